Background: an optimization exercise with open tools, aiming at a short achievable clock period and few clock cycles. Do not read the settings as production practice.
At most, simulation tests tie the RTL to the original design; equivalence was not proved.
The runs stand in the order in which they began. Some may have run side by side, so a run need not build on the results above it, and the first need not be the original design.
The series may have gaps, and a smaller design here may also do less where the tests do not look.
For runs 2 and 4 to 6, only the layout was checked, not whether the RTL still works.
The clock port is modelled as an ideal driver; clocking choices that lean on that would not hold on a real chip.
Power is estimated from default activity; no workload was simulated.

==> design.v <==
 module ALU(
	input [1:0] ALUOp,
	input [31:0] SrcA,
	input [31:0] SrcB,	
	output signed [31:0] ALUout,
	output flag
 );
   reg signed [32:0] tout;
	always @(*)begin  
		case(ALUOp)
			2'b00: tout <= SrcA + SrcB;
			2'b01: tout <= SrcA - SrcB;
			2'b10: tout <= SrcA & SrcB;
			2'b11: tout <= SrcA | SrcB;
		endcase
	end
    assign flag = tout[32];  
    assign ALUout = tout[31:0];  
endmodule
 module DECODER(
	input [31:0] INST,
	output [4:0] rs,
	output [4:0] rt,
	output [4:0] rd,
	output [1:0] ALUOp,
	output InstType,
	output RegWrite,
	output MemWrite,
	output MemRegWriteSelect,
	output BranchEnable
 );
	wire [31:0] opcode;
	wire [5:0]  funct;
	assign opcode = INST[31:26];
	assign rs = INST[25:21];
	assign funct = INST[5:0];
	assign rt = INST[20:16];
	assign rd = INST[15:11];
	reg [1:0]ALUOp_temp;
	assign ALUOp = ALUOp_temp;
	reg InstType_temp;
	assign InstType = InstType_temp;
	reg RegWrite_temp;
	assign RegWrite = RegWrite_temp;
	reg MemWrite_temp;
	assign MemWrite = MemWrite_temp;
	reg MemRegWriteSelect_temp;
	assign MemRegWriteSelect = MemRegWriteSelect_temp;
	reg BranchEnable_temp;
	assign BranchEnable = BranchEnable_temp;
	always @(*)begin
		if(opcode == 6'b0)begin  
			InstType_temp = 0;
			BranchEnable_temp = 0;
			case(funct)
				6'b100000 : begin ALUOp_temp = 2'b00; 
									RegWrite_temp = 1;
									MemWrite_temp = 0;
									MemRegWriteSelect_temp = 0;
								end
				6'b101011 : begin ALUOp_temp = 2'b01; 
									RegWrite_temp = 1;
									MemWrite_temp = 0;
									MemRegWriteSelect_temp = 0;
								end
				6'b100100 : begin ALUOp_temp = 2'b01; 
									RegWrite_temp = 1;
									MemWrite_temp = 0;
									MemRegWriteSelect_temp = 0;
								end
				6'b100101 : begin ALUOp_temp = 2'b11; 
									RegWrite_temp = 1;
									MemWrite_temp = 0;
									MemRegWriteSelect_temp = 0;
								end
				default   : begin ALUOp_temp = 2'b00; 
									RegWrite_temp = 1;
									MemWrite_temp = 0;
									MemRegWriteSelect_temp = 0;
							   end
			endcase
		end
		else begin  
			InstType_temp = 1;
			case(opcode)
				6'b001000 : begin ALUOp_temp = 2'b00; 
									RegWrite_temp = 1;
									MemWrite_temp = 0;
									MemRegWriteSelect_temp = 0;
									BranchEnable_temp = 0;
								end
				6'b101011 : begin ALUOp_temp = 2'b00; 
									RegWrite_temp = 0;
									MemWrite_temp = 1;
									MemRegWriteSelect_temp = 0;
									BranchEnable_temp = 0;
								end
				6'b100011 : begin ALUOp_temp = 2'b00; 
									RegWrite_temp = 1;
									MemWrite_temp = 0;
									MemRegWriteSelect_temp = 1;
									BranchEnable_temp = 0;
								end
				6'b000111 : begin ALUOp_temp = 2'b00; 
									RegWrite_temp = 0;
									MemWrite_temp = 0;
									MemRegWriteSelect_temp = 1;
									BranchEnable_temp = 1;
								end
				default :   begin ALUOp_temp = 2'b00; 
									RegWrite_temp = 1;
									MemWrite_temp = 0;
									MemRegWriteSelect_temp = 0;
									BranchEnable_temp = 0;
								end
			endcase
		end
	end
 endmodule
	 module REGISTER(
	input CLK,
	input RST,
	input [4:0] REGNUM0,REGNUM1,REGNUM2,  
	input [31:0] data_in,
	input WE0,  
	output [31:0] DOUT0,DOUT1
	);
	reg[31:0] r[15:0];  
	assign DOUT0 = (REGNUM0==0 || REGNUM0[4]) ? 0 : r[REGNUM0[3:0]];
	assign DOUT1 = (REGNUM1==0 || REGNUM1[4]) ? 0 : r[REGNUM1[3:0]];
	integer i;
	always @(posedge CLK) begin
		if(WE0 && !REGNUM2[4]) r[REGNUM2[3:0]] <= data_in;
		if(RST)begin
			for(i=0;i<16;i=i+1)
				r[i] <= 0;
		end
	end
endmodule
	 module RAM(
	input CLK,
	input RST,
	input [5:0] ADDR,
	input [31:0] data_in,
	input WE0,
	output [31:0] ReadData,
	output [9:0]M0
	);
	reg[31:0] m[31:0];  
	assign ReadData = m[ADDR[4:0]];
	assign M0 = m[5'b0][9:0];
	integer i;
	always @(posedge CLK) begin
		if(WE0) m[ADDR[4:0]] <= data_in;
		if(RST)begin
			for(i=0;i<32;i=i+1)
				m[i] <= 0;
		end
	end
endmodule
 module PC(
	input CLK,
	input RST,
	output [4:0] IADDR,  
	input [31:0] IDATA,  
	output[31:0] INST,  
	input BranchTrue,
	input [31:0] SrcB
);
	wire [4:0] addr;
	assign IADDR = addr;
	assign INST = IDATA;  
	COUNTER5b COUNTER(.CLK(CLK),
							.RST(RST),
							.addr(addr),
							.BranchTrue(BranchTrue),
							.SrcB(SrcB)
							);
endmodule
module COUNTER5b(
	input CLK,
	input RST,
	output [4:0] addr,
	input BranchTrue,
	input [31:0] SrcB
);
	reg[4:0] count;
	always @(posedge CLK) begin
		if(RST == 1 ) begin
			count <= 5'b0;
		end
		else if(BranchTrue == 1) begin
			count <= count + SrcB[4:0];
		end
		else begin
			count <= count + 5'b1;
		end
	end
	assign addr = count;
endmodule
module MY32CPU_top(
	input CLK,
	input RST,
	output [4:0] imem_addr,    
	input [31:0] imem_data,    
	output reg_we,             
	output [4:0] reg_waddr,
	output [31:0] reg_wdata,
	output mem_we,             
	output [4:0] mem_addr,
	output [31:0] mem_wdata,
	output [9:0] LEDR
);
	wire [31:0] INST;
	wire [4:0] rs;
	wire [4:0] rt;
	wire [4:0] rd;
	reg [4:0] A0;  
	reg [4:0] A1;
	reg [4:0] A2;
	wire InstType;
	wire [1:0] ALUOp;
	wire signed [31:0] ALUout;
	wire [31:0] SrcA;  
	reg [31:0] SrcB;
	wire[31:0] RD0;  
	wire[31:0] RD1;
	wire WriteEnable;
	wire MemWriteEnable;
	wire[31:0] ReadData;
	wire flag;
	assign SrcA = RD0;
	wire MemRegWriteSelect;  
	reg [31:0]REG_DIN;
	wire BranchEnable;
	reg BranchTrue;
	always @(*)begin
		A0 = rs;
		if(InstType == 0)begin 
			A1 <= rt;
			A2 <= rd;
			SrcB <= RD1;
		end
		else begin  
			A1 <= rt;
			A2 <= rt;
			SrcB <= INST[5:0];  
		end
		if(MemRegWriteSelect == 0)begin
			REG_DIN <= ALUout;
		end
		else begin
			REG_DIN <= ReadData;
		end
		if(BranchEnable)begin  
			if(SrcA >0)begin
				BranchTrue <= 1;
			end
			else begin
				BranchTrue <= 0;
			end
		end
		else begin
			BranchTrue <= 0;
		end
	end
	assign reg_we = WriteEnable;
	assign reg_waddr = A2;
	assign reg_wdata = REG_DIN;
	assign mem_we = MemWriteEnable;
	assign mem_addr = ALUout[4:0];
	assign mem_wdata = RD1;
	DECODER DEC(.INST(INST),
					.rs(rs),
					.rt(rt),
					.rd(rd),
					.ALUOp(ALUOp),
					.InstType(InstType),
					.RegWrite(WriteEnable),
					.MemWrite(MemWriteEnable),
					.MemRegWriteSelect(MemRegWriteSelect),
					.BranchEnable(BranchEnable)
					);
	REGISTER REG(.REGNUM0(A0),
					 .REGNUM1(A1),
					 .REGNUM2(A2),
					 .data_in(REG_DIN),
					 .DOUT0(RD0),  
					 .DOUT1(RD1),  
					 .CLK(CLK),
					 .RST(RST),
					 .WE0(WriteEnable)
					 );
	PC PC(.CLK(CLK),  
			.RST(RST),
			.IADDR(imem_addr),
			.IDATA(imem_data),
			.INST(INST),
			.BranchTrue(BranchTrue),
			.SrcB(SrcB)
			);
	ALU ALU(.ALUOp(ALUOp),
			  .SrcA(SrcA),
			  .SrcB(SrcB),
			  .ALUout(ALUout),
			  .flag(flag));
	RAM RAM(.CLK(CLK),
			  .RST(RST),
			  .ADDR(ALUout[5:0]),
			  .data_in(RD1),
			  .WE0(MemWriteEnable),
			  .ReadData(ReadData),
			  .M0(LEDR)
			  );
endmodule
==> run.sh <==
#!/bin/bash
# synth_recipe.tcl (not shown) runs the flow's synth.tcl, then flattens the netlist and writes it again
# the make line also repeats each setting of config.mk as NAME=value (left out here)
make -C /OpenROAD-flow-scripts/flow DESIGN_CONFIG=/design/flow/config.mk WORK_HOME=/design/flow/orfs CLKGATE_MAP_FILE= SYNTH_SCRIPT=/design/flow/synth_recipe.tcl finish
==> config.mk <==
export PLATFORM = sky130hd
export DESIGN_NAME = MY32CPU_top
export DESIGN_NICKNAME = MY32CPU_top
export VERILOG_FILES = /design/flow/design.v
export SDC_FILE = /design/flow/constraint.sdc
export NUM_CORES = 4
export LEC_CHECK = 0
export CAP_MARGIN = 20
export CORE_MARGIN = 2
export CORE_UTILIZATION = 40
export PLACE_DENSITY = 0.6
export SLEW_MARGIN = 20
==> constraint.sdc <==
create_clock -name core_clock -period 11.0 [get_ports {CLK}]
set_input_delay 2.2000 -clock core_clock [delete_from_list [all_inputs] [get_ports {CLK}]]
set_output_delay 2.2000 -clock core_clock [all_outputs]
set_load 0.01 [all_outputs]
==> results of run 1 <==
-- final cells by class --
class                   instances  share of cell area
diodes                          6            0.000177
clock buffers                 251              0.0572
clock inverters                46             0.00635
inverters                      53             0.00248
multi-input cells            5859               0.472
flip-flops and latches       1541               0.364
well taps                    2464              0.0364
repair buffers                571              0.0618
repair inverters                1           0.0000590
-- placed cells by master, fill, tap and decap left out, types with 20 or more instances in the layout --
| master | instances |
|---|---|
| mux2i_1 | 49 |
| dfxtp_1 | 1541 |
| mux4_2 | 518 |
| o32ai_1 | 24 |
| a31oi_1 | 20 |
| inv_1 | 46 |
| a311oi_1 | 20 |
| o31ai_1 | 29 |
| clkbuf_1 | 51 |
| mux2_2 | 37 |
| nand2_1 | 2150 |
| a21o_1 | 26 |
| nand4_1 | 27 |
| o211ai_1 | 34 |
| and2_1 | 49 |
| nor2_4 | 37 |
| xor2_1 | 23 |
| nand3b_1 | 214 |
| o21ai_1 | 24 |
| nor2_1 | 258 |
| nor4_1 | 26 |
| a211oi_1 | 120 |
| buf_4 | 405 |
| buf_12 | 43 |
| nor3_1 | 41 |
| o22ai_1 | 184 |
| and3_1 | 24 |
| clkinv_2 | 24 |
| nand2b_1 | 207 |
| a22oi_1 | 128 |
| clkdlybuf4s50_1 | 108 |
| o21ai_0 | 216 |
| clkbuf_16 | 169 |
| clkbuf_8 | 31 |
| ha_1 | 37 |
| a21oi_1 | 1048 |
| nand3_1 | 28 |
-- state kept, by name, summed over array words and instances (netlist names) --
name / cells
REG.r: 512
PC.COUNTER.count: 5
RAM.m: 1024
-- repair_timing --
action                                  in CTS  in global routing
resized for setup                            2                 22
buffers inserted                             0                  4
endpoints found under the setup margin       2                 17
pin swaps                                    0                  2
gates cloned                                 0                  1
-- final timing paths --
kind / start / endpoint / slack, ns
worst min-delay path: RAM.m[24][23] / RAM.m[24][23] / 0.45
worst max register to register: REG.r[15][0] / REG.r[8][28] / 4.35
worst max-delay path: imem_data[18] / reg_wdata[17] / 0.16
worst min register to register: RAM.m[24][23] / RAM.m[24][23] / 0.45
-- per-layer routing --
layer,vias to the layer above,GRT usage,routed length [microns],share of wire
met5,-,0,70,0.00023
met4,12,0.180,19700,0.065
met3,842,0.0772,35300,0.12
met2,4048,0.461,130000,0.43
met1,32900,0.414,116000,0.38
li1,29100,-,-,-
-- stage by stage --
step / util / TNS [ns] / total power [mW] / instances / worst slack [ns]
final: 0.463 / 0 / 12.5 / 10800 / 0.161
after floorplan: - / 0 / 6.43 / 8297 / 0.243
after global placement: 0.431 / -0.0615 / 6.96 / 10500 / -0.0494
after detailed placement: 0.432 / 0 / 6.97 / 10500 / 0.0197
after global routing: 0.463 / -0.0664 / 12.8 / 10800 / -0.0344
after CTS: 0.461 / 0 / 12.5 / 10800 / 0.0333
-- where the power goes --
group,internal (mW),switching [mW]
logic,0.424,0.865
clock network,3.15,2.48
registers,5.60,0.0127
-- cell families (layout without fill, tap and decap cells) --
logic type / after synthesis / in the layout / synth area share
XOR/XNOR: 42 / 42 / 0.00498
other: 0 / 6 / 0
flip-flops: 1541 / 1541 / 0.418
adder cells (fa/ha/maj): 39 / 39 / 0.00681
buffers and inverters: 897 / 922 / 0.0508
multiplexers: 607 / 607 / 0.171
AO/OA/AOI/OAI: 1995 / 1995 / 0.159
AND/OR/NAND/NOR: 3176 / 3176 / 0.190
-- worst max-delay path: cells and delay by family --
family	cells	cell delay, ns
XOR/XNOR	2	0.36
multiplexers	2	1.14
AND/OR/NAND/NOR	5	0.84
buffers and inverters	10	2.49
AO/OA/AOI/OAI	5	1.12
adder cells (fa/ha/maj)	1	0.38
==> impl_metrics.tcl, run 1 <==
set metrics [dict create \
    initial_core_util 0.403 \
    hp-class "flip-flop to flip-flop" \
    p_per_area_nw_per_um2 148 \
    antenna_found_initial 14 \
    netlist.area_leader.share 0.418 \
    synth-async-reset-ratio 0 \
    crit_required_ns 8.80 \
    cap_viol_max_count 0 \
    tightest_slew_ns 1.21 \
    path_common_cell "buf_4" \
    min_period_over_period 0.985 \
    syn_avg_cell_area_sq_um 8.91 \
    path_max_fanout 28 \
    ys_ff_latch 1541 \
    ys_warn_count 6 \
    synth_area_sq_um 73900 \
    drt_iter0_drc 9033 \
    netlist_instances 8297 \
    cts_max_level 4 \
    slew_headroom 0.187 \
    layout-drive-gt1-share 0.170 \
    grt-ovfl-total 0 \
    insertion_delay_ns 0.86 \
    rows 157 \
    fin_skew_ns 0.0606 \
    synth_seq_area_share 0.418 \
    hold_path_depth 2 \
    period_needed_ns 10.84 \
    regArea_sq_um 30800 \
    clock_path_buffers 3 \
    grt_first_pass_wirelength_microns 435000 \
    ctsHoldBuffers 0 \
    synth_fp_nets 8370 \
    area_growth_pct 14.7 \
    drt_wl_total_microns 301000 \
    wl_per_cell_microns 27.9 \
    drc 0 \
    track_usage 0.312 \
    numCtsBuffers 167 \
    cts_root_buf "clkbuf_16" \
    die_w_microns 434 \
    synth_flop_cell "dfxtp_1" \
    port_buffers 119 \
    critPathKind "primary input to primary output" \
    rr_worst_depth 28 \
    via_per_inst 6.20 \
    die_h_microns 434 \
    synth_top_area_cell "dfxtp_1" \
    report.final.hold_viol_count 0 \
    num_vias 66900 \
    setup_viol 0 \
    pin_count 125 \
    place.gp.congestion 0.987 \
    path_clk_slew_ns 0.06 \
    dpl.hpwl_microns 189000 \
    die-area_sq_um 188000 \
    critPathArrivalTime_ns 8.64 \
    synth_edf_count 0 \
    dpl-instance-area_sq_um 79100 \
    cts.sink_count 1541 \
    status "no timing/DRC/antenna violations" \
    fmax_mhz 92.3 \
    grt_pass1_vias 62800 \
    multi_input_area_sq_um 40000 \
    yosysMostFrequentCell "nand2_1" \
    core-area_sq_um 183000 \
    yosysUniqueCellTypes 94 \
    synthTopCellsByArea "dfxtp_1 (42%), mux4_2 (16%), nand2_1 (11%)" \
    worst_hold_slack_ns 0.448 \
    cts_tree "built" \
    end_kind "primary output" \
    fill_cells 17400 \
    power_leakage_nw 27.8 \
    crit_slowest_cell "clkdlybuf4s50_1" \
    final_nets 8267 \
    critical-path-max-stage-delay_ns 0.61 \
    vdd_drop_max_mv 0.134 \
    grt_start_max_net_pins 288 \
    start_kind "primary input" \
    drv_slew 0 \
    synth_commonest_cells "nand2_1 (2,152), dfxtp_1 (1,541), a21oi_1 (1,052)" \
    ant_nets 0 \
    fin_area_sq_um 84800 \
    firstDrtPassIters 6 \
]
Testbench counts, summed over its fixed seeds: cycles 19,041.
==> inputs of run 2 (changes only) <==
==> design.v (replaced) <==
module MY32CPU_top(
	input CLK,
	input RST,
	output [4:0] imem_addr,
	input [31:0] imem_data,
	output reg_we,
	output [4:0] reg_waddr,
	output [31:0] reg_wdata,
	output mem_we,
	output [4:0] mem_addr,
	output [31:0] mem_wdata,
	output [9:0] LEDR
);
	integer i;
	reg [31:0] R [1:15];    
	reg [31:0] M [0:31];    
	reg [15:0] nz;          
	reg [31:0] Mnz;         
	reg [31:0] C  [0:31];   
	reg [4:0]  T  [0:31];   
	reg [31:0] V;           
	reg [31:0] BR;          
	reg [31:0] PT;          
	reg        fp_v;
	reg [4:0]  fp_pc;
	reg [31:0] fp_inst;
	reg [4:0] pc;
	assign imem_addr = pc;
	wire [4:0] pc1 = pc + 5'd1;
	wire [4:0] pc2 = pc + 5'd2;
	wire [4:0] pc3 = pc + 5'd3;
	wire        h0  = V[pc];
	wire        br0 = BR[pc];
	wire        h1  = V[pc1];
	wire        br1 = BR[pc1];
	wire        h2  = V[pc2];
	wire        br2 = BR[pc2];
	wire [31:0] c0  = C[pc];
	wire [4:0]  rs0 = c0[25:21];
	wire [4:0]  rs1 = C[pc1][25:21];
	wire [4:0]  rs2 = C[pc2][25:21];
	wire [4:0]  t0  = T[pc];
	wire [4:0]  t1  = T[pc1];
	wire [4:0]  t2  = T[pc2];
	wire        fp0 = PT[pc]  & nz[rs0[3:0]];
	wire        fp1 = PT[pc1] & nz[rs1[3:0]];
	wire        fp2 = PT[pc2] & nz[rs2[3:0]];
	wire [31:0] i0 = h0 ? c0 : imem_data;
	wire fbub  = h0 & br0;                        
	wire fold1 = h0 & ~br0 & h1 & br1;            
	wire fold2 = fold1 & ~fp1 & h2 & br2;         
	wire [4:0] f_next = fbub  ? (fp0 ? t0 : pc1) :
	                    fold2 ? (fp2 ? t2 : pc3) :
	                    fold1 ? (fp1 ? t1 : pc2) : pc1;
	wire       f_hasbr = fbub | fold1;
	wire [4:0] f_brs1  = fbub ? rs0 : rs1;
	wire       f_pred1 = fbub ? fp0 : fp1;
	wire [4:0] f_alt1  = fbub ? (fp0 ? pc1 : t0) : (fp1 ? pc2 : t1);
	wire [4:0] f_alt2  = fp2 ? pc3 : t2;
	reg        d_valid;
	reg [31:0] d_inst;
	reg [4:0]  d_pc;
	reg        d_fbr, d_pred1, d_br2, d_pred2;
	reg [4:0]  d_brs1, d_alt1, d_brs2, d_alt2;
	wire [5:0] d_op = d_inst[31:26];
	wire [4:0] d_rs = d_inst[25:21];
	wire [4:0] d_rt = d_inst[20:16];
	wire [4:0] d_rd = d_inst[15:11];
	wire [5:0] d_fn = d_inst[5:0];
	wire d_isbr = (d_op == 6'b000111);
	wire d_isr  = (d_op == 6'b000000);
	wire d_issw = (d_op == 6'b101011);
	wire d_islw = (d_op == 6'b100011);
	wire d_rsok = (d_rs != 5'd0) & ~d_rs[4];
	wire d_rtok = (d_rt != 5'd0) & ~d_rt[4];
	wire [4:0] d_tgt = d_pc + d_inst[4:0];
	wire d_mbr   = d_isbr & ~d_fbr;
	wire d_bpred = d_rsok & nz[d_rs[3:0]];
	wire [4:0] d_dest = d_isr ? d_rd : d_rt;
	wire d_wr   = ~d_isbr & ~d_issw;
	wire d_wreg = d_wr & (d_dest != 5'd0) & ~d_dest[4];
	wire d_hasbr = d_isbr | d_fbr;
	wire [4:0] d_b1s  = d_mbr ? d_rs : d_brs1;
	wire d_b1p = d_mbr ? d_bpred : d_pred1;
	wire [4:0] d_b1a = d_mbr ? (d_bpred ? d_pc + 5'd1 : d_tgt) : d_alt1;
	wire d_sub = d_isr & ((d_fn == 6'b101011) | (d_fn == 6'b100100));
	wire d_or  = d_isr & (d_fn == 6'b100101);
	reg        e_valid;
	reg [31:0] e_a, e_b, e_sd;
	reg        e_sub, e_or, e_lw, e_sw, e_wr, e_wreg;
	reg [4:0]  e_dest;
	reg [15:0] e_wsel;
	reg [4:0]  e_maddr;
	reg        e_br1, e_pred1, e_dep1, e_br2, e_pred2, e_dep2;
	reg [4:0]  e_brs1, e_alt1, e_brs2, e_alt2;
	wire [31:0] e_bx  = e_b ^ {32{e_sub}};
	wire [31:0] e_sum = e_a + e_bx + {31'd0, e_sub};
	wire [31:0] e_ld  = M[e_maddr];
	wire [31:0] e_res = e_lw ? e_ld : e_or ? (e_a | e_b) : e_sum;
	wire [31:0] e_k     = {e_a[30:0] | e_bx[30:0], e_sub};
	wire        e_zadd  = ~|(e_a ^ e_bx ^ e_k);
	wire        e_resnz = e_lw ? Mnz[e_maddr] : e_or ? |(e_a | e_b) : ~e_zadd;
	wire e_c1 = e_dep1 ? e_resnz : ((e_brs1[4] | (e_brs1 == 5'd0)) ? 1'b0 : nz[e_brs1[3:0]]);
	wire e_c2 = e_dep2 ? e_resnz : ((e_brs2[4] | (e_brs2 == 5'd0)) ? 1'b0 : nz[e_brs2[3:0]]);
	wire e_mis1 = e_br1 & (e_c1 != e_pred1);
	wire e_mis2 = e_br2 & (e_c2 != e_pred2);
	wire squash = e_valid & (e_mis1 | e_mis2);
	wire [4:0] e_alt = e_mis1 ? e_alt1 : e_alt2;
	wire d_redir = d_valid & d_mbr & d_bpred & ~squash;
	wire [31:0] rf_a = (~d_rsok) ? 32'd0 : R[d_rs[3:0]];
	wire [31:0] rf_b = (~d_rtok) ? 32'd0 : R[d_rt[3:0]];
	wire byp_a = e_valid & e_wreg & (e_dest == d_rs);
	wire byp_b = e_valid & e_wreg & (e_dest == d_rt);
	wire [31:0] d_a  = byp_a ? e_res : rf_a;
	wire [31:0] d_bv = byp_b ? e_res : rf_b;
	wire [31:0] d_imm = {26'd0, d_inst[5:0]};
	reg        o_reg_we, o_mem_we;
	reg [4:0]  o_waddr, o_maddr;
	reg [31:0] o_wdata, o_mwdata;
	assign reg_we    = o_reg_we;
	assign reg_waddr = o_waddr;
	assign reg_wdata = o_wdata;
	assign mem_we    = o_mem_we;
	assign mem_addr  = o_maddr;
	assign mem_wdata = o_mwdata;
	assign LEDR      = M[0][9:0];
	always @(posedge CLK) begin
		if (RST) begin
			pc <= 5'd0;
			V <= 32'd0;
			fp_v <= 1'b0;
			d_valid <= 1'b0;
			e_valid <= 1'b0;
			o_reg_we <= 1'b0;
			o_mem_we <= 1'b0;
			nz <= 16'd0;
			Mnz <= 32'd0;
			for (i = 1; i < 16; i = i + 1) R[i] <= 32'd0;
			for (i = 0; i < 32; i = i + 1) M[i] <= 32'd0;
		end else begin
			fp_v <= ~h0;
			fp_pc <= pc;
			fp_inst <= imem_data;
			if (fp_v) begin
				V[fp_pc] <= 1'b1;
				C[fp_pc] <= fp_inst;
				BR[fp_pc] <= (fp_inst[31:26] == 6'b000111);
				PT[fp_pc] <= (fp_inst[25:21] != 5'd0) & ~fp_inst[25];
				T[fp_pc] <= fp_pc + fp_inst[4:0];
			end
			pc <= squash ? e_alt : d_redir ? d_tgt : f_next;
			d_valid <= ~squash & ~d_redir;
			d_inst <= i0;
			d_pc <= pc;
			d_fbr <= f_hasbr;
			d_brs1 <= f_brs1;
			d_pred1 <= f_pred1;
			d_alt1 <= f_alt1;
			d_br2 <= fold2;
			d_brs2 <= rs2;
			d_pred2 <= fp2;
			d_alt2 <= f_alt2;
			e_valid <= d_valid & ~squash;
			e_a <= d_a;
			e_b <= d_isr ? d_bv : d_imm;
			e_sd <= d_bv;
			e_sub <= d_sub;
			e_or <= d_or;
			e_lw <= d_islw;
			e_sw <= d_issw;
			e_wr <= d_wr;
			e_wreg <= d_wreg;
			e_dest <= d_dest;
			for (i = 0; i < 16; i = i + 1) e_wsel[i] <= d_wreg & (d_dest[3:0] == i);
			e_maddr <= d_a[4:0] + d_inst[4:0];
			e_br1 <= d_hasbr;
			e_pred1 <= d_b1p;
			e_brs1 <= d_b1s;
			e_alt1 <= d_b1a;
			e_dep1 <= d_wreg & (d_dest == d_b1s);
			e_br2 <= d_br2;
			e_pred2 <= d_pred2;
			e_brs2 <= d_brs2;
			e_alt2 <= d_alt2;
			e_dep2 <= d_wreg & (d_dest == d_brs2);
			for (i = 1; i < 16; i = i + 1)
				if (e_valid & e_wsel[i]) begin
					R[i] <= e_res;
					nz[i] <= e_resnz;
				end
			if (e_valid & e_sw) begin
				M[e_maddr] <= e_sd;
				Mnz[e_maddr] <= |e_sd;
			end
			o_reg_we <= e_valid & e_wr;
			o_mem_we <= e_valid & e_sw;
			o_waddr <= e_dest;
			o_wdata <= e_res;
			o_maddr <= e_maddr;
			o_mwdata <= e_sd;
		end
	end
endmodule
==> flow/run.sh (new file) <==
#!/bin/bash
# Standard ORFS layout, with timing repair aiming at a setup slack margin well above the
# default so that the layout is optimised for a short achieved period. The SDC is the standard flow's.
set -euo pipefail
MARGIN=${MARGIN:-7.5}
bash standard.sh SETUP_SLACK_MARGIN=$MARGIN finish > make_finish.log 2>&1
==> standard.sh (new file) <==
#!/bin/bash
# synth_recipe.tcl (not shown) runs the flow's synth.tcl, then flattens the netlist and writes it again
# the make line also repeats each setting of config.mk as NAME=value (left out here)
make -C /OpenROAD-flow-scripts/flow DESIGN_CONFIG=/design/flow/config.mk WORK_HOME=/design/flow/orfs CLKGATE_MAP_FILE= SYNTH_SCRIPT=/design/flow/synth_recipe.tcl "${@:-finish}"
--- a/config.mk
+++ b/config.mk
@@ -6,4 +6,5 @@
 export NUM_CORES = 4
 export LEC_CHECK = 0
+export ABC_CLOCK_PERIOD_IN_PS = 3000
 export CAP_MARGIN = 20
 export CORE_MARGIN = 2
removed: run.sh
==> run 2 against run 1 <==
  * Worst setup slack better by 6.7 ns
  * Sequential power up 140%
  * Final cell count rose by 39%
  * Die area grew 87%
  * Synthesized cell count increased by 19%
  * Critical path type is now flip-flop to flip-flop
  * Power increased by 150%
  * Still clean on timing, DRC and antenna
  * Sequential cell count grew 1455
  * Worst hold slack got worse by 0.018 ns
  * Non-clock buffer count increased by 247
  * Largest cell class is now registers
  * Global-route usage down 4.8 points
  * First-iteration DRC count grew 60%
  * Routed wire length increased by 59%
==> impl_metrics.tcl, run 2 <==
set metrics [dict create \
    status "no timing/DRC/antenna violations" \
    grt-ovfl-total 0 \
    tightest_slew_ns 1.35 \
    antenna_found_initial 15 \
    numCtsBuffers 325 \
    drt_wl_total_microns 479000 \
    cts_max_level 5 \
    synth_edf_count 2422 \
    p_per_area_nw_per_um2 188 \
    critPathKind "flip-flop to flip-flop" \
    fmax_mhz 241 \
    path_clk_slew_ns 0.06 \
    synthTopCellsByArea "edfxtp_1 (53%), mux4_2 (13%), dfxtp_1 (8.3%)" \
    initial_core_util 0.401 \
    fin_ws_ns 6.84 \
    cap_viol_max_count 0 \
    layout-drive-gt1-share 0.276 \
    largest_reg_flops 1024 \
    core-area_sq_um 345000 \
    port_buffers 119 \
    report.final.hold_viol_count 0 \
    synth_commonest_cells "edfxtp_1 (2,422), and2_1 (1,056), nand2_1 (851)" \
    end_kind "flip-flop" \
    period_needed_ns 4.16 \
    synth_area_sq_um 139000 \
    final_common_cell "edfxtp_1" \
    ys_ff_latch 2996 \
    die_h_microns 592 \
    power_leakage_nw 55.6 \
    cts.sink_count 2996 \
    fin_area_sq_um 165000 \
    synth_flop_cell "edfxtp_1" \
    largest-register "M" \
    grt_start_max_net_pins 111 \
    path_max_fanout 7 \
    place.gp.congestion 0.930 \
    start_kind "flip-flop" \
    setup_viol 0 \
    p_int_mw 22.1 \
    fin_util 0.478 \
    dpl-instance-area_sq_um 145000 \
    place_ws_ns 4.38 \
    drc 0 \
    tns_ns 0 \
    layout_common_cells "edfxtp_1 (2,422), and2_1 (1,040), mux4_2 (835), nand2_1 (792), dfxtp_1 (563)" \
    swShare 0.289 \
    finalPower_mw 31.0 \
    netlist.area_leader.share 0.525 \
    drv_slew 0 \
    clock_path_buffers 4 \
    critPathArrivalTime_ns 4.94 \
    wl_per_cell_microns 31.9 \
    area_growth_pct 19.2 \
    netlist_instances 9897 \
    yosysMostFrequentCell "edfxtp_1" \
    hp-class "flip-flop to flip-flop" \
    die-area_sq_um 351000 \
    dpl.hpwl_microns 258000 \
    power.share.sequential 0.425 \
    syn_avg_cell_area_sq_um 14.0 \
    cts_root_buf "clkbuf_16" \
    yosysUniqueCellTypes 107 \
    via_per_inst 6.28 \
    ctsHoldBuffers 0 \
    synth_fp_nets 10000 \
    synth_top_area_cell "edfxtp_1" \
    min_period_over_period 0.378 \
    worst_hold_slack_ns 0.430 \
    cts_tree "built" \
    ant_nets 0 \
    final_cells 15000 \
    firstDrtPassIters 7 \
    final_nets 10300 \
    grt_first_pass_wirelength_microns 669000 \
    insertion_delay_ns 0.94 \
    reg_top3 "M (1024), C (864), R (480)" \
    vdd_drop_max_mv 0.156 \
    rows 216 \
    comb_power_share 0.232 \
    synth_seq_area_share 0.608 \
    die_w_microns 592 \
    grt_pass1_vias 91800 \
    crit_required_ns 11.78 \
    power.net_switching_mw 8.94 \
    slew_headroom 0.0899 \
    dp_cells 14000 \
    drt_iter0_drc 14400 \
    track_usage 0.265 \
    ys_warn_count 34 \
    fin_skew_ns 0.0363 \
    pin_count 125 \
    clock_power_share 0.343 \
    rsz0062_at_grt "yes" \
    synth-async-reset-ratio 0 \
    num_vias 94300 \
]
==> run 2: power by group through the flow <==
stage               combinational [mW]  clock, mW  sequential [mW]
finish                            7.19       10.6             13.2
CTS                               6.62       10.7             13.2
floorplan                         3.75          0             13.2
detailed placement                5.41          0             13.5
global placement                  5.35          0             13.4
global route                      7.42       11.1             13.2
==> run 2: layout make-up <==
cell class	instances	area, sq um
Clock buffer	435	8890
Fill cell	29300	180000
Multi-Input combinational cell	5902	54800
Antenna cell	9	22.5
Sequential cell	2996	84300
Timing Repair Buffer	818	9620
Inverter	135	581
Tap cell	4578	5730
Clock inverter	143	1220
==> run 2: repair_timing <==
item | in CTS | in global routing
endpoints found under the setup margin | 2997 | 1477
endpoints found under the hold margin | 0 | 0
gates resized for setup | 1130 | 375
gates cloned | 50 | 14
buffers inserted | 243 | 93
pin swaps | 164 | 109
==> run 2: logic make-up (layout without fill, tap and decap cells) <==
| logic type | Yosys count | after routing | share of synthesized area |
|---|---|---|---|
| buffers and inverters | 1001 | 1531 | 0.0303 |
| AND/OR/NAND/NOR | 2813 | 2814 | 0.102 |
| XOR/XNOR | 136 | 136 | 0.00860 |
| adder cells (fa/ha/maj) | 91 | 91 | 0.00844 |
| AO/OA/AOI/OAI | 1723 | 1724 | 0.0822 |
| multiplexers | 1137 | 1137 | 0.160 |
| flip-flops | 2996 | 2996 | 0.608 |
| other | 0 | 9 | 0 |
==> run 2: final timing paths <==
path                start       to  slack (ns)  cells past startpoint
hold reg to reg   d_pred2  e_pred2        0.43                      0
hold / removal    d_pred2  e_pred2        0.43                      0
setup / recovery    e_sub    pc[2]        6.84                     17
setup reg to reg    e_sub    pc[2]        6.84                     17
==> run 2: routing by layer <==
| metal | global-route usage | up-vias | share of wire |
|---|---|---|---|
| met5 | 0 | - | 0.000015 |
| met4 | 0.129 | 2 | 0.060 |
| met3 | 0.0542 | 1457 | 0.11 |
| met2 | 0.417 | 6219 | 0.46 |
| met1 | 0.350 | 48200 | 0.37 |
| li1 | - | 38500 | - |
==> run 2: critical path, stage by stage, from the launching register on <==
cell and delay, ns:
edfxtp_1 0.43, buf_8 0.18, buf_16 0.17, xor2_2 0.18, inv_1 0.09, ha_4 0.27, xnor2_1 0.15, nor4_2 0.28
nand4_1 0.26, or4_4 0.65, a31oi_4 0.22, nand3_2 0.13, a221oi_4 0.31, buf_6 0.17, o21ai_1 0.08, nor4b_4 0.15
a41oi_2 0.19, o211ai_1 0.13
==> inputs of run 3 (changes only) <==
==> design.v (replaced) <==
module MY32CPU_top(
	input CLK,
	input RST,
	output [4:0] imem_addr,
	input [31:0] imem_data,
	output reg_we,
	output [4:0] reg_waddr,
	output [31:0] reg_wdata,
	output mem_we,
	output [4:0] mem_addr,
	output [31:0] mem_wdata,
	output [9:0] LEDR
);
	integer i, j;
	reg rst_q;
	reg [31:0] R [1:15];    
	reg [31:0] M [0:31];    
	reg [15:0] nz;          
	reg [31:0] Mnz;         
	reg [9:0]  led;         
	reg [31:0] C  [0:31];   
	reg [4:0]  T  [0:31];   
	reg [31:0] V;           
	reg [31:0] BR;          
	reg [31:0] PT;          
	reg [4:0]  NX [0:31];   
	reg [31:0] QB;          
	reg [31:0] Q1;          
	reg [31:0] Q2;          
	reg [31:0] QP1;         
	reg [31:0] QP2;         
	reg        fp_v;
	reg [4:0]  fp_pc;
	reg [31:0] fp_inst;
	reg [31:0] P;           
	reg [4:0]  n_nx [0:31];
	reg [31:0] n_qb, n_q1, n_q2, n_qp1, n_qp2;
	reg [4:0]  k1, k2;
	always @(*) begin
		for (i = 0; i < 32; i = i + 1)
			P[i] = PT[i] & nz[C[i][24:21]];
		for (i = 0; i < 32; i = i + 1) begin
			k1 = i + 1;
			k2 = i + 2;
			n_qb[i] = V[i] & BR[i];
			n_q1[i] = V[i] & ~BR[i] & V[k1] & BR[k1];
			n_q2[i] = n_q1[i] & ~P[k1] & V[k2] & BR[k2];
			n_qp1[i] = BR[i] ? P[i] : P[k1];
			n_qp2[i] = P[k2];
			if (n_qb[i])
				n_nx[i] = P[i] ? T[i] : i + 1;
			else if (n_q2[i])
				n_nx[i] = P[k2] ? T[k2] : i + 3;
			else if (n_q1[i])
				n_nx[i] = P[k1] ? T[k1] : i + 2;
			else
				n_nx[i] = i + 1;
		end
	end
	reg [4:0] pc;
	assign imem_addr = pc;
	wire [4:0] pc1 = pc + 5'd1;
	wire [4:0] pc2 = pc + 5'd2;
	wire [4:0] pc3 = pc + 5'd3;
	wire        h0  = V[pc];
	wire [31:0] c0  = C[pc];
	wire [4:0]  rs0 = c0[25:21];
	wire [4:0]  rs1 = C[pc1][25:21];
	wire [4:0]  rs2 = C[pc2][25:21];
	wire [4:0]  t0  = T[pc];
	wire [4:0]  t1  = T[pc1];
	wire [4:0]  t2  = T[pc2];
	wire [31:0] i0 = h0 ? c0 : imem_data;
	reg  [15:0] f_rsoh, f_rtoh;
	always @(*)
		for (i = 0; i < 16; i = i + 1) begin
			f_rsoh[i] = (i0[25:21] == i) & (i != 0);
			f_rtoh[i] = (i0[20:16] == i) & (i != 0);
		end
	wire       fbub  = h0 & QB[pc];
	wire       fold1 = h0 & Q1[pc];
	wire       fold2 = h0 & Q2[pc];
	wire       fp1   = QP1[pc];
	wire       fp2   = QP2[pc];
	wire [4:0] f_next = h0 ? NX[pc] : pc1;
	wire       f_hasbr = fbub | fold1;
	wire [4:0] f_brs1  = fbub ? rs0 : rs1;
	wire [4:0] f_alt1  = fbub ? (fp1 ? pc1 : t0) : (fp1 ? pc2 : t1);
	wire [4:0] f_alt2  = fp2 ? pc3 : t2;
	reg        d_valid;
	reg [31:0] d_inst;
	reg [4:0]  d_pc;
	reg        d_fbr, d_pred1, d_br2, d_pred2;
	reg [15:0] d_rsoh, d_rtoh;
	reg [4:0]  d_brs1, d_alt1, d_brs2, d_alt2;
	wire [5:0] d_op = d_inst[31:26];
	wire [4:0] d_rs = d_inst[25:21];
	wire [4:0] d_rt = d_inst[20:16];
	wire [4:0] d_rd = d_inst[15:11];
	wire [5:0] d_fn = d_inst[5:0];
	wire d_isbr = (d_op == 6'b000111);
	wire d_isr  = (d_op == 6'b000000);
	wire d_issw = (d_op == 6'b101011);
	wire d_islw = (d_op == 6'b100011);
	wire d_rsok = (d_rs != 5'd0) & ~d_rs[4];
	wire d_rtok = (d_rt != 5'd0) & ~d_rt[4];
	wire [4:0] d_tgt = d_pc + d_inst[4:0];
	wire d_mbr   = d_isbr & ~d_fbr;
	wire d_bpred = d_rsok & nz[d_rs[3:0]];
	wire [4:0] d_dest = d_isr ? d_rd : d_rt;
	wire d_wr   = ~d_isbr & ~d_issw;
	wire d_wreg = d_wr & (d_dest != 5'd0) & ~d_dest[4];
	wire d_hasbr = d_isbr | d_fbr;
	wire [4:0] d_b1s  = d_mbr ? d_rs : d_brs1;
	wire d_b1p = d_mbr ? d_bpred : d_pred1;
	wire [4:0] d_b1a = d_mbr ? (d_bpred ? d_pc + 5'd1 : d_tgt) : d_alt1;
	wire d_sub = d_isr & ((d_fn == 6'b101011) | (d_fn == 6'b100100));
	wire d_or  = d_isr & (d_fn == 6'b100101);
	reg        e_valid;
	reg [31:0] e_a, e_bx, e_sd;
	reg        e_sub, e_or, e_lw, e_sw, e_wr, e_wreg;
	reg [4:0]  e_dest;
	reg [15:0] e_wsel;
	reg [4:0]  e_maddr;
	reg        e_br1, e_pred1, e_dep1, e_br2, e_pred2, e_dep2;
	reg [4:0]  e_brs1, e_alt1, e_brs2, e_alt2;
	wire [31:0] e_sum = e_a + e_bx + {31'd0, e_sub};
	wire [31:0] e_ld  = M[e_maddr];
	wire [31:0] e_res = e_lw ? e_ld : e_or ? (e_a | e_bx) : e_sum;
	wire [31:0] e_k     = {e_a[30:0] | e_bx[30:0], e_sub};
	wire        e_zadd  = ~|(e_a ^ e_bx ^ e_k);
	wire        e_resnz = e_lw ? Mnz[e_maddr] : e_or ? |(e_a | e_bx) : ~e_zadd;
	wire e_c1 = e_dep1 ? e_resnz : ((e_brs1[4] | (e_brs1 == 5'd0)) ? 1'b0 : nz[e_brs1[3:0]]);
	wire e_c2 = e_dep2 ? e_resnz : ((e_brs2[4] | (e_brs2 == 5'd0)) ? 1'b0 : nz[e_brs2[3:0]]);
	wire e_mis1 = e_br1 & (e_c1 != e_pred1);
	wire e_mis2 = e_br2 & (e_c2 != e_pred2);
	reg        mis_q;
	reg [4:0]  alt_q;
	wire e_live = e_valid & ~mis_q;
	wire squash = e_live & (e_mis1 | e_mis2);
	wire [4:0] e_alt = e_mis1 ? e_alt1 : e_alt2;
	wire d_redir = d_valid & ~mis_q & d_mbr & d_bpred;
	reg        w_we;
	reg [4:0]  w_dest;
	reg [14:0] w_sel;
	reg [31:0] w_res;
	reg [31:0] rf_a, rf_b;
	always @(*) begin
		rf_a = 32'd0;
		rf_b = 32'd0;
		for (i = 1; i < 16; i = i + 1) begin
			rf_a = rf_a | (R[i] & {32{d_rsoh[i]}});
			rf_b = rf_b | (R[i] & {32{d_rtoh[i]}});
		end
	end
	wire bype_a = e_valid & e_wreg & (e_dest == d_rs);
	wire bype_b = e_valid & e_wreg & (e_dest == d_rt);
	wire bypw_a = w_we & (w_dest == d_rs);
	wire bypw_b = w_we & (w_dest == d_rt);
	wire [31:0] d_a  = bype_a ? e_res : bypw_a ? w_res : rf_a;
	wire [31:0] d_bv = bype_b ? e_res : bypw_b ? w_res : rf_b;
	wire [31:0] d_imm = {26'd0, d_inst[5:0]};
	reg        o_reg_we, o_mem_we;
	reg [4:0]  o_waddr, o_maddr;
	reg [31:0] o_wdata, o_mwdata;
	assign reg_we    = o_reg_we;
	assign reg_waddr = o_waddr;
	assign reg_wdata = o_wdata;
	assign mem_we    = o_mem_we;
	assign mem_addr  = o_maddr;
	assign mem_wdata = o_mwdata;
	assign LEDR      = led;
	always @(posedge CLK) begin
		rst_q <= RST;
		if (RST) begin
			pc <= 5'd0;
			V <= 32'd0;
			fp_v <= 1'b0;
			d_valid <= 1'b0;
			e_valid <= 1'b0;
			mis_q <= 1'b0;
			o_reg_we <= 1'b0;
			o_mem_we <= 1'b0;
			led <= 10'd0;
		end else begin
			fp_v <= ~h0;
			if (fp_v) V[fp_pc] <= 1'b1;
			pc <= mis_q ? alt_q : d_redir ? d_tgt : f_next;
			d_valid <= ~mis_q & ~d_redir;
			e_valid <= d_valid & ~mis_q;
			mis_q <= squash;
			o_reg_we <= e_live & e_wr;
			o_mem_we <= e_live & e_sw;
			if (e_live & e_sw & (e_maddr == 5'd0)) led <= e_sd[9:0];
		end
	end
	always @(posedge CLK) begin
		if (rst_q) begin
			nz <= 16'd0;
			Mnz <= 32'd0;
			for (i = 1; i < 16; i = i + 1) R[i] <= 32'd0;
			for (i = 0; i < 32; i = i + 1) M[i] <= 32'd0;
		end else begin
			for (i = 1; i < 16; i = i + 1) begin
				if (e_live & e_wsel[i]) nz[i] <= e_resnz;
				if (w_we & w_sel[i - 1]) R[i] <= w_res;
			end
			if (e_live & e_sw) begin
				M[e_maddr] <= e_sd;
				Mnz[e_maddr] <= |e_sd;
			end
		end
	end
	always @(posedge CLK) begin
		fp_pc <= pc;
		fp_inst <= imem_data;
		if (fp_v) begin
			C[fp_pc] <= fp_inst;
			BR[fp_pc] <= (fp_inst[31:26] == 6'b000111);
			PT[fp_pc] <= (fp_inst[25:21] != 5'd0) & ~fp_inst[25];
			T[fp_pc] <= fp_pc + fp_inst[4:0];
		end
		for (i = 0; i < 32; i = i + 1) NX[i] <= n_nx[i];
		QB <= n_qb;
		Q1 <= n_q1;
		Q2 <= n_q2;
		QP1 <= n_qp1;
		QP2 <= n_qp2;
		d_inst <= i0;
		d_pc <= pc;
		d_fbr <= f_hasbr;
		d_brs1 <= f_brs1;
		d_pred1 <= fp1;
		d_alt1 <= f_alt1;
		d_br2 <= fold2;
		d_brs2 <= rs2;
		d_pred2 <= fp2;
		d_alt2 <= f_alt2;
		d_rsoh <= f_rsoh;
		d_rtoh <= f_rtoh;
		e_a <= d_a;
		e_bx <= d_isr ? (d_bv ^ {32{d_sub}}) : d_imm;
		e_sd <= d_bv;
		e_sub <= d_sub;
		e_or <= d_or;
		e_lw <= d_islw;
		e_sw <= d_issw;
		e_wr <= d_wr;
		e_wreg <= d_wreg;
		e_dest <= d_dest;
		for (i = 0; i < 16; i = i + 1) e_wsel[i] <= d_wreg & (d_dest[3:0] == i);
		e_maddr <= d_a[4:0] + d_inst[4:0];
		e_br1 <= d_hasbr;
		e_pred1 <= d_b1p;
		e_brs1 <= d_b1s;
		e_alt1 <= d_b1a;
		e_dep1 <= d_wreg & (d_dest == d_b1s);
		e_br2 <= d_br2;
		e_pred2 <= d_pred2;
		e_brs2 <= d_brs2;
		e_alt2 <= d_alt2;
		e_dep2 <= d_wreg & (d_dest == d_brs2);
		alt_q <= e_alt;
		w_we <= e_live & e_wreg;
		w_dest <= e_dest;
		for (i = 1; i < 16; i = i + 1) w_sel[i - 1] <= e_wsel[i];
		if (e_live & e_wreg) w_res <= e_res;
		o_waddr <= e_dest;
		o_wdata <= e_res;
		o_maddr <= e_maddr;
		o_mwdata <= e_sd;
	end
endmodule
==> run 3 against run 2 <==
  * Still clean
  * Register-to-register slack gained 0.47 ns
  * Sequential power grew 11%
  * Sequential share of layout area increased by 0.078 points
  * Global-route usage grew 2.9 points
  * Clock skew up 0.055 ns
  * Critical path type is now flip-flop to primary output
  * Largest cell class unchanged
  * Highest routed layer unchanged
==> impl_metrics.tcl, run 3 <==
set metrics [dict create \
    dpl.hpwl_microns 349000 \
    yosysMostFrequentCell "edfxtp_1" \
    synthMuxAreaShare 0.153 \
    track_usage 0.293 \
    grt_first_pass_wirelength_microns 813000 \
    reg_top3 "M (1024), C (864), R (480)" \
    report.final.hold_viol_count 0 \
    clock_path_buffers 4 \
    core-area_sq_um 379000 \
    ctsHoldBuffers 0 \
    met3_usage 0.0732 \
    grt_busiest_layer "met2" \
    rr_worst_depth 15 \
    fin_util 0.463 \
    synth_edf_count 2144 \
    synth_seq_area_share 0.587 \
    tightest_slew_ns 1.32 \
    die_w_microns 622 \
    port_buffers 119 \
    period_needed_ns 3.77 \
    synth_top_family_by_area "multiplexers" \
    synth_compound_area_frac 0.0957 \
    gr-usage-met2 0.445 \
    slew_headroom 0.116 \
    antenna_found_initial 38 \
    initial_core_util 0.402 \
    path_clk_slew_ns 0.06 \
    wl_per_cell_microns 34.1 \
    synth_fa_ha_area_frac 0.00836 \
    largest_reg_flops 1024 \
    rows 226 \
    netlist.area_leader.share 0.422 \
    path_max_fanout 3 \
    numCtsBuffers 362 \
    grt-ovfl-total 0 \
    ys_warn_count 4 \
    synth_simple_gate_area_frac 0.115 \
    hold_path_depth 0 \
    tns_ns 0 \
    ys_ff_latch 3406 \
    num_vias 110000 \
    status "no timing/DRC/antenna violations" \
    layout_common_cells "edfxtp_1 (2,144), nand2_1 (1,565), dfxtp_1 (1,138), and2_1 (1,050), mux4_2 (859)" \
    fill_cells 33400 \
    pin_count 125 \
    layout-drive-gt1-share 0.213 \
    critPathKind "flip-flop to primary output" \
    synth_xor_area_frac 0.00677 \
    end_kind "primary output" \
    p_per_area_nw_per_um2 195 \
    die_h_microns 622 \
    synth_top_area_cell "edfxtp_1" \
    power_leakage_nw 60.3 \
    fin_skew_ns 0.0913 \
    synthTopCellsByArea "edfxtp_1 (42%), dfxtp_1 (17%), mux4_2 (13%)" \
    fmax_mhz 265 \
    grt_start_max_net_pins 102 \
    cts.sink_count 3406 \
    synth_flop_cell "edfxtp_1" \
    cts_root_buf "clkbuf_16" \
    yosysUniqueCellTypes 91 \
    die-area_sq_um 387000 \
    grt_pass1_vias 106000 \
    rsz0062_at_grt "yes" \
    grt.met1_usage 0.387 \
    ant_nets 0 \
    synth-async-reset-ratio 0 \
    largest-register "M" \
    critPathArrivalTime_ns 1.57 \
    drv_slew 0 \
    firstDrtPassIters 12 \
    cap_viol_max_count 0 \
    start_kind "flip-flop" \
    cts_max_level 5 \
    syn_avg_cell_area_sq_um 12.8 \
    final_nets 12100 \
    drc 0 \
    crit_required_ns 8.80 \
    synth_commonest_cells "edfxtp_1 (2,144), nand2_1 (1,572), dfxtp_1 (1,262)" \
    insertion_delay_ns 0.98 \
    area_growth_pct 15.2 \
    min_period_over_period 0.343 \
    drt_iter0_drc 18100 \
    synth_area_sq_um 153000 \
    place.gp.congestion 0.957 \
    vdd_drop_max_mv 0.150 \
    drt_wl_total_microns 590000 \
    cts_tree "built" \
    via_per_inst 6.37 \
    synth_fp_nets 12100 \
    final_common_cell "edfxtp_1" \
    netlist_instances 12000 \
    hp-class "flip-flop to flip-flop" \
    setup_viol 0 \
]
## run 3: cell count changes in the layout (fill, tap and decap cells not counted), moves of 76 or more
cell / change
a21oi_1: +359
a21oi_2: -101
a221oi_1: +126
a22o_1: +141
a22oi_1: -107
and3_1: +79
buf_6: -76
dfxtp_1: +575
dfxtp_2: +87
edfxtp_1: -278
inv_1: +101
nand2_1: +773
## run 3: final timing paths
check / from / end / slack (ns)
worst min-delay path: d_alt2[0] / e_alt2[0] / 0.33
worst min register to register: d_alt2[0] / e_alt2[0] / 0.33
worst max register to register: e_maddr[3] / e_maddr[4] / 7.31
worst max-delay path: pc[0] / imem_addr[0] / 7.23
## run 3: cells by family (layout without fill, tap and decap cells)
family / after synthesis / after routing
AND/OR/NAND/NOR: 3647 / 3648
flip-flops: 3406 / 3406
AO/OA/AOI/OAI: 2200 / 2200
buffers and inverters: 1242 / 1547
multiplexers: 1240 / 1240
XOR/XNOR: 118 / 118
adder cells (fa/ha/maj): 99 / 99
other: 0 / 11
## run 3: final cells by class
class,count,area [sq um],share of cell area
diodes,11,27.5,0.000157
clock buffers,520,10600,0.0601
clock inverters,152,1590,0.00907
inverters,232,905,0.00514
multi-input cells,7305,59700,0.340
flip-flops and latches,3406,89900,0.511
well taps,5016,6280,0.0357
repair buffers,643,6840,0.0389
## run 3: report_power, final
| part | internal (mW) | switching (mW) | leakage (nW) |
|---|---|---|---|
| clock | 7.18 | 5.32 | 5.97 |
| sequential | 14.2 | 0.489 | 31.0 |
| combinational | 2.81 | 4.31 | 23.4 |
| total | 24.2 | 10.1 | 60.3 |
## run 3: worst max-delay path, stage by stage (launching register included)
cell and delay, ns:
dfxtp_4 0.39, buf_16 0.14, buf_8 0.12
## run 3: repair_timing
| item | CTS | global route |
|---|---|---|
| pin swaps | 15 | 22 |
| resized for setup | 769 | 141 |
| endpoints found under the setup margin | 1445 | 280 |
| gates cloned | 23 | 10 |
| buffers inserted | 72 | 97 |
## run 3: metrics by stage
step | cell area (sq um) | total power, mW | instances | worst slack (ns) | hold slack [ns]
6_report | 176000 | 34.3 | 17300 | 7.23 | 0.327
5_1_grt | 176000 | 35.1 | 17300 | 7.21 | 0.324
4_1_cts | 174000 | 33.9 | 17200 | 7.18 | 0.324
3_5_place_dp | 159000 | 20.9 | 16400 | 5.43 | 0.313
3_3_place_gp | 159000 | 20.8 | 16400 | 5.35 | 0.313
2_1_floorplan | 153000 | 18.5 | 12000 | 7.13 | 0.310
## run 3: metal layers
layer,vias up,part of all wire
li1,44800,-
met1,55500,0.37
met2,7987,0.44
met3,1717,0.12
met4,26,0.066
met5,-,0.00030
Testbench counts for the RTL of run 3, summed over its fixed seeds: cycles 16,612.
==> inputs of run 4 (changes only) <==
--- a/design.v
+++ b/design.v
@@ -17,5 +17,4 @@
 	reg [31:0] M [0:31];    
 	reg [15:0] nz;          
-	reg [31:0] Mnz;         
 	reg [9:0]  led;         
 	reg [31:0] C  [0:31];   
@@ -25,4 +24,5 @@
 	reg [31:0] PT;          
 	reg [4:0]  NX [0:31];   
+	reg [31:0] NH;          
 	reg [31:0] QB;          
 	reg [31:0] Q1;          
@@ -35,9 +35,13 @@
 	reg [31:0] P;           
 	reg [4:0]  n_nx [0:31];
+	reg [31:0] n_nh;
+	reg [31:0] VT;          
 	reg [31:0] n_qb, n_q1, n_q2, n_qp1, n_qp2;
 	reg [4:0]  k1, k2;
 	always @(*) begin
-		for (i = 0; i < 32; i = i + 1)
+		for (i = 0; i < 32; i = i + 1) begin
 			P[i] = PT[i] & nz[C[i][24:21]];
+			VT[i] = V[T[i]];
+		end
 		for (i = 0; i < 32; i = i + 1) begin
 			k1 = i + 1;
@@ -48,20 +52,27 @@
 			n_qp1[i] = BR[i] ? P[i] : P[k1];
 			n_qp2[i] = P[k2];
-			if (n_qb[i])
+			if (n_qb[i]) begin
 				n_nx[i] = P[i] ? T[i] : i + 1;
-			else if (n_q2[i])
+				n_nh[i] = P[i] ? VT[i] : V[k1];
+			end else if (n_q2[i]) begin
 				n_nx[i] = P[k2] ? T[k2] : i + 3;
-			else if (n_q1[i])
+				n_nh[i] = P[k2] ? VT[k2] : V[(i + 3) % 32];
+			end else if (n_q1[i]) begin
 				n_nx[i] = P[k1] ? T[k1] : i + 2;
-			else
+				n_nh[i] = P[k1] ? VT[k1] : V[k2];
+			end else begin
 				n_nx[i] = i + 1;
+				n_nh[i] = V[k1];
+			end
 		end
 	end
 	reg [4:0] pc;
-	assign imem_addr = pc;
+	reg [4:0] ia;
+	assign imem_addr = ia;
 	wire [4:0] pc1 = pc + 5'd1;
 	wire [4:0] pc2 = pc + 5'd2;
 	wire [4:0] pc3 = pc + 5'd3;
-	wire        h0  = V[pc];
+	reg         hq;
+	wire        h0  = hq;
 	wire [31:0] c0  = C[pc];
 	wire [4:0]  rs0 = c0[25:21];
@@ -107,5 +118,4 @@
 	wire [4:0] d_tgt = d_pc + d_inst[4:0];
 	wire d_mbr   = d_isbr & ~d_fbr;
-	wire d_bpred = d_rsok & nz[d_rs[3:0]];
 	wire [4:0] d_dest = d_isr ? d_rd : d_rt;
 	wire d_wr   = ~d_isbr & ~d_issw;
@@ -113,6 +123,6 @@
 	wire d_hasbr = d_isbr | d_fbr;
 	wire [4:0] d_b1s  = d_mbr ? d_rs : d_brs1;
-	wire d_b1p = d_mbr ? d_bpred : d_pred1;
-	wire [4:0] d_b1a = d_mbr ? (d_bpred ? d_pc + 5'd1 : d_tgt) : d_alt1;
+	wire d_dep1 = d_wreg & (d_dest == d_b1s);
+	wire d_dep2 = d_wreg & (d_dest == d_brs2);
 	wire d_sub = d_isr & ((d_fn == 6'b101011) | (d_fn == 6'b100100));
 	wire d_or  = d_isr & (d_fn == 6'b100101);
@@ -123,26 +133,46 @@
 	reg [15:0] e_wsel;
 	reg [4:0]  e_maddr;
+	reg [31:0] e_moh;       
 	reg        e_br1, e_pred1, e_dep1, e_br2, e_pred2, e_dep2;
 	reg [4:0]  e_brs1, e_alt1, e_brs2, e_alt2;
 	wire [31:0] e_sum = e_a + e_bx + {31'd0, e_sub};
-	wire [31:0] e_ld  = M[e_maddr];
+	reg  [31:0] e_ld;
+	always @(*) begin
+		e_ld = 32'd0;
+		for (i = 0; i < 32; i = i + 1)
+			e_ld = e_ld | (M[i] & {32{e_moh[i]}});
+	end
 	wire [31:0] e_res = e_lw ? e_ld : e_or ? (e_a | e_bx) : e_sum;
-	wire [31:0] e_k     = {e_a[30:0] | e_bx[30:0], e_sub};
-	wire        e_zadd  = ~|(e_a ^ e_bx ^ e_k);
-	wire        e_resnz = e_lw ? Mnz[e_maddr] : e_or ? |(e_a | e_bx) : ~e_zadd;
-	wire e_c1 = e_dep1 ? e_resnz : ((e_brs1[4] | (e_brs1 == 5'd0)) ? 1'b0 : nz[e_brs1[3:0]]);
-	wire e_c2 = e_dep2 ? e_resnz : ((e_brs2[4] | (e_brs2 == 5'd0)) ? 1'b0 : nz[e_brs2[3:0]]);
-	wire e_mis1 = e_br1 & (e_c1 != e_pred1);
-	wire e_mis2 = e_br2 & (e_c2 != e_pred2);
-	reg        mis_q;
-	reg [4:0]  alt_q;
-	wire e_live = e_valid & ~mis_q;
-	wire squash = e_live & (e_mis1 | e_mis2);
-	wire [4:0] e_alt = e_mis1 ? e_alt1 : e_alt2;
-	wire d_redir = d_valid & ~mis_q & d_mbr & d_bpred;
-	reg        w_we;
+	reg        w_live, w_we;
 	reg [4:0]  w_dest;
 	reg [14:0] w_sel;
 	reg [31:0] w_res;
+	reg        w_br1, w_pred1, w_dep1, w_br2, w_pred2, w_dep2;
+	reg [4:0]  w_brs1, w_alt1, w_brs2, w_alt2;
+	wire w_resnz = |w_res;
+	wire w_c1 = w_dep1 ? w_resnz : ((w_brs1[4] | (w_brs1 == 5'd0)) ? 1'b0 : nz[w_brs1[3:0]]);
+	wire w_c2 = w_dep2 ? w_resnz : ((w_brs2[4] | (w_brs2 == 5'd0)) ? 1'b0 : nz[w_brs2[3:0]]);
+	wire w_mis1 = w_br1 & (w_c1 != w_pred1);
+	wire w_mis2 = w_br2 & (w_c2 != w_pred2);
+	wire squash = w_live & (w_mis1 | w_mis2);
+	wire [4:0] w_alt = w_mis1 ? w_alt1 : w_alt2;
+	wire e_live = e_valid & ~squash;
+	wire e_wlive = e_valid & e_wreg;
+	wire d_cur1 = ~d_b1s[4] & (d_b1s != 5'd0) &
+	              ((w_we & (w_dest == d_b1s)) ? w_resnz : nz[d_b1s[3:0]]);
+	wire d_cur2 = ~d_brs2[4] & (d_brs2 != 5'd0) &
+	              ((w_we & (w_dest == d_brs2)) ? w_resnz : nz[d_brs2[3:0]]);
+	wire d_p1   = d_mbr ? 1'b0 : d_pred1;
+	wire d_chk1 = d_hasbr & ~d_dep1 & ~(e_wlive & (e_dest == d_b1s));
+	wire d_chk2 = d_br2 & ~d_dep2 & ~(e_wlive & (e_dest == d_brs2));
+	wire d_mis1 = d_chk1 & (d_cur1 != d_p1);
+	wire d_mis2 = d_chk2 & (d_cur2 != d_pred2);
+	wire [4:0] d_a1 = d_mbr ? d_tgt : d_alt1;
+	wire d_redir = d_valid & ~squash & (d_mis1 | d_mis2);
+	wire [4:0] d_rtgt = d_mis1 ? d_a1 : d_alt2;
+	wire d_b1p = d_chk1 ? d_cur1 : d_p1;
+	wire d_b2p = d_chk2 ? d_cur2 : d_pred2;
+	wire [4:0] d_b1a = d_mbr ? ((d_chk1 & d_cur1) ? d_pc + 5'd1 : d_tgt) : d_alt1;
+	wire d_b2v = d_br2 & ~d_mis1;
 	reg [31:0] rf_a, rf_b;
 	always @(*) begin
@@ -161,4 +191,5 @@
 	wire [31:0] d_bv = bype_b ? e_res : bypw_b ? w_res : rf_b;
 	wire [31:0] d_imm = {26'd0, d_inst[5:0]};
+	wire [4:0]  d_maddr = d_a[4:0] + d_inst[4:0];
 	reg        o_reg_we, o_mem_we;
 	reg [4:0]  o_waddr, o_maddr;
@@ -175,9 +206,12 @@
 		if (RST) begin
 			pc <= 5'd0;
+			ia <= 5'd0;
+			hq <= 1'b0;
 			V <= 32'd0;
 			fp_v <= 1'b0;
 			d_valid <= 1'b0;
 			e_valid <= 1'b0;
-			mis_q <= 1'b0;
+			w_live <= 1'b0;
+			w_we <= 1'b0;
 			o_reg_we <= 1'b0;
 			o_mem_we <= 1'b0;
@@ -186,11 +220,15 @@
 			fp_v <= ~h0;
 			if (fp_v) V[fp_pc] <= 1'b1;
-			pc <= mis_q ? alt_q : d_redir ? d_tgt : f_next;
-			d_valid <= ~mis_q & ~d_redir;
-			e_valid <= d_valid & ~mis_q;
-			mis_q <= squash;
+			pc <= squash ? w_alt : d_redir ? d_rtgt : f_next;
+			ia <= (d_redir & ~squash) ? d_rtgt : squash ? w_alt : f_next;
+			hq <= squash ? (w_mis1 ? V[w_alt1] : V[w_alt2]) :
+			      d_redir ? (d_mis1 ? V[d_a1] : V[d_alt2]) : hq ? NH[pc] : V[pc1];
+			d_valid <= ~squash & ~d_redir;
+			e_valid <= d_valid & ~squash;
+			w_live <= e_live;
+			w_we <= e_live & e_wreg;
 			o_reg_we <= e_live & e_wr;
 			o_mem_we <= e_live & e_sw;
-			if (e_live & e_sw & (e_maddr == 5'd0)) led <= e_sd[9:0];
+			if (e_live & e_sw & e_moh[0]) led <= e_sd[9:0];
 		end
 	end
@@ -198,16 +236,13 @@
 		if (rst_q) begin
 			nz <= 16'd0;
-			Mnz <= 32'd0;
 			for (i = 1; i < 16; i = i + 1) R[i] <= 32'd0;
 			for (i = 0; i < 32; i = i + 1) M[i] <= 32'd0;
 		end else begin
 			for (i = 1; i < 16; i = i + 1) begin
-				if (e_live & e_wsel[i]) nz[i] <= e_resnz;
+				if (w_we & w_sel[i - 1]) nz[i] <= w_resnz;
 				if (w_we & w_sel[i - 1]) R[i] <= w_res;
 			end
-			if (e_live & e_sw) begin
-				M[e_maddr] <= e_sd;
-				Mnz[e_maddr] <= |e_sd;
-			end
+			for (i = 0; i < 32; i = i + 1)
+				if (e_live & e_sw & e_moh[i]) M[i] <= e_sd;
 		end
 	end
@@ -222,4 +257,5 @@
 		end
 		for (i = 0; i < 32; i = i + 1) NX[i] <= n_nx[i];
+		NH <= n_nh;
 		QB <= n_qb;
 		Q1 <= n_q1;
@@ -250,17 +286,26 @@
 		e_dest <= d_dest;
 		for (i = 0; i < 16; i = i + 1) e_wsel[i] <= d_wreg & (d_dest[3:0] == i);
-		e_maddr <= d_a[4:0] + d_inst[4:0];
+		e_maddr <= d_maddr;
+		for (i = 0; i < 32; i = i + 1) e_moh[i] <= (d_maddr == i);
 		e_br1 <= d_hasbr;
 		e_pred1 <= d_b1p;
 		e_brs1 <= d_b1s;
 		e_alt1 <= d_b1a;
-		e_dep1 <= d_wreg & (d_dest == d_b1s);
-		e_br2 <= d_br2;
-		e_pred2 <= d_pred2;
+		e_dep1 <= d_dep1;
+		e_br2 <= d_b2v;
+		e_pred2 <= d_b2p;
 		e_brs2 <= d_brs2;
 		e_alt2 <= d_alt2;
-		e_dep2 <= d_wreg & (d_dest == d_brs2);
-		alt_q <= e_alt;
-		w_we <= e_live & e_wreg;
+		e_dep2 <= d_dep2;
+		w_br1 <= e_br1;
+		w_pred1 <= e_pred1;
+		w_dep1 <= e_dep1;
+		w_brs1 <= e_brs1;
+		w_alt1 <= e_alt1;
+		w_br2 <= e_br2;
+		w_pred2 <= e_pred2;
+		w_dep2 <= e_dep2;
+		w_brs2 <= e_brs2;
+		w_alt2 <= e_alt2;
 		w_dest <= e_dest;
 		for (i = 1; i < 16; i = i + 1) w_sel[i - 1] <= e_wsel[i];
--- a/flow/run.sh
+++ b/flow/run.sh
@@ -3,4 +3,4 @@
 # default so that the layout is optimised for a short achieved period. The SDC is the standard flow's.
 set -euo pipefail
-MARGIN=${MARGIN:-7.5}
+MARGIN=${MARGIN:-7.35}
 bash standard.sh SETUP_SLACK_MARGIN=$MARGIN finish > make_finish.log 2>&1
--- a/config.mk
+++ b/config.mk
@@ -6,5 +6,5 @@
 export NUM_CORES = 4
 export LEC_CHECK = 0
-export ABC_CLOCK_PERIOD_IN_PS = 3000
+export ABC_CLOCK_PERIOD_IN_PS = 1500
 export CAP_MARGIN = 20
 export CORE_MARGIN = 2
==> run 4 against run 3 <==
  * The run now fails in global routing (5_1_grt)
  * Area after synthesis rose by 3.4%
  * Synthesized cell count rose by 28%
==> impl_metrics.tcl, run 4 <==
set metrics [dict create \
    netlist_instances 15300 \
    synthTopCellsByArea "dfxtp_1 (30%), edfxtp_1 (21%), mux4_2 (14%)" \
    yosysUniqueCellTypes 93 \
    synth_top_area_cell "dfxtp_1" \
    pin_count 125 \
    ys_ff_latch 3465 \
    place.gp.congestion 1.00 \
    die_h_microns 632 \
    netlist.area_leader.share 0.297 \
    cts_max_level 5 \
    track_usage 0.360 \
    synth_fp_nets 15400 \
    dpl.hpwl_microns 383000 \
    rows 230 \
    haltStage "global routing (5_1_grt)" \
    synth_area_sq_um 158000 \
    clock_path_buffers 4 \
    ctsHoldBuffers 0 \
    synth_flop_cell "dfxtp_1" \
    synth_edf_count 1120 \
    cts_root_buf "clkbuf_16" \
    syn_avg_cell_area_sq_um 10.3 \
    cts.sink_count 3465 \
    synth_commonest_cells "nand2_1 (3,742), dfxtp_1 (2,345), a21oi_1 (1,762)" \
    initial_core_util 0.402 \
    place_ws_ns 4.55 \
    port_buffers 119 \
    ys_warn_count 5 \
    error "[ERROR GRT-0232] Routing congestion too high. Check the congestion heatmap in the GUI." \
    grt_start_max_net_pins 217 \
    synth_seq_area_share 0.510 \
    die_w_microns 632 \
    grt-ovfl-total 1 \
    numCtsBuffers 361 \
    yosysMostFrequentCell "nand2_1" \
    synth-async-reset-ratio 0 \
    status "did not finish" \
]
[run 4: changes by cell type after synthesis, sizes merged, moves of 99 or more]
cell    delta
a21oi   +1002
clkbuf   +509
dfxtp   +1083
edfxtp  -1024
a22o      +99
nand2   +2171
mux2i    -101
a22oi    +158
a221oi   +135
and2     -996
nor2     +109
mux4     +151
[run 4: cell families after synthesis]
group / Yosys count / synth area share
AOI/OAI and AO/OA: 3587 / 0.144
adders and majority gates: 94 / 0.00769
and+or+nand+nor: 5037 / 0.130
buffers and inverters: 1744 / 0.0416
xor gates and xnor gates: 109 / 0.00605
muxes: 1256 / 0.161
DFF: 3465 / 0.510
[run 4: power groups by stage]
| stage | registers, mW | logic, mW | clock network [mW] |
|---|---|---|---|
| 4_1_cts | 14.1 | 4.74 | 12.9 |
| 3_5_place_dp | 14.5 | 4.37 | 0 |
| 3_3_place_gp | 14.5 | 4.35 | 0 |
| 2_1_floorplan | 14.2 | 3.05 | 0 |
[run 4: how the worst min path moves through the flow]
stage | end | slack [ns] | depth (start not counted)
3_5_place_dp | w_alt1[2] | 0.31 | 0
3_3_place_gp | w_pred2 | 0.31 | 0
4_1_cts | w_dep1 | 0.26 | 0
2_1_floorplan | o_maddr[0] | 0.31 | 0
[run 4: what timing repair did]
item | CTS
pin swaps | 91
gates resized for setup | 1022
setup endpoints to repair | 1373
hold endpoints to repair | 0
setup buffers | 172
gates cloned | 19
[run 4: metal layers]
metal | track usage | GRT overflow
met1 | 0.435 | 0
met2 | 0.479 | 1
met3 | 0.185 | 0
met4 | 0.270 | 0
met5 | 0.0482 | 0
[run 4: stage by stage]
stage	total power [mW]	hold slack [ns]	std cells	utilization	cell area [sq um]
3_3_place_gp	18.8	0.310	19500	0.417	164000
4_1_cts	31.8	0.262	20400	0.459	180000
3_5_place_dp	18.8	0.312	19500	0.417	164000
2_1_floorplan	17.2	0.310	15300	-	158000
==> inputs of run 5 (changes only) <==
--- a/design.v
+++ b/design.v
@@ -99,4 +99,17 @@
 	wire [4:0] f_alt1  = fbub ? (fp1 ? pc1 : t0) : (fp1 ? pc2 : t1);
 	wire [4:0] f_alt2  = fp2 ? pc3 : t2;
+	wire [5:0] f_op   = i0[31:26];
+	wire [5:0] f_fn   = i0[5:0];
+	wire f_isbr = (f_op == 6'b000111);
+	wire f_isr  = (f_op == 6'b000000);
+	wire f_issw = (f_op == 6'b101011);
+	wire f_islw = (f_op == 6'b100011);
+	wire [4:0] f_dest = f_isr ? i0[15:11] : i0[20:16];
+	wire f_wr   = ~f_isbr & ~f_issw;
+	wire f_wreg = f_wr & (f_dest != 5'd0) & ~f_dest[4];
+	wire f_mbr  = f_isbr & ~f_hasbr;          
+	wire [4:0] f_b1s = f_mbr ? i0[25:21] : f_brs1;
+	wire f_sub  = f_isr & ((f_fn == 6'b101011) | (f_fn == 6'b100100));
+	wire f_or   = f_isr & (f_fn == 6'b100101);
 	reg        d_valid;
 	reg [31:0] d_inst;
@@ -105,4 +118,13 @@
 	reg [15:0] d_rsoh, d_rtoh;
 	reg [4:0]  d_brs1, d_alt1, d_brs2, d_alt2;
+	reg        d_isbr, d_isr, d_issw, d_islw, d_wr, d_wreg, d_mbr, d_sub, d_or;
+	reg [4:0]  d_dest, d_b1s;
+	wire d_dep1  = d_wreg & (d_dest == d_b1s);
+	wire d_dep2  = d_wreg & (d_dest == d_brs2);
+	wire d_edep1 = e_valid & e_wreg & (e_dest == d_b1s);
+	wire d_edep2 = e_valid & e_wreg & (e_dest == d_brs2);
+	wire d_wdep1 = w_we & (w_dest == d_b1s);
+	wire d_wdep2 = w_we & (w_dest == d_brs2);
+	reg        bype_a, bype_b, bypw_a, bypw_b;
 	wire [5:0] d_op = d_inst[31:26];
 	wire [4:0] d_rs = d_inst[25:21];
@@ -110,21 +132,8 @@
 	wire [4:0] d_rd = d_inst[15:11];
 	wire [5:0] d_fn = d_inst[5:0];
-	wire d_isbr = (d_op == 6'b000111);
-	wire d_isr  = (d_op == 6'b000000);
-	wire d_issw = (d_op == 6'b101011);
-	wire d_islw = (d_op == 6'b100011);
 	wire d_rsok = (d_rs != 5'd0) & ~d_rs[4];
 	wire d_rtok = (d_rt != 5'd0) & ~d_rt[4];
 	wire [4:0] d_tgt = d_pc + d_inst[4:0];
-	wire d_mbr   = d_isbr & ~d_fbr;
-	wire [4:0] d_dest = d_isr ? d_rd : d_rt;
-	wire d_wr   = ~d_isbr & ~d_issw;
-	wire d_wreg = d_wr & (d_dest != 5'd0) & ~d_dest[4];
 	wire d_hasbr = d_isbr | d_fbr;
-	wire [4:0] d_b1s  = d_mbr ? d_rs : d_brs1;
-	wire d_dep1 = d_wreg & (d_dest == d_b1s);
-	wire d_dep2 = d_wreg & (d_dest == d_brs2);
-	wire d_sub = d_isr & ((d_fn == 6'b101011) | (d_fn == 6'b100100));
-	wire d_or  = d_isr & (d_fn == 6'b100101);
 	reg        e_valid;
 	reg [31:0] e_a, e_bx, e_sd;
@@ -158,12 +167,9 @@
 	wire [4:0] w_alt = w_mis1 ? w_alt1 : w_alt2;
 	wire e_live = e_valid & ~squash;
-	wire e_wlive = e_valid & e_wreg;
-	wire d_cur1 = ~d_b1s[4] & (d_b1s != 5'd0) &
-	              ((w_we & (w_dest == d_b1s)) ? w_resnz : nz[d_b1s[3:0]]);
-	wire d_cur2 = ~d_brs2[4] & (d_brs2 != 5'd0) &
-	              ((w_we & (w_dest == d_brs2)) ? w_resnz : nz[d_brs2[3:0]]);
+	wire d_cur1 = ~d_b1s[4] & (d_b1s != 5'd0) & (d_wdep1 ? w_resnz : nz[d_b1s[3:0]]);
+	wire d_cur2 = ~d_brs2[4] & (d_brs2 != 5'd0) & (d_wdep2 ? w_resnz : nz[d_brs2[3:0]]);
 	wire d_p1   = d_mbr ? 1'b0 : d_pred1;
-	wire d_chk1 = d_hasbr & ~d_dep1 & ~(e_wlive & (e_dest == d_b1s));
-	wire d_chk2 = d_br2 & ~d_dep2 & ~(e_wlive & (e_dest == d_brs2));
+	wire d_chk1 = d_hasbr & ~d_dep1 & ~d_edep1;
+	wire d_chk2 = d_br2 & ~d_dep2 & ~d_edep2;
 	wire d_mis1 = d_chk1 & (d_cur1 != d_p1);
 	wire d_mis2 = d_chk2 & (d_cur2 != d_pred2);
@@ -184,8 +190,4 @@
 		end
 	end
-	wire bype_a = e_valid & e_wreg & (e_dest == d_rs);
-	wire bype_b = e_valid & e_wreg & (e_dest == d_rt);
-	wire bypw_a = w_we & (w_dest == d_rs);
-	wire bypw_b = w_we & (w_dest == d_rt);
 	wire [31:0] d_a  = bype_a ? e_res : bypw_a ? w_res : rf_a;
 	wire [31:0] d_bv = bype_b ? e_res : bypw_b ? w_res : rf_b;
@@ -275,4 +277,19 @@
 		d_rsoh <= f_rsoh;
 		d_rtoh <= f_rtoh;
+		d_isbr <= f_isbr;
+		d_isr <= f_isr;
+		d_issw <= f_issw;
+		d_islw <= f_islw;
+		d_wr <= f_wr;
+		d_wreg <= f_wreg;
+		d_mbr <= f_mbr;
+		d_sub <= f_sub;
+		d_or <= f_or;
+		d_dest <= f_dest;
+		d_b1s <= f_b1s;
+		bype_a <= d_valid & d_wreg & (d_dest == i0[25:21]);
+		bype_b <= d_valid & d_wreg & (d_dest == i0[20:16]);
+		bypw_a <= e_valid & e_wreg & (e_dest == i0[25:21]);
+		bypw_b <= e_valid & e_wreg & (e_dest == i0[20:16]);
 		e_a <= d_a;
 		e_bx <= d_isr ? (d_bv ^ {32{d_sub}}) : d_imm;
@@ -311,5 +328,5 @@
 		for (i = 1; i < 16; i = i + 1) w_sel[i - 1] <= e_wsel[i];
 		if (e_live & e_wreg) w_res <= e_res;
-		o_waddr <= e_dest;
+		if (e_live & e_wr) o_waddr <= e_dest;
 		o_wdata <= e_res;
 		o_maddr <= e_maddr;
==> flow/run.sh (replaced) <==
#!/bin/bash
# Standard ORFS layout (standard.sh), with timing repair aiming at a setup slack
# margin well above the default so that the layout is optimised for a short achieved period,
# and extra repair passes after CTS (flow/post_cts.tcl). The SDC is the standard flow's.
set -euo pipefail
MARGIN=${MARGIN:-7.35}
bash standard.sh SETUP_SLACK_MARGIN=$MARGIN POST_CTS_TCL=$PWD/flow/post_cts.tcl finish > make_finish.log 2>&1
==> flow/post_cts.tcl (new file) <==
# Extra setup repair passes after CTS, with rising margins: a single pass tends to stop at
# the first endpoint it cannot improve. The SDC is the standard flow's; only the repair targets change.
foreach m {7.2 7.3 7.4 7.45} {
  repair_timing -setup -setup_margin $m -repair_tns 100 -skip_last_gasp -match_cell_footprint
}
detailed_placement
check_placement -verbose
==> run 5 against run 4 <==
  * The run again fails in global routing (5_1_grt)
  * Area after synthesis up 0.27%
  * Synthesized cell count down 1.0%
==> impl_metrics.tcl, run 5 <==
set metrics [dict create \
    synthMuxAreaShare 0.165 \
    netlist.area_leader.share 0.296 \
    synth_top_area_cell "dfxtp_1" \
    synth_edf_count 1125 \
    port_buffers 119 \
    netlist_instances 15100 \
    synth_fa_ha_area_frac 0.00767 \
    rows 231 \
    yosysUniqueCellTypes 103 \
    synth_fp_nets 15300 \
    cts.sink_count 3467 \
    status "did not finish" \
    synth_top_family_by_area "multiplexers" \
    ys_warn_count 5 \
    syn_avg_cell_area_sq_um 10.5 \
    synth_seq_area_share 0.510 \
    initial_core_util 0.401 \
    error "[ERROR GRT-0232] Routing congestion too high. Check the congestion heatmap in the GUI." \
    haltStage "global routing (5_1_grt)" \
    yosysMostFrequentCell "nand2_1" \
    synth_area_sq_um 158000 \
    die_h_microns 633 \
    ys_ff_latch 3467 \
    synthTopCellsByArea "dfxtp_1 (30%), edfxtp_1 (21%), mux4_2 (15%)" \
    grt-ovfl-total 5 \
    track_usage 0.443 \
    synth_commonest_cells "nand2_1 (3,668), dfxtp_1 (2,342), a21oi_1 (1,838)" \
    synth-async-reset-ratio 0 \
    dpl-instance-area_sq_um 164000 \
    pin_count 125 \
    place.gp.congestion 1.03 \
    place_ws_ns 4.98 \
    synth_simple_gate_area_frac 0.125 \
    synth_flop_cell "dfxtp_1" \
    die_w_microns 633 \
    dpl.hpwl_microns 384000 \
    grt_start_max_net_pins 192 \
    synth_xor_area_frac 0.00603 \
    synth_compound_area_frac 0.141 \
]
[run 5: changes by cell type after synthesis, moves of 74 or more]
cell / change
buf_4: +96
a21oi_1: +76
nor2_1: -110
buf_2: +204
a22oi_1: +173
nand2_1: -74
clkbuf_1: -342
[run 5: kinds of logic after synthesis]
| family | count (synthesis) |
|---|---|
| AO/OA/AOI/OAI | 3592 |
| XOR/XNOR | 109 |
| adder cells (fa/ha/maj) | 94 |
| buffers and inverters | 1712 |
| flip-flops | 3467 |
| multiplexers | 1319 |
| AND/OR/NAND/NOR | 4845 |
[run 5: layer usage]
metal | global-route usage | overflow
met3 | 0.323 | 4
met2 | 0.544 | 0
met1 | 0.485 | 1
met4 | 0.368 | 0
met5 | 0.200 | 0
[run 5: worst max path at each step]
stage | from | end | slack (ns)
3_5_place_dp | w_res[15] | M[0][18] | 4.98
3_3_place_gp | w_res[22] | M[0][28] | 5.08
2_1_floorplan | pc[0] | d_b1s[2] | 7.17
[run 5: power groups by stage]
stage | clock network, mW | logic [mW] | registers (mW)
2_1_floorplan | 0 | 1.84 | 13.9
3_3_place_gp | 0 | 2.55 | 14.1
3_5_place_dp | 0 | 2.57 | 14.1
[run 5: per-stage QoR]
stage	total power, mW	std cells
3_3_place_gp	16.7	19400
3_5_place_dp	16.7	19400
2_1_floorplan	15.7	15100
==> inputs of run 6 (changes only) <==
--- a/design.v
+++ b/design.v
@@ -19,4 +19,21 @@
 	reg [9:0]  led;         
 	reg [31:0] C  [0:31];   
+	reg [12:0] PD [0:31];   
+	function [12:0] predecode(input [31:0] w);
+		reg isbr, isr, issw, islw, wr;
+		reg [4:0] dest;
+		begin
+			isbr = (w[31:26] == 6'b000111);
+			isr  = (w[31:26] == 6'b000000);
+			issw = (w[31:26] == 6'b101011);
+			islw = (w[31:26] == 6'b100011);
+			dest = isr ? w[15:11] : w[20:16];
+			wr   = ~isbr & ~issw;
+			predecode = {isbr, isr, issw, islw,
+			             isr & ((w[5:0] == 6'b101011) | (w[5:0] == 6'b100100)),
+			             isr & (w[5:0] == 6'b100101),
+			             wr, wr & (dest != 5'd0) & ~dest[4], dest};
+		end
+	endfunction
 	reg [4:0]  T  [0:31];   
 	reg [31:0] V;           
@@ -99,17 +116,17 @@
 	wire [4:0] f_alt1  = fbub ? (fp1 ? pc1 : t0) : (fp1 ? pc2 : t1);
 	wire [4:0] f_alt2  = fp2 ? pc3 : t2;
-	wire [5:0] f_op   = i0[31:26];
-	wire [5:0] f_fn   = i0[5:0];
-	wire f_isbr = (f_op == 6'b000111);
-	wire f_isr  = (f_op == 6'b000000);
-	wire f_issw = (f_op == 6'b101011);
-	wire f_islw = (f_op == 6'b100011);
-	wire [4:0] f_dest = f_isr ? i0[15:11] : i0[20:16];
-	wire f_wr   = ~f_isbr & ~f_issw;
-	wire f_wreg = f_wr & (f_dest != 5'd0) & ~f_dest[4];
+	wire [12:0] m_pd = predecode(imem_data);
+	wire [12:0] f_pd = h0 ? PD[pc] : m_pd;
+	wire f_isbr = f_pd[12];
+	wire f_isr  = f_pd[11];
+	wire f_issw = f_pd[10];
+	wire f_islw = f_pd[9];
+	wire f_sub  = f_pd[8];
+	wire f_or   = f_pd[7];
+	wire f_wr   = f_pd[6];
+	wire f_wreg = f_pd[5];
+	wire [4:0] f_dest = f_pd[4:0];
 	wire f_mbr  = f_isbr & ~f_hasbr;          
 	wire [4:0] f_b1s = f_mbr ? i0[25:21] : f_brs1;
-	wire f_sub  = f_isr & ((f_fn == 6'b101011) | (f_fn == 6'b100100));
-	wire f_or   = f_isr & (f_fn == 6'b100101);
 	reg        d_valid;
 	reg [31:0] d_inst;
@@ -254,4 +271,5 @@
 		if (fp_v) begin
 			C[fp_pc] <= fp_inst;
+			PD[fp_pc] <= predecode(fp_inst);
 			BR[fp_pc] <= (fp_inst[31:26] == 6'b000111);
 			PT[fp_pc] <= (fp_inst[25:21] != 5'd0) & ~fp_inst[25];
==> run 6 against run 5 <==
  * The run again fails in global routing (5_1_grt)
  * Area after synthesis increased by 1.3%
  * Synthesized cell count is 1.3% higher
==> impl_metrics.tcl, run 6 <==
set metrics [dict create \
    status "did not finish" \
    haltStage "global routing (5_1_grt)" \
    error "[ERROR GRT-0232] Routing congestion too high. Check the congestion heatmap in the GUI." \
    synth_commonest_cells "nand2_1 (3,751), dfxtp_1 (2,342), a21oi_1 (1,802)" \
    track_usage 0.487 \
    yosysUniqueCellTypes 90 \
    synth_fp_nets 15500 \
    port_buffers 119 \
    netlist_instances 15300 \
    synth_area_sq_um 160000 \
    syn_avg_cell_area_sq_um 10.5 \
    dp_cells 19600 \
    cts.sink_count 3531 \
    initial_core_util 0.402 \
    die_h_microns 637 \
    yosysMostFrequentCell "nand2_1" \
    ys_ff_latch 3531 \
    synth_flop_cell "dfxtp_1" \
    die_w_microns 637 \
    pin_count 125 \
    grt_start_max_net_pins 205 \
    synth-async-reset-ratio 0 \
    netlist.area_leader.share 0.292 \
    ys_warn_count 5 \
    synth_seq_area_share 0.515 \
    rows 232 \
    grt-ovfl-total 3 \
    place.gp.congestion 0.987 \
    dpl.hpwl_microns 393000 \
    synth_edf_count 1189 \
    synth_top_area_cell "dfxtp_1" \
    synthTopCellsByArea "dfxtp_1 (29%), edfxtp_1 (22%), mux4_2 (14%)" \
]
==> run 6: cell count changes after synthesis, moves of 21 or more <==
| cell | before | now |
|---|---|---|
| mux2i_1 | 185 | 208 |
| buf_2 | 218 | 155 |
| nand3_1 | 203 | 224 |
| nand2_1 | 3668 | 3751 |
| buf_4 | 96 | 2 |
| clkbuf_1 | 965 | 1154 |
| a21oi_1 | 1838 | 1802 |
| o21ai_0 | 288 | 314 |
| edfxtp_1 | 1125 | 1189 |
==> run 6: stage by stage <==
stage | setup WS [ns] | cell area, sq um
3_5_place_dp | 4.92 | 166000
3_3_place_gp | 4.94 | 166000
2_1_floorplan | 7.18 | 161000
==> run 6: logic make-up after synthesis <==
kind of cell | count (synthesis) | share of synthesized area
and+or+nand+nor | 4930 | 0.125
AOI/OAI and AO/OA | 3576 | 0.138
DFF | 3531 | 0.515
buffers and inverters | 1721 | 0.0418
muxes | 1356 | 0.166
xor gates and xnor gates | 122 | 0.00666
adders and majority gates | 94 | 0.00757
==> run 6: worst max path at each step <==
stage               slack, ns       from        end
floorplan                7.18      pc[0]  d_alt1[1]
global placement         4.94  w_res[28]    M[0][0]
detailed placement       4.92  w_res[28]    M[0][0]
==> run 6: metal layers <==
metal	GRT usage	overflow
met1	0.526	1
met2	0.578	0
met3	0.392	0
met4	0.393	1
met5	0.286	1
==> run 6: power by group through the flow <==
stage                     Sequential (mW)  Clock, mW  Combinational, mW
after floorplan                      14.5          0               3.25
after global placement               14.8          0               4.69
after detailed placement             14.8          0               4.72
==> inputs of run 7 (changes only) <==
--- a/design.v
+++ b/design.v
@@ -19,21 +19,4 @@
 	reg [9:0]  led;         
 	reg [31:0] C  [0:31];   
-	reg [12:0] PD [0:31];   
-	function [12:0] predecode(input [31:0] w);
-		reg isbr, isr, issw, islw, wr;
-		reg [4:0] dest;
-		begin
-			isbr = (w[31:26] == 6'b000111);
-			isr  = (w[31:26] == 6'b000000);
-			issw = (w[31:26] == 6'b101011);
-			islw = (w[31:26] == 6'b100011);
-			dest = isr ? w[15:11] : w[20:16];
-			wr   = ~isbr & ~issw;
-			predecode = {isbr, isr, issw, islw,
-			             isr & ((w[5:0] == 6'b101011) | (w[5:0] == 6'b100100)),
-			             isr & (w[5:0] == 6'b100101),
-			             wr, wr & (dest != 5'd0) & ~dest[4], dest};
-		end
-	endfunction
 	reg [4:0]  T  [0:31];   
 	reg [31:0] V;           
@@ -116,17 +99,17 @@
 	wire [4:0] f_alt1  = fbub ? (fp1 ? pc1 : t0) : (fp1 ? pc2 : t1);
 	wire [4:0] f_alt2  = fp2 ? pc3 : t2;
-	wire [12:0] m_pd = predecode(imem_data);
-	wire [12:0] f_pd = h0 ? PD[pc] : m_pd;
-	wire f_isbr = f_pd[12];
-	wire f_isr  = f_pd[11];
-	wire f_issw = f_pd[10];
-	wire f_islw = f_pd[9];
-	wire f_sub  = f_pd[8];
-	wire f_or   = f_pd[7];
-	wire f_wr   = f_pd[6];
-	wire f_wreg = f_pd[5];
-	wire [4:0] f_dest = f_pd[4:0];
+	wire [5:0] f_op   = i0[31:26];
+	wire [5:0] f_fn   = i0[5:0];
+	wire f_isbr = (f_op == 6'b000111);
+	wire f_isr  = (f_op == 6'b000000);
+	wire f_issw = (f_op == 6'b101011);
+	wire f_islw = (f_op == 6'b100011);
+	wire [4:0] f_dest = f_isr ? i0[15:11] : i0[20:16];
+	wire f_wr   = ~f_isbr & ~f_issw;
+	wire f_wreg = f_wr & (f_dest != 5'd0) & ~f_dest[4];
 	wire f_mbr  = f_isbr & ~f_hasbr;          
 	wire [4:0] f_b1s = f_mbr ? i0[25:21] : f_brs1;
+	wire f_sub  = f_isr & ((f_fn == 6'b101011) | (f_fn == 6'b100100));
+	wire f_or   = f_isr & (f_fn == 6'b100101);
 	reg        d_valid;
 	reg [31:0] d_inst;
@@ -271,5 +254,4 @@
 		if (fp_v) begin
 			C[fp_pc] <= fp_inst;
-			PD[fp_pc] <= predecode(fp_inst);
 			BR[fp_pc] <= (fp_inst[31:26] == 6'b000111);
 			PT[fp_pc] <= (fp_inst[25:21] != 5'd0) & ~fp_inst[25];
@@ -345,7 +327,7 @@
 		w_dest <= e_dest;
 		for (i = 1; i < 16; i = i + 1) w_sel[i - 1] <= e_wsel[i];
-		if (e_live & e_wreg) w_res <= e_res;
-		if (e_live & e_wr) o_waddr <= e_dest;
-		o_wdata <= e_res;
+		w_res <= e_res;
+		o_waddr <= e_wr ? e_dest : 5'd0;
+		o_wdata <= e_wr ? e_res : 32'd0;
 		o_maddr <= e_maddr;
 		o_mwdata <= e_sd;
==> run 7 against run 6 <==
  * The run again fails in global routing (5_1_grt)
  * Synthesized cell count rose by 0.12%
  * Area after synthesis fell by 1.8%
==> impl_metrics.tcl, run 7 <==
set metrics [dict create \
    status "did not finish" \
    haltStage "global routing (5_1_grt)" \
    error "[ERROR GRT-0232] Routing congestion too high. Check the congestion heatmap in the GUI." \
    synth_top_area_cell "dfxtp_1" \
    grt-ovfl-total 23 \
    dpl.hpwl_microns 387000 \
    rows 230 \
    syn_avg_cell_area_sq_um 10.3 \
    yosysUniqueCellTypes 83 \
    pin_count 125 \
    yosysMostFrequentCell "nand2_1" \
    synth-async-reset-ratio 0 \
    dpl-instance-area_sq_um 163000 \
    synth_area_sq_um 157000 \
    netlist_instances 15300 \
    place.gp.congestion 1.01 \
    ys_warn_count 5 \
    dp_cells 19600 \
    synth_edf_count 1088 \
    die_w_microns 631 \
    synth_flop_cell "dfxtp_1" \
    track_usage 0.512 \
    synth_fp_nets 15500 \
    synthTopCellsByArea "dfxtp_1 (30%), edfxtp_1 (21%), mux4_2 (13%)" \
    netlist.area_leader.share 0.302 \
    grt_start_max_net_pins 250 \
    port_buffers 119 \
    initial_core_util 0.401 \
    ys_ff_latch 3467 \
    synth_seq_area_share 0.510 \
    die_h_microns 631 \
    cts.sink_count 3467 \
    synth_commonest_cells "nand2_1 (3,734), dfxtp_1 (2,379), a21oi_1 (1,848)" \
]
## run 7: worst max-delay path by stage
| stage | startpoint | endpoint | slack, ns | cells past startpoint |
|---|---|---|---|---|
| after floorplan | pc[0] | hq | 6.92 | 21 |
| after global placement | pc[0] | d_wreg | 5.45 | 11 |
| after detailed placement | pc[0] | d_wreg | 5.45 | 11 |
## run 7: per-layer routing
layer | overflow | GRT usage
met5 | 2 | 0.321
met4 | 8 | 0.445
met3 | 2 | 0.419
met2 | 6 | 0.611
met1 | 5 | 0.529
## run 7: cells by family after synthesis
family | count (synthesis) | share of synthesized area
AO/OA/AOI/OAI | 3679 | 0.146
XOR/XNOR | 115 | 0.00640
adder cells (fa/ha/maj) | 94 | 0.00771
buffers and inverters | 1733 | 0.0459
flip-flops | 3467 | 0.510
multiplexers | 1321 | 0.157
AND/OR/NAND/NOR | 4940 | 0.127
## run 7: power by group through the flow
stage	clock, mW	combinational [mW]	sequential [mW]
after floorplan	0	3.64	14.2
after global placement	0	5.21	14.6
after detailed placement	0	5.24	14.6
## run 7: per-stage QoR
step           setup slack [ns]  total power, mW
2_1_floorplan              6.92             17.9
3_3_place_gp               5.45             19.8
3_5_place_dp               5.45             19.9
Testbench counts for the RTL of run 7, summed over its fixed seeds: cycles 16,519.
==> inputs of run 8 (changes only) <==
==> flow/run.sh (replaced) <==
#!/bin/bash
# Standard ORFS layout, with timing repair aiming at a setup slack margin well above the
# default so that the layout is optimised for a short achieved period. The SDC is the standard flow's.
set -euo pipefail
MARGIN=${MARGIN:-7.5}
bash standard.sh SETUP_SLACK_MARGIN=$MARGIN finish > make_finish.log 2>&1
--- a/config.mk
+++ b/config.mk
@@ -6,5 +6,5 @@
 export NUM_CORES = 4
 export LEC_CHECK = 0
-export ABC_CLOCK_PERIOD_IN_PS = 1500
+export ABC_CLOCK_PERIOD_IN_PS = 3000
 export CAP_MARGIN = 20
 export CORE_MARGIN = 2
removed: flow/post_cts.tcl
==> run 8 against run 7 <==
  * The run again fails in global routing (5_1_grt)
  * Area after synthesis unchanged
  * Synthesized cell count unchanged
==> impl_metrics.tcl, run 8 <==
set metrics [dict create \
    status "did not finish" \
    haltStage "global routing (5_1_grt)" \
    error "[ERROR GRT-0232] Routing congestion too high. Check the congestion heatmap in the GUI." \
    track_usage 0.473 \
    grt-ovfl-total 1 \
    place.gp.congestion 0.990 \
    ys_warn_count 5 \
    synth_seq_area_share 0.510 \
    initial_core_util 0.401 \
    synth_edf_count 1088 \
    ctsHoldBuffers 0 \
    grt_start_max_net_pins 209 \
    dpl-instance-area_sq_um 163000 \
    cts.sink_count 3467 \
    synth_flop_cell "dfxtp_1" \
    cts_max_level 5 \
    port_buffers 119 \
    dpl.hpwl_microns 393000 \
    synth_area_sq_um 157000 \
    syn_avg_cell_area_sq_um 10.3 \
    clock_path_buffers 4 \
    netlist_instances 15300 \
    synthTopCellsByArea "dfxtp_1 (30%), edfxtp_1 (21%), mux4_2 (13%)" \
    numCtsBuffers 374 \
    yosysMostFrequentCell "nand2_1" \
    yosysUniqueCellTypes 83 \
    die_h_microns 631 \
    die_w_microns 631 \
    rows 230 \
    ys_ff_latch 3467 \
    synth-async-reset-ratio 0 \
    cts_root_buf "clkbuf_16" \
    dp_cells 19600 \
    pin_count 125 \
    synth_top_area_cell "dfxtp_1" \
    synth_fp_nets 15500 \
    netlist.area_leader.share 0.302 \
    place_ws_ns 5.36 \
    synth_commonest_cells "nand2_1 (3,734), dfxtp_1 (2,379), a21oi_1 (1,848)" \
]
==> run 8: cell counts after synthesis <==
Identical to the previous run, type by type.
==> run 8: worst max-delay path by stage <==
stage / end / slack (ns) / cells past startpoint
3_5_place_dp: d_alt1[1] / 5.36 / 9
4_1_cts: M[4][22] / 7.27 / 16
3_3_place_gp: d_alt1[1] / 5.35 / 9
2_1_floorplan: d_b1s[2] / 6.94 / 21
==> run 8: kinds of logic after synthesis <==
| family | count (synthesis) | share of synthesized area |
|---|---|---|
| adders and majority gates | 94 | 0.00771 |
| DFF | 3467 | 0.510 |
| AOI/OAI and AO/OA | 3679 | 0.146 |
| xor gates and xnor gates | 115 | 0.00640 |
| muxes | 1321 | 0.157 |
| and+or+nand+nor | 4940 | 0.127 |
| buffers and inverters | 1733 | 0.0459 |
==> run 8: timing repair <==
item	CTS
endpoints found under the setup margin	1421
pin swaps	571
buffers inserted	366
cloned	174
gates resized for setup	2500
==> run 8: per-layer routing <==
metal | GRT overflow | GRT usage
met4 | 0 | 0.420
met2 | 0 | 0.585
met5 | 1 | 0.248
met3 | 0 | 0.354
met1 | 0 | 0.494
==> run 8: power by group through the flow <==
| stage | Sequential, mW | Combinational [mW] | Clock [mW] |
|---|---|---|---|
| after CTS | 14.3 | 6.14 | 13.1 |
| after floorplan | 14.2 | 3.66 | 0 |
| after detailed placement | 14.6 | 5.31 | 0 |
| after global placement | 14.6 | 5.29 | 0 |
==> inputs of run 9 (changes only) <==
--- a/config.mk
+++ b/config.mk
@@ -9,5 +9,5 @@
 export CAP_MARGIN = 20
 export CORE_MARGIN = 2
-export CORE_UTILIZATION = 40
-export PLACE_DENSITY = 0.6
+export CORE_UTILIZATION = 33
+export PLACE_DENSITY = 0.55
 export SLEW_MARGIN = 20
==> run 9 against run 8 <==
  * The run fails in detailed routing (5_2_route)
  * Synthesized cell count is the same
  * Area after synthesis is the same
==> impl_metrics.tcl, run 9 <==
set metrics [dict create \
    status "did not finish" \
    haltStage "detailed routing (5_2_route)" \
    error "[ERROR DRT-0218] Guide is not connected to design for net M\\[6\\]\\[14\\]" \
    die_w_microns 695 \
    pin_count 125 \
    ys_ff_latch 3467 \
    synth_flop_cell "dfxtp_1" \
    cts.sink_count 3467 \
    synthTopCellsByArea "dfxtp_1 (30%), edfxtp_1 (21%), mux4_2 (13%)" \
    synth_commonest_cells "nand2_1 (3,734), dfxtp_1 (2,379), a21oi_1 (1,848)" \
    synth_area_sq_um 157000 \
    grt_first_pass_wirelength_microns 1070000 \
    yosysMostFrequentCell "nand2_1" \
    netlist_instances 15300 \
    synth_fp_nets 15500 \
    synth_edf_count 1088 \
    yosysUniqueCellTypes 83 \
    grt_start_max_net_pins 184 \
    netlist.area_leader.share 0.302 \
    numCtsBuffers 374 \
    initial_core_util 0.332 \
    rows 253 \
    place.gp.congestion 0.966 \
    worst_endpoint "e_moh[26]$_DFF_P_/D" \
    antenna_found_initial 89 \
    clock_path_buffers 4 \
    dpl.hpwl_microns 403000 \
    synth-async-reset-ratio 0 \
    place_ws_ns 5.28 \
    track_usage 0.315 \
    die_h_microns 695 \
    ctsHoldBuffers 0 \
    worstEpCategory "register data pin" \
    cts_root_buf "clkbuf_16" \
    grt-ovfl-total 0 \
    syn_avg_cell_area_sq_um 10.3 \
    cts_max_level 5 \
    grt_pass1_vias 131000 \
    synth_seq_area_share 0.510 \
    port_buffers 119 \
    ys_warn_count 5 \
    synth_top_area_cell "dfxtp_1" \
]
run 9: cell counts after synthesis:
Identical to the previous run, type by type.
run 9: per-stage QoR:
step	cells	cell area [sq um]	hold WS, ns
after global placement	20600	164000	0.310
after global routing	22300	206000	0.322
after detailed placement	20600	164000	0.312
after CTS	21900	193000	0.301
after floorplan	15300	158000	0.310
run 9: what timing repair did:
action                                  in CTS  in global routing
gates resized for setup                   2559               2438
endpoints found under the setup margin    1389               1387
buffers inserted                           422                283
gates cloned                               168                 40
pin swaps                                  790               1054
run 9: power by group through the flow:
stage / clock [mW] / sequential [mW] / combinational [mW]
after global routing: 13.9 / 14.4 / 6.77
after CTS: 13.2 / 14.3 / 6.06
after detailed placement: 0 / 14.6 / 5.36
after global placement: 0 / 14.6 / 5.34
after floorplan: 0 / 14.2 / 3.66
run 9: worst max path at each step:
stage                endpoint  slack [ns]  cells past startpoint  startpoint
floorplan            d_b1s[2]        6.94                     21       pc[0]
global placement    e_moh[30]        5.01                     17   e_moh[25]
detailed placement   M[0][17]        5.28                     13    w_res[8]
CTS                 e_moh[30]        6.78                     19    e_moh[5]
global route         e_bx[19]        5.68                     10   e_moh[13]
run 9: layer usage:
metal	GRT usage
met1	0.388
met3	0.148
met5	0.0321
met2	0.429
met4	0.220
run 9: logic make-up after synthesis:
kind of cell,count (synthesis),share of synthesized area
compound gates,3679,0.146
xor+xnor,115,0.00640
fa+ha+maj,94,0.00771
buf+inv,1733,0.0459
flops,3467,0.510
mux,1321,0.157
simple gates,4940,0.127
==> inputs of run 10 (changes only) <==
--- a/flow/run.sh
+++ b/flow/run.sh
@@ -3,4 +3,4 @@
 # default so that the layout is optimised for a short achieved period. The SDC is the standard flow's.
 set -euo pipefail
-MARGIN=${MARGIN:-7.5}
+MARGIN=${MARGIN:-7.4}
 bash standard.sh SETUP_SLACK_MARGIN=$MARGIN finish > make_finish.log 2>&1
--- a/config.mk
+++ b/config.mk
@@ -9,5 +9,5 @@
 export CAP_MARGIN = 20
 export CORE_MARGIN = 2
-export CORE_UTILIZATION = 33
-export PLACE_DENSITY = 0.55
+export CORE_UTILIZATION = 40
+export PLACE_DENSITY = 0.6
 export SLEW_MARGIN = 20
==> run 10 against run 9 <==
  * The flow stops in global routing (5_1_grt)
  * Area after synthesis unchanged
  * Synthesized cell count is the same
==> impl_metrics.tcl, run 10 <==
set metrics [dict create \
    synth_area_sq_um 157000 \
    cts_root_buf "clkbuf_16" \
    synth_commonest_cells "nand2_1 (3,734), dfxtp_1 (2,379), a21oi_1 (1,848)" \
    synth_edf_count 1088 \
    synth_fp_nets 15500 \
    yosysMostFrequentCell "nand2_1" \
    error "[ERROR GRT-0232] Routing congestion too high. Check the congestion heatmap in the GUI." \
    dpl-instance-area_sq_um 163000 \
    port_buffers 119 \
    synthTopCellsByArea "dfxtp_1 (30%), edfxtp_1 (21%), mux4_2 (13%)" \
    die_w_microns 631 \
    grt-ovfl-total 12 \
    netlist.area_leader.share 0.302 \
    pin_count 125 \
    synth_top_area_cell "dfxtp_1" \
    cts_max_level 5 \
    synth-async-reset-ratio 0 \
    cts.sink_count 3467 \
    syn_avg_cell_area_sq_um 10.3 \
    initial_core_util 0.401 \
    haltStage "global routing (5_1_grt)" \
    grt_start_max_net_pins 231 \
    clock_path_buffers 4 \
    ys_warn_count 5 \
    numCtsBuffers 376 \
    yosysUniqueCellTypes 83 \
    die_h_microns 631 \
    synth_flop_cell "dfxtp_1" \
    synth_seq_area_share 0.510 \
    rows 230 \
    place.gp.congestion 0.995 \
    dpl.hpwl_microns 393000 \
    netlist_instances 15300 \
    track_usage 0.473 \
    ys_ff_latch 3467 \
    status "did not finish" \
]
-- run 10: per-stage QoR --
stage               power (mW)  utilization  hold WS [ns]  setup WS [ns]  instances
detailed placement        19.9        0.415         0.312           5.36      19600
floorplan                 17.9            -         0.310           6.94      15300
CTS                       33.4        0.479         0.295           7.17      20700
global placement          19.9        0.415         0.310           5.31      19600
-- run 10: power by group through the flow --
stage | Clock (mW) | Sequential, mW | Combinational [mW]
after global placement | 0 | 14.6 | 5.26
after CTS | 13.2 | 14.3 | 5.87
after floorplan | 0 | 14.2 | 3.65
after detailed placement | 0 | 14.6 | 5.28
-- run 10: kinds of logic after synthesis --
group | after synthesis | synth area share
AND/OR/NAND/NOR | 4940 | 0.127
AO/OA/AOI/OAI | 3679 | 0.146
flip-flops | 3467 | 0.510
buffers and inverters | 1733 | 0.0459
multiplexers | 1321 | 0.157
XOR/XNOR | 115 | 0.00640
adder cells (fa/ha/maj) | 94 | 0.00771
-- run 10: worst max path at each step --
stage | to | slack [ns] | depth (start not counted) | startpoint
CTS | M[15][25] | 7.17 | 16 | nz[15]
detailed placement | d_wreg | 5.36 | 13 | pc[0]
global placement | d_wreg | 5.31 | 13 | pc[0]
floorplan | d_b1s[2] | 6.94 | 21 | pc[0]
-- run 10: metal layers --
layer  GRT usage  GRT overflow
met1       0.495             4
met4       0.403             1
met2       0.587             0
met5       0.228             0
met3       0.367             7
-- run 10: repair_timing --
action | CTS
hold buffers | 0
buffers inserted | 316
pin swaps | 487
resized for setup | 2089
cloned | 136
setup endpoints to repair | 1512
==> inputs of run 11 (changes only) <==
==> flow/run.sh (replaced) <==
#!/bin/bash
# Standard ORFS layout (standard.sh), with timing repair aiming at a setup slack
# margin well above the default so that the layout is optimised for a short achieved period,
# and more global-routing congestion iterations. The SDC is the standard flow's.
set -euo pipefail
MARGIN=${MARGIN:-7.5}
bash standard.sh SETUP_SLACK_MARGIN=$MARGIN \
  "GLOBAL_ROUTE_ARGS=-congestion_iterations 100 -congestion_report_iter_step 5 -verbose" \
  finish > make_finish.log 2>&1
==> run 11 against run 10 <==
  * The flow again stops in global routing (5_1_grt)
  * Area after synthesis unchanged
  * Synthesized cell count stayed put
==> impl_metrics.tcl, run 11 <==
set metrics [dict create \
    rows 230 \
    grt_start_max_net_pins 209 \
    dpl-instance-area_sq_um 163000 \
    clock_path_buffers 4 \
    synth_flop_cell "dfxtp_1" \
    die_h_microns 631 \
    netlist.area_leader.share 0.302 \
    cts_root_buf "clkbuf_16" \
    haltStage "global routing (5_1_grt)" \
    synth_top_area_cell "dfxtp_1" \
    syn_avg_cell_area_sq_um 10.3 \
    initial_core_util 0.401 \
    synthMuxAreaShare 0.157 \
    netlist_instances 15300 \
    synth_fa_ha_area_frac 0.00771 \
    track_usage 0.495 \
    yosysUniqueCellTypes 83 \
    synth_commonest_cells "nand2_1 (3,734), dfxtp_1 (2,379), a21oi_1 (1,848)" \
    dpl.hpwl_microns 393000 \
    ctsHoldBuffers 0 \
    ys_ff_latch 3467 \
    place.gp.congestion 0.990 \
    cts_max_level 5 \
    synth_xor_area_frac 0.00640 \
    port_buffers 119 \
    synth_compound_area_frac 0.146 \
    status "did not finish" \
    grt-ovfl-total 10 \
    synth_fp_nets 15500 \
    synth_seq_area_share 0.510 \
    pin_count 125 \
    numCtsBuffers 374 \
    yosysMostFrequentCell "nand2_1" \
    cts.sink_count 3467 \
    error "[ERROR GRT-0232] Routing congestion too high. Check the congestion heatmap in the GUI." \
    die_w_microns 631 \
    synth_edf_count 1088 \
    synth_area_sq_um 157000 \
    synth_top_family_by_area "multiplexers" \
    synthTopCellsByArea "dfxtp_1 (30%), edfxtp_1 (21%), mux4_2 (13%)" \
    synth_simple_gate_area_frac 0.127 \
    ys_warn_count 5 \
    synth-async-reset-ratio 0 \
]
[run 11: cell counts after synthesis]
Identical to the previous run, type by type.
[run 11: how the worst min path moves through the flow]
stage / start / end / slack (ns)
floorplan: d_islw / e_lw / 0.31
global placement: d_wr / e_wr / 0.31
detailed placement: e_maddr[1] / o_maddr[1] / 0.31
CTS: e_wsel[14] / w_sel[13] / 0.29
[run 11: layer usage]
layer	overflow	track usage
met5	0	0.220
met3	5	0.391
met1	0	0.525
met2	0	0.607
met4	5	0.411
[run 11: logic make-up after synthesis]
group	after synthesis
AO/OA/AOI/OAI	3679
XOR/XNOR	115
adder cells (fa/ha/maj)	94
buffers and inverters	1733
flip-flops	3467
multiplexers	1321
AND/OR/NAND/NOR	4940
[run 11: stage by stage]
step | std cells | util | setup slack [ns]
after floorplan | 15300 | - | 6.94
after global placement | 19600 | 0.415 | 5.35
after detailed placement | 19600 | 0.415 | 5.36
after CTS | 20800 | 0.487 | 7.27
[run 11: power by group through the flow]
| stage | clock, mW | sequential (mW) | combinational [mW] |
|---|---|---|---|
| 2_1_floorplan | 0 | 14.2 | 3.66 |
| 3_3_place_gp | 0 | 14.6 | 5.29 |
| 3_5_place_dp | 0 | 14.6 | 5.31 |
| 4_1_cts | 13.1 | 14.3 | 6.14 |
[run 11: what timing repair did]
| item | CTS |
|---|---|
| endpoints found under the hold margin | 0 |
| buffers inserted | 366 |
| pin swaps | 571 |
| setup endpoints to repair | 1421 |
| gates cloned | 174 |
| resized for setup | 2500 |

## re-timing with driven ports
No port has a modelled driver above. Below, the same layouts with a new extraction and two added sets of constraints. Step 1: set_driving_cell puts a clkbuf_16 on CLK and a buf_2 on each other input, an assumption about the parent block. Step 2 also shifts input and output timing later by t, the mid clock arrival at the registers, as if the neighbouring blocks saw the same clock. a / b / c = ideal ports / drivers / drivers and shift; a / b = the first two.
run | shift t [ns] | setup WS [ns] | worst setup path at the end | worst slew at a driven data input, ns
run 1 | 0.924 | 0.161 / 0.118 / 0.118 | input to output | 0.05
run 2 | 1.004 | 6.844 / 6.819 / 6.444 | input to register | 0.27
run 3 | 1.038 | 7.232 / 7.126 / 6.892 | input to register | 0.11
After both steps setup and hold are still met in every run listed. The setup slack of run 2, which loses most, moves by -0.025 ns with the drivers and by -0.400 ns with both steps.
